Background: an optimization exercise with open tools, aiming at small area and a short achievable clock period. Do not read the settings as production practice.
Only simulation tests tie the RTL to the original design; equivalence was not proved.
Order is by start time. A run may have started before the one above it ended, and the first run may already hold edits.
Not every run is shown, and edits may drop behaviour that the tests do not exercise.
Power figures rest on the tool's default switching activity, not on a simulated workload.

**flow/design.v**
```verilog
`timescale 1ns / 1ps
module selector16To1(
    input [31:0] iC0,
    input [31:0] iC1,
    input [31:0] iC2,
    input [31:0] iC3,
    input [31:0] iC4,
    input [31:0] iC5,
    input [31:0] iC6,
    input [31:0] iC7,
    input [31:0] iC8,
    input [31:0] iC9,
    input [31:0] iC10,
    input [31:0] iC11,
    input [31:0] iC12,
    input [31:0] iC13,
    input [31:0] iC14,
    input [31:0] iC15,
    input [31:0] iC16,
    input [31:0] iC17,
    input [31:0] iC18,
    input [31:0] iC19,
    input [31:0] iC20,
    input [31:0] iC21,
    input [31:0] iC22,
    input [31:0] iC23,
    input [31:0] iC24,
    input [31:0] iC25,
    input [31:0] iC26,
    input [31:0] iC27,
    input [31:0] iC28,
    input [31:0] iC29,
    input [31:0] iC30,
    input [31:0] iC31,
    input [4:0] raddr,
    input rena,
    output reg [31:0] rdata
    );
    always @ (*) begin
        if (rena == 1) begin
        case(raddr)
            5'b00000: rdata = iC0;
            5'b00001: rdata = iC1;
            5'b00010: rdata = iC2;
            5'b00011: rdata = iC3;
            5'b00100: rdata = iC4;
            5'b00101: rdata = iC5;
            5'b00110: rdata = iC6;
            5'b00111: rdata = iC7;
            5'b01000: rdata = iC8;
            5'b01001: rdata = iC9;
            5'b01010: rdata = iC10;
            5'b01011: rdata = iC11;
            5'b01100: rdata = iC12;
            5'b01101: rdata = iC13;
            5'b01110: rdata = iC14;
            5'b01111: rdata = iC15;
            5'b10000: rdata = iC16;
            5'b10001: rdata = iC17;
            5'b10010: rdata = iC18;
            5'b10011: rdata = iC19;
            5'b10100: rdata = iC20;
            5'b10101: rdata = iC21;
            5'b10110: rdata = iC22;
            5'b10111: rdata = iC23;
            5'b11000: rdata = iC24;
            5'b11001: rdata = iC25;
            5'b11010: rdata = iC26;
            5'b11011: rdata = iC27;
            5'b11100: rdata = iC28;
            5'b11101: rdata = iC29;
            5'b11110: rdata = iC30;
            5'b11111: rdata = iC31;
            default: rdata = 0;
        endcase
        end
        else rdata = 32'b0;
    end
endmodule
module decoder5To32(
    input [4:0] iData,
    input iEna,
    output reg [31:0] oData
    );
    always @ (iEna or iData)
    begin
        oData = 32'h0000_0000;
        if (iEna == 1)
            oData[iData[0] + 2*iData[1] + 4*iData[2] + 8*iData[3] + 16*iData[4]] = 1'b1;
    end
endmodule
   module reg32(
    input clk,
    input rst,
    input wena,
    input [31:0] wdata,
    output reg [31:0] data_out
    );
    reg [31:0] register;
    always @ (posedge clk or posedge rst) begin
        if (rst)
            data_out <= 32'h0000_0000;
        else if (wena == 0)
            data_out <= register;
    end
    always @ (posedge clk) begin
        if (!rst && wena == 1)
            register <= wdata;
    end
endmodule
module Regfiles(
    input clk,
    input rst,
    input we,
    input [4:0] raddr1,
    input [4:0] raddr2,
    input [4:0] waddr,
    input [31:0] wdata,
    output reg [31:0] rdata1,
    output reg [31:0] rdata2
    );
    wire [31:0] wrdata1;
    wire [31:0] wrdata2;
    wire [31:0] out_decoder;
    decoder5To32 decoder(waddr, we, out_decoder);        
    wire [31:0] out_reg0;
    wire [31:0] out_reg1; 
    wire [31:0] out_reg2; 
    wire [31:0] out_reg3; 
    wire [31:0] out_reg4; 
    wire [31:0] out_reg5; 
    wire [31:0] out_reg6;
    wire [31:0] out_reg7;
    wire [31:0] out_reg8;
    wire [31:0] out_reg9; 
    wire [31:0] out_reg10; 
    wire [31:0] out_reg11;
    wire [31:0] out_reg12; 
    wire [31:0] out_reg13; 
    wire [31:0] out_reg14; 
    wire [31:0] out_reg15; 
    wire [31:0] out_reg16; 
    wire [31:0] out_reg17; 
    wire [31:0] out_reg18; 
    wire [31:0] out_reg19; 
    wire [31:0] out_reg20; 
    wire [31:0] out_reg21; 
    wire [31:0] out_reg22;
    wire [31:0] out_reg23; 
    wire [31:0] out_reg24; 
    wire [31:0] out_reg25; 
    wire [31:0] out_reg26; 
    wire [31:0] out_reg27; 
    wire [31:0] out_reg28; 
    wire [31:0] out_reg29; 
    wire [31:0] out_reg30; 
    wire [31:0] out_reg31;
    reg32 r0(clk, rst, out_decoder[0], wdata, out_reg0);
    reg32 r1(clk, rst, out_decoder[1], wdata, out_reg1);   
    reg32 r2(clk, rst, out_decoder[2], wdata, out_reg2);    
    reg32 r6(clk, rst, out_decoder[3], wdata, out_reg3);    
    reg32 r3(clk, rst, out_decoder[4], wdata, out_reg4);    
    reg32 r4(clk, rst, out_decoder[5], wdata, out_reg5);    
    reg32 r5(clk, rst, out_decoder[6], wdata, out_reg6);    
    reg32 r7(clk, rst, out_decoder[7], wdata, out_reg7);    
    reg32 r8(clk, rst, out_decoder[8], wdata, out_reg8);    
    reg32 r9(clk, rst, out_decoder[9], wdata, out_reg9);    
    reg32 r10(clk, rst, out_decoder[10], wdata, out_reg10);  
    reg32 r11(clk, rst, out_decoder[11], wdata, out_reg11);    
    reg32 r12(clk, rst, out_decoder[12], wdata, out_reg12);    
    reg32 r13(clk, rst, out_decoder[13], wdata, out_reg13);    
    reg32 r14(clk, rst, out_decoder[14], wdata, out_reg14);    
    reg32 r15(clk, rst, out_decoder[15], wdata, out_reg15);    
    reg32 r16(clk, rst, out_decoder[16], wdata, out_reg16);    
    reg32 r17(clk, rst, out_decoder[17], wdata, out_reg17);    
    reg32 r18(clk, rst, out_decoder[18], wdata, out_reg18);    
    reg32 r19(clk, rst, out_decoder[19], wdata, out_reg19);    
    reg32 r20(clk, rst, out_decoder[20], wdata, out_reg20);    
    reg32 r21(clk, rst, out_decoder[21], wdata, out_reg21);    
    reg32 r22(clk, rst, out_decoder[22], wdata, out_reg22);    
    reg32 r23(clk, rst, out_decoder[23], wdata, out_reg23);    
    reg32 r24(clk, rst, out_decoder[24], wdata, out_reg24);    
    reg32 r25(clk, rst, out_decoder[25], wdata, out_reg25);    
    reg32 r26(clk, rst, out_decoder[26], wdata, out_reg26);    
    reg32 r27(clk, rst, out_decoder[27], wdata, out_reg27);    
    reg32 r28(clk, rst, out_decoder[28], wdata, out_reg28);    
    reg32 r29(clk, rst, out_decoder[29], wdata, out_reg29);   
    reg32 r30(clk, rst, out_decoder[30], wdata, out_reg30);    
    reg32 r31(clk, rst, out_decoder[31], wdata, out_reg31);  
    selector16To1 s1(out_reg0, out_reg1, out_reg2, out_reg3, out_reg4, out_reg5, out_reg6, out_reg7, out_reg8, out_reg9, out_reg10, out_reg11,
          out_reg12, out_reg13, out_reg14, out_reg15, out_reg16, out_reg17, out_reg18, out_reg19, out_reg20, out_reg21, out_reg22,
          out_reg23, out_reg24, out_reg25, out_reg26, out_reg27, out_reg28, out_reg29, out_reg30, out_reg31,
          raddr1, 1'b1, wrdata1);         
    selector16To1 s2(out_reg0, out_reg1, out_reg2, out_reg3, out_reg4, out_reg5, out_reg6, out_reg7, out_reg8, out_reg9, out_reg10, out_reg11,
          out_reg12, out_reg13, out_reg14, out_reg15, out_reg16, out_reg17, out_reg18, out_reg19, out_reg20, out_reg21, out_reg22,
          out_reg23, out_reg24, out_reg25, out_reg26, out_reg27, out_reg28, out_reg29, out_reg30, out_reg31,
          raddr2, 1'b1, wrdata2);
    always @ (*) begin
        rdata1 <= wrdata1;
        rdata2 <= wrdata2;
    end
endmodule
```
**flow/run.sh**
```bash
#!/bin/bash
# synth_recipe.tcl (not shown) runs the flow's synth.tcl, then flattens the netlist and writes it again
# the make line also repeats each setting of config.mk as NAME=value (left out here)
make -C /OpenROAD-flow-scripts/flow DESIGN_CONFIG=/design/flow/config.mk WORK_HOME=/design/flow/orfs CLKGATE_MAP_FILE= SYNTH_SCRIPT=/design/flow/synth_recipe.tcl finish
```
**flow/config.mk**
```make
export PLATFORM = sky130hd
export DESIGN_NAME = Regfiles
export DESIGN_NICKNAME = Regfiles
export VERILOG_FILES = /design/flow/design.v
export SDC_FILE = /design/flow/constraint.sdc
export NUM_CORES = 4
export LEC_CHECK = 0
export CAP_MARGIN = 20
export CORE_MARGIN = 2
export CORE_UTILIZATION = 40
export SLEW_MARGIN = 20
```
**flow/constraint.sdc**
```tcl
create_clock -name core_clock -period 6.5 [get_ports {clk}]
set_input_delay 1.3000 -clock core_clock [delete_from_list [all_inputs] [get_ports {clk}]]
set_output_delay 1.3000 -clock core_clock [all_outputs]
set_load 0.01 [all_outputs]
```
==> run summary, run 1 <==
- Setup repair after global routing missed its margin: false
- The HPWL after detailed placement is 257000 um.
- The floorplan step set the die width to 457 um.
* Total global routing overflow: 0
* Final Wtd Congestion: 1.02
- Most used flip-flop cell after synthesis: edfxtp_1
- For this design the ratio of total power to cell area is 289 nW/um^2.
- Initial core utilization: 40.2%
* Floorplan die area: 209000 um^2
- Status: no timing/DRC/antenna violations
* Antenna violations before repair: 21
* Routed via count: 60018
* Leak Pwr: 0.0358 uW
* Share of Yosys cell area claimed by the top area cell type: 37.5%
- The detail route stage leaves a number of antenna-violating nets equal to 0.
- Clock network latency to the later pin of the worst-skew pair: 890 ps
- During placement, the flow inserted port buffers numbering 113.
- Net switching is 23.5% of the power.
- The layout has 17610 filler cells.
- Counting I/O delays and the setup requirement, the final critical path takes 6360 ps.
- CP max FO: 8
- Setup violations remaining at the end of the flow were counted as 0.
- The clock passes through at most 3 buffers.
* Worst path cell trace: clkdlybuf4s50_1, nand2b_1, buf_4, nor2_4, buf_4, a22oi_1, nand2_1, a311oi_1, a21oi_1, buf_4, clkdlybuf4s50_1
- The detailed router finished its first iteration with 10880 violations.
- The area growth from synthesis to layout is 18.4%.
- # IOs: 114
* Number of clock buffers inserted by TritonCTS: 208
- When the netlist entered floorplanning its net count stood at 5407.
* Global-route total usage across every layer: 38.6%
- On the final layout, the worst clock skew is 53.6 ps.
* Number of synthesis warnings: 4
* Routed wire per std cell: 47.7 um
* Post-Route Setup TNS: 0 ps
- Pin count of the biggest net entering global routing: 155
* Sequential share of power: 49.5%
* FP Rows: 166
- STA classifies the critical path startpoint as an input pin.
- Of the available clock period, the critical path in the final layout requires 97.8%.
* Proportion of power drawn by combinational gates: 5.6%
* Hold violation total from the final report: 0
* First-pass GRT wire length: 539000 um
- Post-CTS clock slew at the launch and capture registers of the worst setup and hold paths: 60 ps
- Crit path buffers/inverters: 5
- After synthesis, the netlist uses 69 different library cells.
- The clock tree synthesis step divided the H-tree into 4 levels.
* Worst hold-check path type: reg2reg
* Post-layout nets: 5785
- Across the VDD grid, the largest voltage drop is 0.310 mV.
* Critical path's largest stage delay: 720 ps
- Internal power: 21500 uW
- Summing all multi-input logic gate instances after layout gives 24800 um^2.
- The floorplan step set the die height to 457 um.
- Library cell used as clock root buffer: clkbuf_16
- The sequential cells in the finished layout cover a total of 56400 um^2.
- In the routed layout, each cell is associated on average with a via count of 6.96.
- The worst setup path is captured at a primary output.
- Clock share of power: 44.9%
- Yosys mapped a number of flops with a built-in enable equal to 1024.
- STA puts the critical path data arrival time at 5060 ps.
- For the pin with the worst max-slew slack, the measured transition is 1280 ps.
- In this run the standard cell core region covers 204000 um^2.
- Power spent charging and discharging nets: 6620 uW
- Most area-consuming cells after synthesis: edfxtp_1, dfrtp_1, mux2_2
- Vias in the first global route: 57065
* Max-capacitance violation count: 0
- Number of buffers inserted to repair setup after CTS: 0
- Fraction of layout cells with a size suffix above 1: 30.9%
- Total of hold buffers inserted after clock tree synthesis: 0
- The clock net in this run drives a total of 2048 sinks.
- The biggest area contributor in the post-synthesis netlist is edfxtp_1.
* Gate count of the mapped netlist: 5355
- Summing the sequential cell areas from Yosys gives 68.7% of the chip area.
- Total design power: 28100 uW
- Drt total wl: 411000 um
- The synthesized netlist occupies a cell area of 82100 um^2.
* DRC violation count after routing: 0
* Worst-case headroom to the max-slew limit: 14.7%
- Timing would allow up to 157 MHz.
- Among all stages on the critical path, the largest delay is contributed by clkdlybuf4s50_1.
- Top Family by Delay on Critical Path: buffers and inverters
- Cell seen most often among critical-path stages: buf_4
- Detailed-routing iteration count for the pre-antenna-repair pass: 10
- Number of gates given a new drive strength after cts: 0
- Dividing the synthesized area by the synthesized cell count gives 15.3 um^2.
- Register bit count reported by yosys: 2048
- Post-route core utilization: 47.6%
- The final-report max-slew violation count is 0.
- CTS tree: built
- STA puts the critical path data required time at 5200 ps.
* Setup CP Type: in2out
* Synth async-reset ratio: 50.0%
==> path summary, 6_finish.rpt <==
kind	slack (ps)	endpoint	start	cells past startpoint
max	140	rdata2[31]	raddr2[0]	11
min	420	r28.data_out[8]$_DFFE_PP0N_	r28.register[8]$_DFFE_PP_	1
max reg2reg	5460	r4.data_out[28]$_DFFE_PP0N_	r4.data_out[28]$_DFFE_PP0N_	1
min reg2reg	420	r28.data_out[8]$_DFFE_PP0N_	r28.register[8]$_DFFE_PP_	1
max in group asynchronous	3670	r30.data_out[28]$_DFFE_PP0N_	rst	5
min in group asynchronous	1190	r22.data_out[31]$_DFFE_PP0N_	rst	4
==> power by group through the flow <==
stage               Combinational (uW)  Clock [uW]  Sequential [uW]
floorplan                          623           0            14100
global placement                  1530           0            14200
detailed placement                1530           0            14200
CTS                               1540       12700            13900
global route                      1610       13200            13900
finish                            1580       12600            13900
==> final cells by class <==
| class | count | share of cell area [%] |
|---|---|---|
| multi-input cells | 2950 | 25.5 |
| clock inverters | 104 | 1.27 |
| inverters | 15 | 0.0618 |
| clock buffers | 292 | 6.15 |
| well taps | 2688 | 3.46 |
| flip-flops and latches | 2048 | 58.0 |
| repair buffers | 510 | 5.55 |
| diodes | 15 | 0.0386 |
==> routing by layer <==
| layer | up-vias | part of all wire, % | global-route usage (%) | routed length [um] |
|---|---|---|---|---|
| met5 | - | 0.025 | 0 | 102 |
| met4 | 16 | 7.7 | 24.4 | 31800 |
| met3 | 1491 | 12 | 11.6 | 48800 |
| met2 | 5176 | 43 | 56.5 | 176000 |
| met1 | 31676 | 38 | 50.1 | 154000 |
| li1 | 21659 | - | - | - |
==> cells by family (layout without fill, tap and decap cells) <==
logic type / after synthesis / count (layout) / synth area share [%]
AO/OA/AOI/OAI: 1080 / 1080 / 9.77
XOR/XNOR: 3 / 3 / 0.0320
buffers and inverters: 357 / 921 / 2.23
adder cells (fa/ha/maj): 2 / 2 / 0.0305
AND/OR/NAND/NOR: 819 / 819 / 4.82
multiplexers: 1046 / 1046 / 14.5
other: 0 / 15 / 0
flip-flops: 2048 / 2048 / 68.7
==> synthesized netlist by cell type, drive strengths merged, types with 13 or more instances <==
library cell,n
buf,242
a31oi,15
nand2b,14
dfrtp,1024
a22oi,826
nand3,59
nand2,260
a22o,21
nand4,103
nor3,81
o21ai,24
mux2,1030
a21oi,83
nor4,29
mux2i,16
a221oi,26
clkbuf,100
a222oi,28
inv,15
and3,13
edfxtp,1024
nor2,196
==> cell usage in the layout, fill, tap and decap left out, types with 29 or more instances in the layout <==
cell / count
clkbuf_1: 43
mux2_1: 97
buf_4: 287
a21oi_1: 82
a22oi_1: 826
clkinv_2: 38
clkbuf_16: 212
edfxtp_1: 1024
nand3_1: 55
mux2_4: 29
nor2_1: 104
buf_12: 108
clkbuf_8: 37
nor2_4: 91
mux2_2: 904
clkdlybuf4s50_1: 94
nand2_1: 250
nand4_1: 103
nor3_1: 62
dfrtp_1: 1024
==> through the flow <==
step	hold WS [ps]	worst slack, ps	instance area (um^2)	instances
after floorplan	432	-12160	82100	5355
after global placement	434	336	90000	8209
after detailed placement	440	323	89900	8210
after CTS	419	304	97100	8606
after global routing	438	169	97200	8610
final	419	143	97200	8622
==> run 2: changes to the inputs <==
==> flow/design.v (replaced) <==
`timescale 1ns / 1ps
module Regfiles(
    input clk,
    input rst,
    input we,
    input [4:0] raddr1,
    input [4:0] raddr2,
    input [4:0] waddr,
    input [31:0] wdata,
    output reg [31:0] rdata1,
    output reg [31:0] rdata2
    );
    reg [31:0] mem [0:31];
    reg [31:0] wb_data;
    reg [4:0]  wb_addr;
    reg        wb_valid;
    reg        vz;
    reg        rst_flag;
    wire wr    = we & ~rst;
    wire same  = waddr == wb_addr;
    wire flush = wb_valid & ~(wr & same);
    always @(posedge clk) begin
        if (flush)
            mem[wb_addr] <= wb_data;
        wb_data  <= wdata;
        wb_addr  <= waddr;
        wb_valid <= wr;
        vz       <= wr & (rst_flag | (vz & same));
    end
    always @(posedge clk or posedge rst) begin
        if (rst)
            rst_flag <= 1'b1;
        else
            rst_flag <= 1'b0;
    end
    wire z1 = rst_flag | (vz & (raddr1 == wb_addr));
    wire z2 = rst_flag | (vz & (raddr2 == wb_addr));
    reg [31:0] sel1, sel2;
    integer i;
    always @(*) begin
        for (i = 0; i < 32; i = i + 1) begin
            sel1[i] = raddr1 == i;
            sel2[i] = raddr2 == i;
        end
    end
    always @(*) begin
        rdata1 = 32'h0;
        rdata2 = 32'h0;
        for (i = 0; i < 32; i = i + 1) begin
            rdata1 = rdata1 | (mem[i] & {32{sel1[i]}});
            rdata2 = rdata2 | (mem[i] & {32{sel2[i]}});
        end
        rdata1 = rdata1 & {32{~z1}};
        rdata2 = rdata2 & {32{~z2}};
    end
endmodule
==> run 2 against run 1 <==
  * The layout now fails its checks (setup timing)
  * Critical path type unchanged
  * Clock-buffer cell count down 156
  * Combinational power down 35%
  * Largest cell class unchanged
  * Clock skew down 23 ps
  * Worst hold slack better by 67 ps
  * Die area down 42%
  * Wire length down 44%
  * Sequential power down 45%
  * Utilization up 0.32 points
==> run summary, run 2 <==
* Maximum achievable frequency: 154 MHz
- The final layout contains routed wiring with a total length of 230000 um.
- Summing over every cut layer, the via total after detailed routing is 39407.
* Number of gates given a new drive strength after cts: 0
* Most frequent standard cell in the layout excluding fill and tap cells: edfxtp_1
- The run finished, with violations left.
- The register with the most flip-flops in the layout has 1024 of them.
- Buffers inserted during clock tree synthesis total 114.
- Global-route total usage across every layer: 37.2%
- Most area-consuming cells after synthesis: edfxtp_1, nand3_1, a22oi_1
- Most used standard cells in the synthesized netlist: edfxtp_1, nand3_1, a22oi_1
- Total of hold buffers inserted after clock tree synthesis: 0
- In this run the count of I/O pins placed on the die edge is 114.
- The most used flip-flop cell after synthesis is edfxtp_1.
- Setup violations remaining at the end of the flow were counted as 1.
- Endpoint arrival time on the critical path: 5210 ps
- The mapped netlist covers 46900 um^2.
- Cell seen most often among critical-path stages: clkdlybuf4s50_1
- Final Hold Slack: 486 ps
- Core outline area: 116000 um^2
- The checks that failed: setup timing.
* Type of destination of the critical path: primary output
* Total design power: 15700 uW
- H-tree levels: 3
* Via/cell ratio: 7.45
* Avg Inst Size Synth: 13.6 um^2
- Setup repair after global routing left no endpoint under its margin.
- For this configuration, the core starts out at a cell density of 40.3%.
- Number of synthesis warnings: 1
- Required time of the worst setup path: 5200 ps
* Final period demand of the worst path: 6510 ps
* CTS tree: built
- Fraction of layout cells with a size suffix above 1: 16.8%
* Maximum clock skew at final layout: 30.1 ps
- Entering global routing, the biggest net connects 81 pins.
- Share of Yosys cell area claimed by the top area cell type: 65.5%
- The root buffer cell chosen for the clock tree is clkbuf_16.
* Die width: 347 um
- The number of nets in the synthesized netlist is 3492.
* Worst slew pin tran: 1280 ps
- Once routing completed, OpenROAD measured the worst setup slack at -6.08 ps.
* Antenna violations before repair: 12
* Category of the worst setup path launch point: input pin
- Clock buffer depth: 3
- Total global routing overflow: 0
- The path class of the tightest hold or removal check is reg2reg.
- Setup CP Type: in2out
- In this run the tightest slew margin relative to its limit is 14.4%.
* I/O Buffers: 113
* Critical path's largest stage delay: 1040 ps
* Register with the most flip-flops: mem
* Sequential cell area fraction in the yosys report: 67.2%
- Clock network latency to the later pin of the worst-skew pair: 730 ps
- Gate count of the mapped netlist: 3442
* Commonest cells after routing, fill and taps aside: edfxtp_1, nand3_1, a22oi_1
* Vias in the first global route: 37253
- For this run, design rule violations remaining after detail routing come to 0.
- Post-layout nets: 3708
- The synthesized design contains 1024 enable-type register cells.
* Post-synthesis cell type count: 74
* Detailed-routing iteration count for the pre-antenna-repair pass: 9
- Floorplan die height: 347 um
* Critical-path top delay cell: nor2_1
- The largest registers in the layout are mem x1024, wb_data x32, wb_addr x5.
- Power spread over the standard cell area amounts to 281 nW/um^2.
- Register bit count reported by yosys: 1064
- The HPWL after detailed placement is 142000 um.
* Clock Sinks: 1064
- Across the VDD grid, the largest voltage drop is 0.219 mV.
* CP max FO: 30
- Relative to the synthesized area, the layout overhead comes to 18.7%.
* Floorplan die area: 120000 um^2
- The synthesized design spends more area on one cell type than any other, namely edfxtp_1.
- Hold violation total from the final report: 0
- Final period utilization: 100%
- Synth async-reset ratio: 0.0940%
* DRT antenna net count: 0
* Number of buffers inserted to repair setup after CTS: 0
- Worst path cell trace: clkdlybuf4s50_1, buf_12, nand3b_2, nor2_1, buf_4, a22oi_1, and3_1, a41oi_1, clkdlybuf4s50_1
* Final-report max-slew violation count: 0
* First-pass GRT wire length: 308000 um
- Final Wtd Congestion: 0.988
- The tool flagged a number of max-cap violations equal to 0.
- Summed over all cells, the static leakage comes to 0.0177 uW.
* Post-CTS clock slew at the launch and capture registers of the worst setup and hold paths: 60 ps
* Routed wire per std cell: 43.5 um
* FP Rows: 125
- Number of fillers in the final layout: 10239
* DR iter-0 viols: 7897
- Yosys instantiated no cell more often than edfxtp_1.
[run 2: cells by family (layout without fill, tap and decap cells)]
kind of cell | Yosys count | after routing | share of synthesized area (%)
AOI/OAI and AO/OA | 768 | 768 | 13.4
DFF | 1064 | 1064 | 67.2
muxes | 38 | 38 | 0.938
and+or+nand+nor | 1243 | 1243 | 14.9
xor gates and xnor gates | 15 | 15 | 0.280
buffers and inverters | 313 | 624 | 3.23
other | 1 | 10 | 0.00799
[run 2: routing by layer]
metal  global-route usage (%)  up-vias  routed length [um]
li1                         -    14761                   -
met3                     13.3     1049               37200
met5                   0.0800        -                  39
met2                     54.0     4374               96000
met1                     47.0    19217               78200
met4                     23.9        6               18500
[run 2: worst max-delay path, delay by kind of cell]
| family | cells | cell delay (ps) |
|---|---|---|
| buffers and inverters | 4 | 1900 |
| AOI/OAI and AO/OA | 2 | 390 |
| and+or+nand+nor | 3 | 1580 |
[run 2: final cells by class]
| type | count | area [um^2] | share of cell area, % |
|---|---|---|---|
| timing repair buffer | 408 | 3840 | 6.89 |
| clock buffer | 136 | 3030 | 5.43 |
| antenna | 9 | 22.5 | 0.0404 |
| multi-input combinational | 2065 | 14400 | 25.9 |
| clock inverter | 75 | 932 | 1.67 |
| tap | 1524 | 1910 | 3.42 |
| sequential | 1064 | 31600 | 56.7 |
| inverter | 5 | 18.8 | 0.0337 |
[run 2: stage by stage]
step	util, %	instances	setup WS (ps)	setup TNS [ps]	instance area [um^2]
finish	47.9	5286	-6.08	-6.08	55700
global route	47.9	5278	104	0	55700
CTS	47.8	5277	207	0	55700
detailed placement	44.4	5066	198	0	51700
global placement	44.4	5065	279	0	51700
floorplan	-	3442	2370	0	46900
[run 2: path summary, 6_finish.rpt]
| path | start | end | slack, ps | depth (start not counted) |
|---|---|---|---|---|
| max reg2reg | wb_addr[2]$_DFF_P_ | mem[28][31]$_DFFE_PP_ | 2580 | 6 |
| min reg2reg | vz$_DFF_P_ | vz$_DFF_P_ | 490 | 2 |
| min in group asynchronous | rst | rst_flag$_DFF_PP1_ | 890 | 2 |
| min | vz$_DFF_P_ | vz$_DFF_P_ | 490 | 2 |
| max in group asynchronous | rst | rst_flag$_DFF_PP1_ | 5590 | 2 |
| max | raddr2[3] | rdata2[27] | -6 | 9 |
[run 2: where the power goes]
| part | internal, uW | total, uW | switching, uW |
|---|---|---|---|
| Sequential | 7540 | 7640 | 101 |
| Clock | 4100 | 7000 | 2890 |
| Combinational | 333 | 1030 | 698 |
| Total | 12000 | 15700 | 3690 |
==> run 3: changes to the inputs <==
--- a/flow/design.v
+++ b/flow/design.v
@@ -35,22 +35,30 @@
     end
-    wire z1 = rst_flag | (vz & (raddr1 == wb_addr));
-    wire z2 = rst_flag | (vz & (raddr2 == wb_addr));
-    reg [31:0] sel1, sel2;
+    reg [31:0] ren;
     integer i;
     always @(*) begin
-        for (i = 0; i < 32; i = i + 1) begin
-            sel1[i] = raddr1 == i;
-            sel2[i] = raddr2 == i;
+        for (i = 0; i < 32; i = i + 1)
+            ren[i] = ~rst_flag & ~(vz & (wb_addr == i));
+    end
+    wire [1023:0] words;
+    genvar g;
+    generate
+        for (g = 0; g < 32; g = g + 1) begin : gw
+            assign words[32*g +: 32] = mem[g];
         end
-    end
+    endgenerate
+    wire [31:0] q1, q2;
+    Regfiles_rdport p1(.a(raddr1), .en(ren), .d(words), .q(q1));
+    Regfiles_rdport p2(.a(raddr2), .en(ren), .d(words), .q(q2));
     always @(*) begin
-        rdata1 = 32'h0;
-        rdata2 = 32'h0;
-        for (i = 0; i < 32; i = i + 1) begin
-            rdata1 = rdata1 | (mem[i] & {32{sel1[i]}});
-            rdata2 = rdata2 | (mem[i] & {32{sel2[i]}});
-        end
-        rdata1 = rdata1 & {32{~z1}};
-        rdata2 = rdata2 & {32{~z2}};
+        rdata1 = q1;
+        rdata2 = q2;
     end
 endmodule
+module Regfiles_rdport(
+    input [4:0] a,
+    input [31:0] en,
+    input [1023:0] d,
+    output [31:0] q
+    );
+    assign q = en[a] ? d[32*a +: 32] : 32'h0;
+endmodule
==> flow/flow/run.sh (new file) <==
#!/bin/bash
# Layout flow: the standard ORFS flow (standard.sh), except that the read-port
# module Regfiles_rdport is replaced, before synthesis, by a hand-mapped
# sky130_fd_sc_hd netlist that flow/gen_rdport.py writes (same function: entry
# a of d when en[a] is set, else 0). Registers are untouched.
set -euo pipefail
python3 -I flow/gen_rdport.py A > rdport_cells.v 2> gen_rdport.log
python3 -I flow/subst.py design.v rdport_cells.v design_mapped.v > subst.log 2>&1
bash standard.sh VERILOG_FILES="$PWD/design_mapped.v" finish > standard.log 2>&1
==> flow/flow/gen_rdport.py (new file) <==
#!/usr/bin/env python3
"""Writes the gate-level netlist of module Regfiles_rdport (one read port of
the register file) in sky130_fd_sc_hd cells.  usage: gen_rdport.py A|B [sizes]"""
import sys

variant = sys.argv[1] if len(sys.argv) > 1 else "B"
SELDRV = sys.argv[2] if len(sys.argv) > 2 else "2"
P = "sky130_fd_sc_hd__"
out = []
w = out.append
w("module Regfiles_rdport(a, en, d, q);")
w("  input [4:0] a;")
w("  input [31:0] en;")
w("  input [1023:0] d;")
w("  output [31:0] q;")
w("  wire [4:0] an;")
w("  wire [3:0] lo;")
w("  wire [7:0] hi;")
w("  wire [31:0] sel;")
n = [0]

def cell(typ, pins):
    n[0] += 1
    conn = ", ".join(".%s(%s)" % (p, s) for p, s in pins)
    w("  %s%s u%d (%s);" % (P, typ, n[0], conn))

for k in range(5):
    cell("inv_1", [("A", "a[%d]" % k), ("Y", "an[%d]" % k)])

def lit(k, v):
    # signal that is 1 when a[k] == v, for a NOR input: pass the opposite
    return "an[%d]" % k if v else "a[%d]" % k

for j in range(4):
    cell("nor2_1", [("A", lit(0, j & 1)), ("B", lit(1, (j >> 1) & 1)), ("Y", "lo[%d]" % j)])
for m in range(8):
    cell("nor3_1", [("A", lit(2, m & 1)), ("B", lit(3, (m >> 1) & 1)), ("C", lit(4, (m >> 2) & 1)),
                    ("Y", "hi[%d]" % m)])

if variant == "B":
    # sel is active low: sel[i] = 0 when entry i is read
    for i in range(32):
        cell("nand3_%s" % SELDRV, [("A", "lo[%d]" % (i & 3)), ("B", "hi[%d]" % (i >> 2)),
                                   ("C", "en[%d]" % i), ("Y", "sel[%d]" % i)])
    for b in range(32):
        w("  wire [15:0] y%d;" % b)
        w("  wire [3:0] g%d;" % b)
        for k in range(16):
            i0, i1 = 2 * k, 2 * k + 1
            cell("o22ai_1", [("A1", "d[%d]" % (32 * i0 + b)), ("A2", "sel[%d]" % i0),
                             ("B1", "d[%d]" % (32 * i1 + b)), ("B2", "sel[%d]" % i1),
                             ("Y", "y%d[%d]" % (b, k))])
        for m in range(4):
            cell("nor4_1", [("A", "y%d[%d]" % (b, 4 * m)), ("B", "y%d[%d]" % (b, 4 * m + 1)),
                            ("C", "y%d[%d]" % (b, 4 * m + 2)), ("D", "y%d[%d]" % (b, 4 * m + 3)),
                            ("Y", "g%d[%d]" % (b, m))])
        cell("and4_1", [("A", "g%d[0]" % b), ("B", "g%d[1]" % b), ("C", "g%d[2]" % b),
                        ("D", "g%d[3]" % b), ("X", "q[%d]" % b)])
else:
    w("  wire [31:0] seln;")
    for i in range(32):
        cell("nand3_1", [("A", "lo[%d]" % (i & 3)), ("B", "hi[%d]" % (i >> 2)),
                         ("C", "en[%d]" % i), ("Y", "seln[%d]" % i)])
        cell("inv_%s" % SELDRV, [("A", "seln[%d]" % i), ("Y", "sel[%d]" % i)])
    for b in range(32):
        w("  wire [10:0] y%d;" % b)
        w("  wire [2:0] g%d;" % b)
        for k in range(11):
            es = [e for e in (3 * k, 3 * k + 1, 3 * k + 2) if e < 32]
            pins = []
            for p, e in zip("ABC", es):
                pins += [(p + "1", "d[%d]" % (32 * e + b)), (p + "2", "sel[%d]" % e)]
            cell("a222oi_1" if len(es) == 3 else "a22oi_1", pins + [("Y", "y%d[%d]" % (b, k))])
        cell("nand4_1", [("A", "y%d[0]" % b), ("B", "y%d[1]" % b), ("C", "y%d[2]" % b),
                         ("D", "y%d[3]" % b), ("Y", "g%d[0]" % b)])
        cell("nand4_1", [("A", "y%d[4]" % b), ("B", "y%d[5]" % b), ("C", "y%d[6]" % b),
                         ("D", "y%d[7]" % b), ("Y", "g%d[1]" % b)])
        cell("nand3_1", [("A", "y%d[8]" % b), ("B", "y%d[9]" % b), ("C", "y%d[10]" % b),
                         ("Y", "g%d[2]" % b)])
        cell("or3_1", [("A", "g%d[0]" % b), ("B", "g%d[1]" % b), ("C", "g%d[2]" % b),
                       ("X", "q[%d]" % b)])
w("endmodule")
print("\n".join(out))
==> flow/flow/subst.py (new file) <==
#!/usr/bin/env python3
# subst.py design.v cells.v out.v : replace module Regfiles_rdport in design.v by cells.v
import re, sys
src = open(sys.argv[1]).read()
cells = open(sys.argv[2]).read()
m = re.search(r"^\s*module\s+Regfiles_rdport\b.*?^\s*endmodule\b", src, re.S | re.M)
assert m, "Regfiles_rdport not found"
open(sys.argv[3], "w").write(src[:m.start()] + "\n" + cells + "\n" + src[m.end():])
==> flow/standard.sh (new file) <==
#!/bin/bash
# synth_recipe.tcl (not shown) runs the flow's synth.tcl, then flattens the netlist and writes it again
# the make line also repeats each setting of config.mk as NAME=value (left out here)
make -C /OpenROAD-flow-scripts/flow DESIGN_CONFIG=/design/flow/config.mk WORK_HOME=/design/flow/orfs CLKGATE_MAP_FILE= SYNTH_SCRIPT=/design/flow/synth_recipe.tcl "${@:-finish}"
--- a/flow/config.mk
+++ b/flow/config.mk
@@ -10,2 +10,3 @@
 export CORE_UTILIZATION = 40
+export SETUP_SLACK_MARGIN = 1.5
 export SLEW_MARGIN = 20
removed: flow/run.sh
==> run 3 against run 2 <==
  * The run now finishes clean
  * Critical path depth grew 1
  * Die area decreased by 11%
  * Sequential share of layout area grew 5.1 points
  * Synthesized cell count fell by 32%
  * Combinational power shrank 42%
  * Sequential power rose by 0.7%
  * Fmax rose by 30%
  * Register-to-register slack better by 750 ps
  * Clock-buffer cell count shrank 13
  * Clock power fell by 7.7%
  * Largest power group unchanged
  * Highest routed layer unchanged
==> run summary, run 3 <==
- Status: no timing/DRC/antenna violations
- Via/cell ratio: 7.68
- DRC violation count after routing: 0
- Vias in the first global route: 31076
- Clock Sinks: 1064
- Maximum achievable frequency: 199 MHz
- In this run the worst path has a maximum fanout of 12.
* Routed via count: 32167
- Sequential cell area fraction in the yosys report: 75.8%
* Register bit count reported by yosys: 1064
- After routing the design area is 51100 um^2.
- Cell area after placement: 46200 um^2
- The final critical path takes up 77.2% of the cycle.
- At the end of routability-driven placement, the weighted congestion stood at 0.914.
* Detailed-routing iteration count for the pre-antenna-repair pass: 13
* Worst-case register-to-register setup slack: 3330 ps
* Pin count of the biggest net entering global routing: 34
- Setup repair after global routing could not meet its margin everywhere.
- Required time of the worst setup path: 5200 ps
* Worst-case headroom to the max-slew limit: 21.9%
* Number of flip-flops under the largest register name: 1024
- The layout has 8484 filler cells.
* Register with the most flip-flops: mem
* Final Hold Slack: 542 ps
- On the final layout, the worst clock skew is 26.5 ps.
* Max-capacitance violation count: 0
* Worst hold-check path type: reg2reg
- Largest area contributor in the netlist: edfxtp_1
- Post-layout nets: 2772
* DR iter-0 viols: 8501
- Routed wire per std cell: 40.5 um
- Highest ir drop seen on vdd: 0.234 mV
- CTS tree: built
- I/O Buffers: 113
- First-pass GRT wire length: 229000 um
* Endpoint arrival time on the critical path: 3720 ps
* Total global routing overflow: 0
- Final-report max-slew violation count: 0
- Proportion of power drawn by combinational gates: 4.0%
* Antenna violations before repair: 10
* Avg Inst Size Synth: 17.8 um^2
- Number of clock buffers inserted by TritonCTS: 105
* Share of Yosys cell area claimed by the top area cell type: 73.8%
- Post-CTS clock slew at the launch and capture registers of the worst setup and hold paths: 70 ps
* FP Rows: 118
- Detailed placement finished with a half-perimeter wire length of 94300 um.
* Floorplan die area: 107000 um^2
- Post-route core utilization: 49.5%
- Most used standard cells in the synthesized netlist: edfxtp_1, a222oi_1, nand3_1, nand4_1
- Sequential share of power: 52.1%
* Drt total wl: 170000 um
- Number of synthesis warnings: 1
- # IOs: 114
- The largest registers in the layout are mem x1024, wb_data x32, wb_addr x5.
- At the pin with the least slew margin, the transition time is 1170 ps.
- H-tree levels: 3
- In the post-synthesis netlist, the biggest area contributors are edfxtp_1, a222oi_1, nand4_1.
- Count of endpoints failing setup in the final report: 0
- For this run, the total global-route usage over all layers was measured as 30.0%.
* Library cell used as clock root buffer: clkbuf_16
- In the synthesized netlist the async set-or-reset flop fraction comes to 0.0940%.
- The analysis attributes to net switching a power of 3160 uW.
- For this design the static power due to leakage is 0.0163 uW.
* Post-synthesis cell type count: 32
* Number of synthesized flops with an enable pin: 1024
- Switching power as a share of total power: 21.4%
* Category of the worst setup path launch point: register
* Clock network latency to the later pin of the worst-skew pair: 700 ps
- The die is 327 um wide.
* Post-Synthesis Net Count: 2389
* Total design power: 14700 uW
- Hold violation total from the final report: 0
* Commonest cells after routing, fill and taps aside: edfxtp_1, a222oi_1, nand4_1
- Area growth syn-to-layout: 22.7%
- The most used flip-flop cell after synthesis is edfxtp_1.
- Post-synthesis instance area: 41700 um^2
- Power density over the cells: 289 nW/um^2
* Most frequent standard cell in the layout excluding fill and tap cells: edfxtp_1
- Once the floorplan was initialized, standard cells occupied 40.3% of the core.
* Floorplan die height: 327 um
- Clock share of power: 43.8%
- The clock passes through at most 3 buffers.
- Type of destination of the critical path: primary output
* Most common cell in the netlist: edfxtp_1
- For the final routed database, the setup TNS stands at 0 ps.
* Fraction of layout cells with a size suffix above 1: 21.3%
* Final period demand of the worst path: 5020 ps
- DRT antenna net count: 0
* Core outline area: 103000 um^2
- The worst setup path is of the reg2out kind.
- Gate count of the mapped netlist: 2339
- Cell internal power was estimated by the tool at 11600 uW.
run 3: cell types whose count changed after synthesis, sizes merged, moves of 103 or more:
cell / previous run / this run
clkbuf: 115 / 12
a22oi: 331 / 64
nand3: 604 / 128
a22o: 214 / 0
and3: 120 / 0
buf: 193 / 13
a222oi: 31 / 640
run 3: kinds of logic (layout without fill, tap and decap cells):
logic type             count (synthesis)  count (layout)  synth area share [%]
buffers and inverters                100             570                  1.02
other                                  1               2               0.00900
AND/OR/NAND/NOR                      400             400                  5.52
flip-flops                          1064            1064                  75.8
AO/OA/AOI/OAI                        769             769                  17.6
XOR/XNOR                               5               5                 0.105
run 3: power by group through the flow:
stage | clock network [uW] | registers [uW] | logic, uW
floorplan | 0 | 7780 | 227
global placement | 0 | 7820 | 539
detailed placement | 0 | 7840 | 538
CTS | 6480 | 7700 | 547
global route | 6750 | 7700 | 608
finish | 6460 | 7690 | 597
run 3: final timing paths:
kind,from,endpoint,cells past startpoint
max in group asynchronous,rst,rst_flag$_DFF_PP1_,2
min,vz$_DFF_P_,vz$_DFF_P_,1
max,wb_addr[1]$_DFF_P_,rdata1[3],10
min in group asynchronous,rst,rst_flag$_DFF_PP1_,2
min reg2reg,vz$_DFF_P_,vz$_DFF_P_,1
max reg2reg,wb_addr[1]$_DFF_P_,mem[2][21]$_DFFE_PP_,5
run 3: timing repair:
item                       in CTS  in global routing
hold buffers                    0                  0
setup buffers                  12                 26
cloned                          2                  6
setup endpoints to repair      64                 64
gates resized for setup       258                107
pin swaps                     156                129
run 3: area by class of cell:
| class | count | area, um^2 | share of cell area [%] |
|---|---|---|---|
| flip-flops and latches | 1064 | 31600 | 61.8 |
| multi-input cells | 1175 | 10500 | 20.5 |
| repair buffers | 297 | 3130 | 6.11 |
| clock buffers | 123 | 2790 | 5.46 |
| well taps | 1380 | 1730 | 3.38 |
| clock inverters | 71 | 863 | 1.69 |
| inverters | 75 | 524 | 1.03 |
| repair inverters | 4 | 35.0 | 0.0685 |
| diodes | 1 | 2.50 | 0.00490 |
run 3: critical path, stage by stage, from the launching register on:
cell	delay, ps
dfxtp_4	380
buf_6	160
nor4_4	420
a21oi_2	130
nand3_2	130
inv_6	110
buf_4	220
a222oi_1	420
nand4_1	280
or3_4	480
clkdlybuf4s15_1	250
run 3: routing by layer:
layer	part of all wire (%)	global-route usage, %
met5	0.021	0
met4	6.8	16.2
met3	15	9.34
met2	45	46.7
met1	33	37.5
run 3: per-stage QoR:
| step | instances | worst slack (ps) |
|---|---|---|
| after floorplan | 2339 | 2610 |
| after global placement | 3946 | 573 |
| after detailed placement | 3946 | 597 |
| after CTS | 4154 | 1440 |
| after global routing | 4189 | 1460 |
| final | 4190 | 1480 |
==> run 4: changes to the inputs <==
--- a/flow/config.mk
+++ b/flow/config.mk
@@ -10,3 +10,3 @@
 export CORE_UTILIZATION = 40
-export SETUP_SLACK_MARGIN = 1.5
+export SETUP_SLACK_MARGIN = 2.5
 export SLEW_MARGIN = 20
==> run 4 against run 3 <==
  * Still clean on timing, DRC and antenna
  * Worst hold slack improved by 32 ps
  * Via count grew 4.5%
  * Combinational power increased by 15%
  * Utilization grew 2.0 points
  * First-iteration DRC count up 12%
  * Global-route usage is 2.3 points higher
  * Critical path type unchanged
  * Critical endpoint is now rdata1[21]
  * Largest cell class unchanged
==> run summary, run 4 <==
* # IOs: 114
* Proportion of power drawn by combinational gates: 4.6%
- Post-synthesis instance area: 41700 um^2
- Number of synthesis warnings: 1
- VDD sags by at most 0.232 mV.
* Sequential share of power: 51.7%
* Final cell count without fillers: 4305
* Most frequent standard cell in the layout excluding fill and tap cells: edfxtp_1
- At the pin with the least slew margin, the transition time is 1290 ps.
- Detailed-routing iteration count for the pre-antenna-repair pass: 14
- Yosys attributes the largest share of cell area to edfxtp_1, a222oi_1, nand4_1.
* Final Wtd Congestion: 0.914
* Number of flip-flops under the largest register name: 1024
- Fraction of layout cells with a size suffix above 1: 26.7%
- The average instance in the mapped netlist occupies 17.8 um^2.
- Vias in the first global route: 31886
- Floorplan die area: 107000 um^2
- Die width: 327 um
- In this run the deepest clock path goes through 3 buffers.
- Clock Sinks: 1064
- Compared with the post-synthesis result, the final layout area differs by 27.6%.
- The first global-routing pass estimated 243000 um of wire.
- Final-report max-slew violation count: 0
- STA classifies the critical path endpoint as a primary output.
- Synthesis produced a netlist with a net count of 2389.
- Placed cells: 3946
- The count of buffers added on input and output ports is 113.
- Most common cell in the netlist: edfxtp_1
- Maximum clock skew at final layout: 31.5 ps
- Share of Yosys cell area claimed by the top area cell type: 73.8%
- Dividing total power by cell area gives a power density of 280 nW/um^2.
- Entering global routing, the biggest net connects 34 pins.
- Status: no timing/DRC/antenna violations
* Clock share of power: 43.6%
* Register with the most flip-flops: mem
- Total of hold buffers inserted after clock tree synthesis: 0
- Adding up every negative setup slack in the final design gives 0 ps.
* DP HPWL: 94300 um
- Max-capacitance violation count: 0
- Number of clock buffers inserted by TritonCTS: 105
- DRT antenna net count: 0
* Most used standard cells in the synthesized netlist: edfxtp_1, a222oi_1, nand3_1, nand4_1
- Clock-pin slew was measured on the worst setup and hold paths at 70 ps.
- The analysis attributes to cell leakage a power of 0.0171 uW.
- The floorplan has 118 rows.
- The min-delay analysis places its worst path in the category reg2reg.
- At the later pin of the worst-skew pair, clock insertion delay measures 710 ps.
- Floorplan die height: 327 um
- The tree is rooted in a clkbuf_16.
- Number of synthesized flops with an enable pin: 1024
- Largest area contributor in the netlist: edfxtp_1
- Antenna violations before repair: 10
* Switching power as a share of total power: 21.7%
* Core outline area: 103000 um^2
* DR iter-0 viols: 9533
- Synth async-reset ratio: 0.0940%
* Sequential cell area fraction in the yosys report: 75.8%
* Category of the worst setup path launch point: register
- For this run, design rule violations remaining after detail routing come to 0.
- Required time of the worst setup path: 5200 ps
- Synthesis instantiated 32 different standard cells from the library.
- Largest registers ranked by flip-flop count: mem x1024, wb_data x32, wb_addr x5
- Routed wire per std cell: 43.4 um
- In this run, synthesis produced a sequential element count of 1064.
* Setup repair after global routing missed its margin: true
* Drt total wl: 187000 um
- Once the floorplan was initialized, standard cells occupied 40.3% of the core.
- Summing over every cut layer, the via total after detailed routing is 33627.
- The internal power of the cells totals 11600 uW.
* Via/cell ratio: 7.81
* Post-layout nets: 2878
* Most used flip-flop cell after synthesis: edfxtp_1
- Setup violations remaining at the end of the flow were counted as 0.
- Worst-case headroom to the max-slew limit: 13.7%
- For the worst setup path, the data arrival time is 3650 ps.
- Static timing analysis puts the maximum clock frequency at 202 MHz.
- Summed over all nets, the switching power comes to 3230 uW.
* CTS tree: built
- In this run the number of H-tree levels came out at 3.
* Gate count of the mapped netlist: 2339
- Global routing finished with a remaining overflow of 0.
- By startpoint and endpoint, the worst setup path is classified as reg2out.
- In the layout the commonest cells are edfxtp_1, a222oi_1, buf_4.
* CP max FO: 8
- The count of final hold-check violations was 0.
- Global routing used 32.3% of the available tracks across all layers.
* Final period demand of the worst path: 4950 ps
- In the finished design, the share of the clock period the worst path needs comes to 76.2%.
==> run 4: cell counts after synthesis <==
Identical to the previous run, type by type.
==> run 4: final cells by class <==
cell class | instances | area (um^2)
repair inverters | 10 | 92.6
multi-input cells | 1175 | 10700
clock buffers | 123 | 2790
clock inverters | 71 | 863
fillers | 8241 | 50200
repair buffers | 397 | 4760
inverters | 75 | 613
well taps | 1380 | 1730
flip-flops and latches | 1064 | 31600
diodes | 10 | 25.0
==> run 4: logic make-up after synthesis <==
group,synth area share [%]
AO/OA/AOI/OAI,17.6
XOR/XNOR,0.105
buffers and inverters,1.02
flip-flops,75.8
other,0.00900
AND/OR/NAND/NOR,5.52
==> run 4: critical path, stage by stage, from the launching register on <==
cell and delay (ps):
dfxtp_4 410, buf_4 190, nor4b_4 260, buf_4 190, a21oi_4 70, nand3_2 100, inv_4 90, clkbuf_16 200
buf_6 180, a222oi_1 400, nand4_1 270, or3_4 440, buf_6 150
==> run 4: final timing paths <==
kind / from / end / slack, ps / cells past startpoint
worst min-delay path: vz$_DFF_P_ / vz$_DFF_P_ / 570 / 1
max in group asynchronous: rst / rst_flag$_DFF_PP1_ / 5570 / 2
worst max register to register: wb_addr[1]$_DFF_P_ / mem[8][17]$_DFFE_PP_ / 3150 / 6
worst max-delay path: wb_addr[1]$_DFF_P_ / rdata1[21] / 1550 / 12
min in group asynchronous: rst / rst_flag$_DFF_PP1_ / 920 / 2
worst min register to register: vz$_DFF_P_ / vz$_DFF_P_ / 570 / 1
==> run 4: through the flow <==
| step | cell area [um^2] | utilization (%) | hold slack, ps | power (uW) | setup WS, ps |
|---|---|---|---|---|---|
| floorplan | 41700 | - | 467 | 8010 | 2610 |
| global placement | 46200 | 44.7 | 484 | 8360 | 573 |
| detailed placement | 46200 | 44.7 | 484 | 8380 | 597 |
| CTS | 52300 | 50.6 | 527 | 14800 | 1690 |
| global route | 53100 | 51.4 | 570 | 15100 | 1530 |
| finish | 53200 | 51.4 | 575 | 14900 | 1550 |
==> run 4: what timing repair did <==
action | CTS | global route
pin swaps | 316 | 176
buffers inserted | 72 | 38
setup endpoints to repair | 64 | 64
gates cloned | 29 | 14
gates resized for setup | 574 | 93
==> run 4: layer usage <==
metal	wire [um]	vias to the layer above	GRT usage (%)	share of wire [%]
met5	212	-	0.266	0.11
met4	16000	10	21.1	8.6
met3	31300	913	11.9	17
met2	80500	3708	49.0	43
met1	58600	16616	38.9	31
li1	-	12380	-	-
==> run 4: power by group through the flow <==
| stage | combinational [uW] | clock [uW] | sequential (uW) |
|---|---|---|---|
| finish | 685 | 6490 | 7690 |
| global route | 693 | 6750 | 7700 |
| CTS | 619 | 6480 | 7690 |
| detailed placement | 538 | 0 | 7840 |
| global placement | 539 | 0 | 7820 |
| floorplan | 227 | 0 | 7780 |
==> run 5: changes to the inputs <==
--- a/flow/design.v
+++ b/flow/design.v
@@ -18,5 +18,6 @@
     reg        rst_flag;
-    wire wr    = we & ~rst;
-    wire same  = waddr == wb_addr;
-    wire flush = wb_valid & ~(wr & same);
+    wire wr      = we & ~rst;
+    wire same    = waddr == wb_addr;
+    wire flush   = wb_valid & ~(wr & same);
+    wire vz_next = wr & (rst_flag | (vz & same));
     always @(posedge clk) begin
@@ -27,3 +28,3 @@
         wb_valid <= wr;
-        vz       <= wr & (rst_flag | (vz & same));
+        vz       <= vz_next;
     end
@@ -37,5 +38,8 @@
     integer i;
-    always @(*) begin
-        for (i = 0; i < 32; i = i + 1)
-            ren[i] = ~rst_flag & ~(vz & (wb_addr == i));
+    always @(posedge clk or posedge rst) begin
+        if (rst)
+            ren <= 32'h0;
+        else
+            for (i = 0; i < 32; i = i + 1)
+                ren[i] <= ~(vz_next & (waddr == i));
     end
==> flow/flow/run.sh (replaced) <==
#!/bin/bash
# Layout flow: the standard ORFS flow (standard.sh), except that
#  - the read-port module Regfiles_rdport is replaced, before synthesis, by a
#    hand-mapped sky130_fd_sc_hd netlist that flow/gen_rdport.py writes (same
#    function: entry a of d when en[a] is set, else 0); registers are untouched;
#  - port buffers are buf_2 cells, and CTS inserts no dummy loads.
set -euo pipefail
python3 -I flow/gen_rdport.py A > rdport_cells.v 2> gen_rdport.log
python3 -I flow/subst.py design.v rdport_cells.v design_mapped.v > subst.log 2>&1
export BUFFER_PORTS_ARGS="-buffer_cell sky130_fd_sc_hd__buf_2"
export CTS_ARGS="-sink_clustering_enable -repair_clock_nets -dont_use_dummy_load -buf_list {sky130_fd_sc_hd__clkbuf_4 sky130_fd_sc_hd__clkbuf_8}"
bash standard.sh VERILOG_FILES="$PWD/design_mapped.v" finish > standard.log 2>&1
--- a/flow/flow/gen_rdport.py
+++ b/flow/flow/gen_rdport.py
@@ -66,3 +66,2 @@
         w("  wire [10:0] y%d;" % b)
-        w("  wire [2:0] g%d;" % b)
         for k in range(11):
@@ -73,10 +72,12 @@
             cell("a222oi_1" if len(es) == 3 else "a22oi_1", pins + [("Y", "y%d[%d]" % (b, k))])
-        cell("nand4_1", [("A", "y%d[0]" % b), ("B", "y%d[1]" % b), ("C", "y%d[2]" % b),
-                         ("D", "y%d[3]" % b), ("Y", "g%d[0]" % b)])
-        cell("nand4_1", [("A", "y%d[4]" % b), ("B", "y%d[5]" % b), ("C", "y%d[6]" % b),
-                         ("D", "y%d[7]" % b), ("Y", "g%d[1]" % b)])
-        cell("nand3_1", [("A", "y%d[8]" % b), ("B", "y%d[9]" % b), ("C", "y%d[10]" % b),
-                         ("Y", "g%d[2]" % b)])
-        cell("or3_1", [("A", "g%d[0]" % b), ("B", "g%d[1]" % b), ("C", "g%d[2]" % b),
-                       ("X", "q[%d]" % b)])
+        h = ["h%d_%d" % (b, j) for j in range(4)]
+        k = ["k%d_%d" % (b, j) for j in range(2)]
+        w("  wire %s;" % ", ".join(h + k))
+        for j in range(3):
+            cell("nand3_1", [("A", "y%d[%d]" % (b, 3 * j)), ("B", "y%d[%d]" % (b, 3 * j + 1)),
+                             ("C", "y%d[%d]" % (b, 3 * j + 2)), ("Y", h[j])])
+        cell("nand2_1", [("A", "y%d[9]" % b), ("B", "y%d[10]" % b), ("Y", h[3])])
+        cell("nor2_1", [("A", h[0]), ("B", h[1]), ("Y", k[0])])
+        cell("nor2_1", [("A", h[2]), ("B", h[3]), ("Y", k[1])])
+        cell("nand2_1", [("A", k[0]), ("B", k[1]), ("Y", "q[%d]" % b)])
 w("endmodule")
--- a/flow/config.mk
+++ b/flow/config.mk
@@ -10,3 +10,3 @@
 export CORE_UTILIZATION = 40
-export SETUP_SLACK_MARGIN = 2.5
+export SETUP_SLACK_MARGIN = 2.0
 export SLEW_MARGIN = 20
==> run 5 against run 4 <==
  * Register-to-register slack lost 160 ps
  * Utilization shrank 2.7 points
  * Final area shrank 3.4%
  * Sequential power grew 2%
  * Power shrank 9.0%
  * Critical path depth is the same
  * Critical path type is now in2out
  * Die area grew 2.3%
  * Clock skew grew 46 ps
  * Combinational power grew 22%
  * Flip-flop and latch count grew 32
  * Largest cell class unchanged
  * Via count shrank 3.6%
==> run summary, run 5 <==
* Total of hold buffers inserted after clock tree synthesis: 0
* Clock Sinks: 1096
- Hold wc startpoint: vz$_DFF_P_
* Area growth syn-to-layout: 20.6%
- The final-report max-slew violation count came to 0.
- For this block, the via count after detailed routing is 32402.
* Share of Yosys cell area claimed by the top area cell type: 72.2%
- Worst-case register-to-register setup slack: 2990 ps
- Data on the critical path is required at its endpoint by 5200 ps.
- After synthesis the netlist holds a flip-flop and latch count of 1096.
- Post-Route Setup TNS: 0 ps
- For this run, design rule violations remaining after detail routing come to 0.
- DP HPWL: 86700 um
- Counting instances, the worst hold path has a depth of 2.
* Power density over the cells: 263 nW/um^2
- Clock-pin slew was measured on the worst setup and hold paths at 50 ps.
- For this run, the register share of the synthesized area comes to 75.9%.
- For this run, the number of Yosys warnings is 1.
- Cell depth of the worst flop-to-flop path: 5
- The synthesized netlist occupies a cell area of 42600 um^2.
- Largest registers ranked by flip-flop count: mem x1024, ren x32, wb_data x32
* Leak Pwr: 0.0168 uW
- The count of final hold-check violations was 0.
- Setup repair after global routing missed its margin: true
- Largest area contributor in the netlist: edfxtp_1
* Category of the worst setup path launch point: input pin
- Endpoint arrival time on the critical path: 3350 ps
* Source of the worst register-to-register timing path: wb_addr[2]$_DFF_P_
- Synth async-reset ratio: 3.01%
- Critical-path top delay cell: a222oi_1
- Worst path cell trace: buf_12, buf_4, nor3_4, buf_12, nand3_4, buf_4, inv_6, a222oi_1, nand3_1, nor2_1, nand2_1, buf_2
- Once layout is complete, the utilization of the core stands at 48.7%.
* Maximum achievable frequency: 215 MHz
- Most frequent standard cell in the layout excluding fill and tap cells: edfxtp_1
* Avg Inst Size Synth: 16.9 um^2
- Core outline area: 105000 um^2
- Beginning of the critical path: raddr1[3]
- Detailed-routing iteration count for the pre-antenna-repair pass: 22
- Most area-consuming cells after synthesis: edfxtp_1, a222oi_1, nand3_1
- The die is 330 um wide.
- Clock buffer depth: 3
* Max-capacitance violation count: 0
- After detailed routing, the number of vias per cell comes to 7.41.
- The worst setup path is captured at a primary output.
- Once the floorplan was initialized, standard cells occupied 40.4% of the core.
- Worst-case headroom to the max-slew limit: 26.0%
- Clock network latency to the later pin of the worst-skew pair: 880 ps
- The endpoint identified for the worst register-to-register timing path is mem[28][11]$_DFFE_PP_.
* Count of endpoints failing setup in the final report: 0
* Post-Synthesis Net Count: 2576
- DR iter-0 viols: 7735
* Final period utilization: 71.5%
* Routed wire per std cell: 38.5 um
- The number of buffers and inverters on the critical path is 6.
- On the final layout, the worst clock skew is 77.7 ps.
* Most used standard cells in the synthesized netlist: edfxtp_1, a222oi_1, nand3_1
- Worst slew pin tran: 1110 ps
* Floorplan die height: 330 um
* Critical path's largest stage delay: 320 ps
- The register with the most flip-flops in the layout has 1024 of them.
- mem holds more flip-flops than any other register.
* Total global routing overflow: 0
* Most used flip-flop cell after synthesis: edfxtp_1
- TritonCTS built the clock tree.
- Top Family by Delay on Critical Path: buffers and inverters
* Drt total wl: 168000 um
* Highest ir drop seen on vdd: 0.219 mV
* Number of synthesized flops with an enable pin: 1024
* FP Rows: 119
- Most common cell in the netlist: edfxtp_1
* Pin count of the biggest net entering global routing: 34
- The worst hold path belongs to the class reg2reg.
* Vias in the first global route: 31462
* Commonest cells after routing, fill and taps aside: edfxtp_1, a222oi_1, nand3_1
- Antenna violations before repair: 3
* Floorplan die area: 109000 um^2
- After synthesis, the netlist uses 35 different library cells.
- The run finished with no timing, DRC or antenna violations.
* Number of clock buffers inserted by TritonCTS: 177
- First-pass GRT wire length: 221000 um
- For the finished layout, the period the worst path requires is 4650 ps.
* H-tree levels: 4
- Setup CP Type: in2out
- Synthesis produced a netlist whose cell count is 2526.
- Once detail routing completed, the nets flagged for antenna violations numbered 0.
* Fraction of layout cells with a size suffix above 1: 25.3%
- In the final design database the tool counted 3030 nets.
- In this run the clock root is driven by a clkbuf_8.
- I/O Buffers: 113
- For hold timing, the worst endpoint is vz$_DFF_P_.
- Routability-driven placement finished with a final weighted congestion of 0.958.
- # IOs: 114
* Global-route total usage across every layer: 28.5%
- Of all nets on the critical path, the largest fanout is 16.
## run 5: cell types whose count changed in the layout (fill, tap and decap cells not counted), sizes merged, moves of 32 or more
cell / change
or3: -63
clkdlybuf4s50: -39
clkbuf: +44
inv: -32
dfrtp: +32
nand3: +163
buf: -58
a21oi: -64
clkinv: -40
nand2: +100
nand4: -128
nor2: +162
## run 5: logic make-up after synthesis
logic type / synth area share (%)
other: 0.00880
DFF: 75.9
and+or+nand+nor: 6.54
buffers and inverters: 0.902
xor gates and xnor gates: 0.0822
AOI/OAI and AO/OA: 16.5
## run 5: what timing repair did
action | in CTS | in global routing
cloned | 5 | 17
setup endpoints to repair | 64 | 63
buffers inserted | 5 | 57
gates resized for setup | 324 | 237
endpoints found under the hold margin | 0 | 0
pin swaps | 48 | 110
## run 5: worst max-delay path by stage
stage / depth (start not counted) / slack [ps] / endpoint
after floorplan: 4 / 2540 / mem[21][0]$_DFFE_PP_
after global placement: 10 / 1150 / rdata2[14]
after detailed placement: 10 / 1160 / rdata2[14]
after CTS: 10 / 1970 / rdata1[20]
after global routing: 11 / 1890 / rdata1[28]
final: 12 / 1850 / rdata1[31]
## run 5: per-layer routing
layer / routed length [um] / share of wire, % / vias to the layer above / track usage (%)
met3: 24500 / 15 / 590 / 8.28
met1: 56600 / 34 / 16189 / 35.6
met2: 77000 / 46 / 3113 / 44.5
met5: 17 / 0.010 / - / 0
li1: - / - / 12508 / -
met4: 10300 / 6.1 / 2 / 16.4
## run 5: per-stage QoR
step           hold slack (ps)  worst slack [ps]  cell area (um^2)  std cells  power, uW
5_1_grt                    545              1890             51400       4370      13800
6_report                   519              1850             51400       4370      13500
3_3_place_gp               481              1150             45700       4106       8620
3_5_place_dp               513              1160             45800       4108       8640
4_1_cts                    509              1970             49600       4295      13400
2_1_floorplan              467              2540             42600       2526       8240
## run 5: worst min-delay path, cell delays in order (launching register included)
cell and delay [ps]:
dfxtp_1 320, o21ai_0 80, o31ai_1 70
## run 5: where the power goes
group          leakage (uW)  switching (uW)  internal (uW)
clock               0.00127            2450           2380
combinational       0.00574             568            267
sequential          0.00983             106           7740
## run 5: final cells by class
class                      count  area (um^2)
antenna                        1         2.50
fill                        8769        54000
sequential                  1096        32400
timing repair buffer         265         2100
clock buffer                 177         2440
multi-input combinational   1342        11100
tap                         1391         1740
timing repair inverter        21          191
inverter                      77         1390
==> run 6: changes to the inputs <==
--- a/flow/config.mk
+++ b/flow/config.mk
@@ -9,3 +9,4 @@
 export CORE_MARGIN = 2
-export CORE_UTILIZATION = 40
+export CORE_UTILIZATION = 65
+export PLACE_DENSITY = 0.75
 export SETUP_SLACK_MARGIN = 2.0
==> run 6 against run 5 <==
  * Sequential power hardly changed
  * Clock power shrank 4%
  * Area after synthesis stayed put
  * Clock-buffer cell count is 9 lower
  * Sequential share of layout area grew 1.9 points
  * Synthesized cell count unchanged
  * Highest routed layer unchanged
==> run summary, run 6 <==
- Status: no timing/DRC/antenna violations
- Clock network latency to the later pin of the worst-skew pair: 840 ps
- By instance count, the leading cell after synthesis is edfxtp_1.
- Total of hold buffers inserted after clock tree synthesis: 0
- The signal on the critical path passes through buf_12, clkinv_8, nor3_4, buf_12, nand3_4, buf_4, inv_6, a222oi_1, nand3_1, nor2_2, nand2_1, buf_2.
* Most frequent standard cell in the layout excluding fill and tap cells: edfxtp_1
- For this run, the top clock speed supported by timing is 214 MHz.
- After synthesis, the most frequently instantiated cells are edfxtp_1, a222oi_1, nand3_1.
* Hold depth: 2
- Post-CTS clock slew at the launch and capture registers of the worst setup and hold paths: 60 ps
- Commonest cells after routing, fill and taps aside: edfxtp_1, a222oi_1, nand3_1
- Avg Inst Size Synth: 16.9 um^2
- # IOs: 114
- Post-synthesis cell type count: 35
* FP Rows: 93
- Post-route core utilization: 77.2%
- Post-layout nets: 2963
- Required time of the worst setup path: 5200 ps
- The congestion estimate from routability-driven global placement came to 0.941.
- Register bit count reported by yosys: 1096
* Most area-consuming cells after synthesis: edfxtp_1, a222oi_1, nand3_1
- In this run the standard cell core region covers 64600 um^2.
* Most used flip-flop cell after synthesis: edfxtp_1
* DR iter-0 viols: 10740
* Floorplan die height: 260 um
- Leak Pwr: 0.0164 uW
- CP max FO: 13
* Maximum clock skew at final layout: 54.6 ps
- Post-synthesis instance area: 42600 um^2
* Final-report max-slew violation count: 0
- Final period demand of the worst path: 4670 ps
- The number of global-route vias before repair was 32132.
- The startpoint identified for the worst hold timing path is vz$_DFF_P_.
- The first global-routing pass estimated 215000 um of wire.
- Setup repair after global routing missed its margin: true
- Worst-case headroom to the max-slew limit: 18.7%
- In the synthesized netlist the async set-or-reset flop fraction comes to 3.01%.
- Buffers inserted during clock tree synthesis total 168.
- Counting every net in the synthesized netlist gives 2576.
* Register with the most flip-flops: mem
- Fin area: 49900 um^2
- Number of flip-flops under the largest register name: 1024
* Power density over the cells: 267 nW/um^2
- Dividing the final minimum period by the clock period gives 71.8%.
- Number of synthesis warnings: 1
* Count of endpoints failing setup in the final report: 0
* Floorplan die area: 67600 um^2
- Summed over all instances, the cell type with the most area after synthesis is edfxtp_1.
- The worst hold path belongs to the class reg2reg.
- Setup CP Type: in2out
- Summed over all layers, the global routing overflow is 0.
* Source of the worst register-to-register timing path: wb_addr[2]$_DFF_P_
- Area growth syn-to-layout: 17.1%
- After routing, the total negative slack on setup checks comes to 0 ps.
- Endpoint arrival time on the critical path: 3370 ps
- VDD sags by at most 0.228 mV.
* Clock buffer depth: 3
- Synthesis produced 2526 cells.
- STA classifies the critical path endpoint as a primary output.
- TritonCTS built the clock tree.
- Among all stages on the critical path, the largest delay is contributed by a222oi_1.
- Once placement completed, the tool counted placed cells totaling 3529.
- Detailed-routing iteration count for the pre-antenna-repair pass: 15
* Hold violation total from the final report: 0
* Routed wire per std cell: 42.9 um
- DP HPWL: 80500 um
- Measured in cells, the most critical reg-to-reg path has a length of 5.
* Worst Hold Path EP: vz$_DFF_P_
* Antenna violations before repair: 8
- In this run the register-to-register setup slack is 3040 ps.
- Max-cap violations in this run came to 0.
- Die width: 260 um
- By instance count, the cell type seen most on the critical path is buf_12.
- Terminus of the critical flop-to-flop path: mem[30][9]$_DFFE_PP_
- Worst slew pin tran: 1220 ps
- Detailed routing inserted a total of 33136 vias.
- Cell area after placement: 44700 um^2
* Drt total wl: 162000 um
* Global-route total usage across every layer: 45.4%
- Clock tree synthesis found a total of 1096 sinks.
- In this design, the stage delay of the slowest critical-path cell is 450 ps.
* Library cell used as clock root buffer: clkbuf_8
* Via/cell ratio: 8.79
- The post-route netlist has 22.8% of its cells at a drive strength greater than 1.
- Final cell count without fillers: 3768
- H-tree levels: 4
* Initial core utilization: 66.0%
- DRC violation count after routing: 0
* I/O Buffers: 113
- Of the post-synthesis cell area, the dominant cell type holds 72.2%.
- The worst setup path is launched from an input pin.
- DRT antenna net count: 0
* Number of synthesized flops with an enable pin: 1024
- Entering global routing, the biggest net connects 34 pins.
- Sequential cells were found to cover 75.9% of the synthesized design area.
- Largest registers ranked by flip-flop count: mem x1024, ren x32, wb_data x32
==> run 6: logic make-up (layout without fill, tap and decap cells) <==
group,after synthesis,after routing,share of synthesized area (%)
AND/OR/NAND/NOR,624,624,6.54
flip-flops,1096,1096,75.9
other,1,3,0.00880
AO/OA/AOI/OAI,713,713,16.5
buffers and inverters,88,473,0.902
XOR/XNOR,4,4,0.0822
==> run 6: worst max path at each step <==
stage,start,endpoint,slack [ps],cells past startpoint
global placement,raddr2[1],rdata2[10],1320,11
CTS,raddr2[3],rdata2[16],1960,11
finish,raddr2[2],rdata2[0],1830,12
floorplan,we,mem[21][0]$_DFFE_PP_,2540,4
global route,raddr1[2],rdata1[18],1920,10
detailed placement,raddr2[4],rdata2[16],1320,10
==> run 6: report_power, final <==
part / internal (uW) / leakage (uW) / total (uW) / switching (uW)
clock: 2270 / 0.00121 / 4660 / 2390
combinational: 257 / 0.00541 / 822 / 564
sequential: 7740 / 0.00983 / 7850 / 112
total: 10300 / 0.0164 / 13300 / 3070
==> run 6: critical path: cells and delay by family <==
kind | cells | cell delay [ps]
buffers and inverters | 6 | 890
AOI/OAI and AO/OA | 1 | 450
and+or+nand+nor | 5 | 710
==> run 6: area by class of cell <==
type,instances,area [um^2]
sequential,1096,32400
inverter,77,1310
timing repair inverter,20,188
antenna,2,5.00
fill,3609,14700
timing repair buffer,208,1640
tap,855,1070
clock buffer,168,2310
multi-input combinational,1342,11000
==> run 6: routing by layer <==
layer,part of all wire [%],vias up,GRT usage [%]
met2,42,4036,64.6
met4,8.2,8,30.8
met5,0.087,-,0
met3,20,910,18.1
met1,29,15813,57.6
li1,-,12369,-
==> run 6: what timing repair did <==
item | 4_1_cts | 5_1_grt
setup buffers | 7 | 42
pin swaps | 27 | 107
gates cloned | 7 | 13
gates resized for setup | 287 | 248
endpoints found under the setup margin | 64 | 64
==> run 6: per-stage QoR <==
step	setup WS (ps)	total power (uW)	hold WS [ps]
global route	1920	13600	537
global placement	1320	8610	479
finish	1830	13300	528
floorplan	2540	8240	467
detailed placement	1320	8620	510
CTS	1960	13100	521
==> run 7: changes to the inputs <==
--- a/flow/flow/run.sh
+++ b/flow/flow/run.sh
@@ -5,3 +5,3 @@
 #    function: entry a of d when en[a] is set, else 0); registers are untouched;
-#  - port buffers are buf_2 cells, and CTS inserts no dummy loads.
+#  - port buffers are buf_2 cells, and CTS uses clkbuf_8 cells, clusters of at most 14 sinks, no dummy loads.
 set -euo pipefail
@@ -10,3 +10,3 @@
 export BUFFER_PORTS_ARGS="-buffer_cell sky130_fd_sc_hd__buf_2"
-export CTS_ARGS="-sink_clustering_enable -repair_clock_nets -dont_use_dummy_load -buf_list {sky130_fd_sc_hd__clkbuf_4 sky130_fd_sc_hd__clkbuf_8}"
+export CTS_ARGS="-sink_clustering_enable -repair_clock_nets -dont_use_dummy_load -buf_list sky130_fd_sc_hd__clkbuf_8 -sink_clustering_size 14 -sink_clustering_max_diameter 80"
 bash standard.sh VERILOG_FILES="$PWD/design_mapped.v" finish > standard.log 2>&1
==> flow/flow/gen_rdport.py (replaced) <==
#!/usr/bin/env python3
"""Writes the gate-level netlist (sky130_fd_sc_hd cells) of module
Regfiles_rdport, one read port of the register file:
q = en[a] ? d[32*a +: 32] : 0.

The address is decoded one-hot (sel[i] = (a == i) & en[i]), then each output
bit is an AND-OR of the 32 entries' bits and their selects.
usage: gen_rdport.py A|C
  A: a222oi (3 entries) + nand3/nand2 + nor2 + nand2
  C: a22oi (2 entries) + nand4 + nor2 + nand2"""
import sys

variant = sys.argv[1] if len(sys.argv) > 1 else "C"
P = "sky130_fd_sc_hd__"
out = []
w = out.append
n = [0]


def cell(typ, pins):
    n[0] += 1
    conn = ", ".join(".%s(%s)" % (p, s) for p, s in pins)
    w("  %s%s u%d (%s);" % (P, typ, n[0], conn))


def lit(k, v):
    # NOR input that is 0 when a[k] == v
    return "an[%d]" % k if v else "a[%d]" % k


w("module Regfiles_rdport(a, en, d, q);")
w("  input [4:0] a;")
w("  input [31:0] en;")
w("  input [1023:0] d;")
w("  output [31:0] q;")
w("  wire [4:0] an;")
w("  wire [3:0] lo;")
w("  wire [7:0] hi;")
w("  wire [31:0] seln, sel;")
for k in range(5):
    cell("inv_1", [("A", "a[%d]" % k), ("Y", "an[%d]" % k)])
for j in range(4):
    cell("nor2_1", [("A", lit(0, j & 1)), ("B", lit(1, (j >> 1) & 1)), ("Y", "lo[%d]" % j)])
for m in range(8):
    cell("nor3_1", [("A", lit(2, m & 1)), ("B", lit(3, (m >> 1) & 1)), ("C", lit(4, (m >> 2) & 1)),
                    ("Y", "hi[%d]" % m)])
for i in range(32):
    cell("nand3_1", [("A", "lo[%d]" % (i & 3)), ("B", "hi[%d]" % (i >> 2)),
                     ("C", "en[%d]" % i), ("Y", "seln[%d]" % i)])
    cell("inv_2", [("A", "seln[%d]" % i), ("Y", "sel[%d]" % i)])

group = 3 if variant == "A" else 2
for b in range(32):
    # y: active-low OR of up to `group` selected entries
    ys = []
    for k in range(0, 32, group):
        es = list(range(k, min(k + group, 32)))
        y = "y%d_%d" % (b, k // group)
        w("  wire %s;" % y)
        pins = []
        for p, e in zip("ABC", es):
            pins += [(p + "1", "d[%d]" % (32 * e + b)), (p + "2", "sel[%d]" % e)]
        cell("a222oi_1" if len(es) == 3 else "a22oi_1", pins + [("Y", y)])
        ys.append(y)
    # h: active-high OR of the groups; 4 of them
    if variant == "A":
        parts = [ys[0:3], ys[3:6], ys[6:9], ys[9:11]]
    else:
        parts = [ys[0:4], ys[4:8], ys[8:12], ys[12:16]]
    hs = []
    for j, part in enumerate(parts):
        h = "h%d_%d" % (b, j)
        w("  wire %s;" % h)
        typ = {2: "nand2_1", 3: "nand3_1", 4: "nand4_1"}[len(part)]
        cell(typ, [(p, s) for p, s in zip("ABCD", part)] + [("Y", h)])
        hs.append(h)
    k0, k1 = "k%d_0" % b, "k%d_1" % b
    w("  wire %s, %s;" % (k0, k1))
    cell("nor2_1", [("A", hs[0]), ("B", hs[1]), ("Y", k0)])
    cell("nor2_1", [("A", hs[2]), ("B", hs[3]), ("Y", k1)])
    cell("nand2_1", [("A", k0), ("B", k1), ("Y", "q[%d]" % b)])
w("endmodule")
print("\n".join(out))
--- a/flow/config.mk
+++ b/flow/config.mk
@@ -9,4 +9,4 @@
 export CORE_MARGIN = 2
-export CORE_UTILIZATION = 65
-export PLACE_DENSITY = 0.75
+export CORE_UTILIZATION = 50
+export PLACE_DENSITY = 0.65
 export SETUP_SLACK_MARGIN = 2.0
==> run 7 against run 6 <==
  * Worst hold slack barely moved
  * Critical path depth fell by 2
  * Via count fell by 1.2%
  * Register-to-register slack barely moved
  * Area after synthesis did not move
  * Fmax fell by 0.62%
  * Die area rose by 30%
  * Sequential power barely moved
  * Critical path type unchanged
  * Critical endpoint is now rdata2[31]
  * Highest routed layer unchanged
==> run summary, run 7 <==
- Count of endpoints failing setup in the final report: 0
* Final Wtd Congestion: 0.904
* # IOs: 114
* Antenna violations before repair: 6
* DP HPWL: 83600 um
- A synthesized cell averages 16.9 um^2.
- The analysis attributes to cell leakage a power of 0.0164 uW.
* Power density over the cells: 239 nW/um^2
* Floorplan die height: 296 um
- Summed over all layers, the global routing overflow is 0.
- Max-capacitance violation count: 0
* Post-Route Setup TNS: 0 ps
- Type of destination of the critical path: primary output
- Post-synthesis cell type count: 35
- Worst-case headroom to the max-slew limit: 21.0%
* First-pass GRT wire length: 222000 um
* Status: no timing/DRC/antenna violations
- Number of clock buffers inserted by TritonCTS: 88
- Final cell count without fillers: 4044
* Post-layout nets: 2949
- STA classifies the critical path startpoint as an input pin.
* Number of synthesis warnings: 1
- Setup repair after global routing missed its margin: true
- In this run the number of H-tree levels came out at 3.
* Final Hold Slack: 528 ps
- Clock Sinks: 1096
- Post-synthesis instance area: 42600 um^2
- The internal power of the cells totals 9220 uW.
* Clock network latency to the later pin of the worst-skew pair: 760 ps
- Core outline area: 84700 um^2
* Endpoint arrival time on the critical path: 3400 ps
* Die width: 296 um
- DRT antenna net count: 0
- Hold violation total from the final report: 0
* Library cell used as clock root buffer: clkbuf_8
- Post-Synthesis Net Count: 2576
- Summed over all nets, the switching power comes to 2870 uW.
- The largest registers in the layout are mem x1024, ren x32, wb_data x32.
* Most area-consuming cells after synthesis: edfxtp_1, a222oi_1, nand3_1
- Synth async-reset ratio: 3.01%
- Area growth syn-to-layout: 18.7%
- The first routing iteration left 9545 violations.
- Most used standard cells in the synthesized netlist: edfxtp_1, a222oi_1, nand3_1
- Placed cells: 3849
- In the synthesized netlist the dominant register cell turns out to be edfxtp_1.
* Number of flip-flops under the largest register name: 1024
- The number of global-route vias before repair was 31214.
- The library cell used most frequently in the layout, excluding fill and tap cells, is edfxtp_1.
- In this run the biggest area consumer among cell types represents 72.2% of the synthesized area.
* Register with the most flip-flops: mem
* I/O Buffers: 113
- The worst setup path is of the in2out kind.
- Proportion of power drawn by combinational gates: 7.3%
- For the pin with the worst max-slew slack, the measured transition is 1180 ps.
* Final period demand of the worst path: 4700 ps
- In the routed design, unresolved DRC markers number 0.
- Clock skew on the completed layout was measured at 105 ps.
- Highest ir drop seen on vdd: 0.185 mV
* Drt total wl: 171000 um
* Number of synthesized flops with an enable pin: 1024
- The filler cells instantiated in the layout total 6130.
- Overall power consumption after layout is estimated at 12100 uW.
- Final period utilization: 72.3%
- Clock buffer depth: 3
- Cells with a size suffix above 1 make up 23.9% of the layout.
- The cell count after synthesis came out at 2526.
* Largest area contributor in the netlist: edfxtp_1
- Final-report max-slew violation count: 0
* Clock share of power: 27.9%
* Switching power as a share of total power: 23.7%
- Most common cell in the netlist: edfxtp_1
* Worst hold-check path type: reg2reg
- Routed via count: 32746
* Routed wire per std cell: 42.3 um
- The library cells used most frequently in the layout, excluding fill and tap cells, are edfxtp_1, a222oi_1, nand3_1.
- TritonCTS built the clock tree.
- Post-CTS clock slew at the launch and capture registers of the worst setup and hold paths: 100 ps
* Sequential share of power: 64.8%
- Global-route total usage across every layer: 36.1%
- In this run the worst path has a maximum fanout of 16.
* Via/cell ratio: 8.10
- The floorplan step defined a die boundary enclosing 87600 um^2.
* FP Rows: 107
* Initial core utilization: 50.3%
- For this run, the detailed router's first-pass iteration total came to 17.
- Sequential cell area fraction in the yosys report: 75.9%
- Entering global routing, the biggest net connects 34 pins.
* Register bit count reported by yosys: 1096
- Maximum achievable frequency: 213 MHz
- Required time of the worst setup path: 5200 ps
-- run 7: power groups by stage --
stage               clock, uW  combinational [uW]  sequential (uW)
floorplan                   0                 310             7930
global placement            0                 653             7970
detailed placement          0                 656             7980
CTS                      3350                 742             7820
global route             3600                 889             7830
finish                   3380                 883             7830
-- run 7: critical path: stages --
cell	delay [ps]
buf_2	140
nor2_1	70
buf_6	160
nand3_4	120
bufinv_16	240
a222oi_1	550
nand3_1	270
nor2_4	240
nand2_1	130
buf_2	160
-- run 7: final timing paths --
path                       slack (ps)  depth (start not counted)          startpoint                     to
max                              1800                         10           raddr2[0]             rdata2[31]
min                               530                          2          vz$_DFF_P_             vz$_DFF_P_
max reg2reg                      3030                          5  wb_addr[2]$_DFF_P_  mem[18][26]$_DFFE_PP_
min reg2reg                       530                          2          vz$_DFF_P_             vz$_DFF_P_
min in group asynchronous         660                          3                 rst       ren[7]$_DFF_PP0_
max in group asynchronous        5460                          3                 rst     rst_flag$_DFF_PP1_
-- run 7: per-stage QoR --
step           setup slack [ps]  util [%]  cell area [um^2]
2_1_floorplan              2540         -             42600
3_3_place_gp               1120      53.5             45300
3_5_place_dp               1140      53.6             45400
4_1_cts                    1960      57.2             48500
5_1_grt                    1850      59.7             50600
6_report                   1800      59.7             50600
-- run 7: layer usage --
| layer | wire length [um] | GRT usage [%] | part of all wire [%] | vias to the layer above |
|---|---|---|---|---|
| met4 | 12600 | 21.5 | 7.3 | 14 |
| li1 | - | - | - | 12352 |
| met1 | 54200 | 45.7 | 32 | 16104 |
| met2 | 74000 | 54.5 | 43 | 3524 |
| met3 | 30100 | 11.9 | 18 | 752 |
| met5 | 137 | 0 | 0.080 | - |
-- run 7: cell type report --
type	instances	area (um^2)	area share [%]
antenna	3	7.51	0.0148
multi-input combinational	1342	11300	22.3
sequential	1096	32400	64.0
tap	1144	1430	2.83
timing repair buffer	261	2400	4.75
clock buffer	88	1210	2.39
inverter	77	1530	3.03
timing repair inverter	33	332	0.656
-- run 7: logic make-up (layout without fill, tap and decap cells) --
family | after synthesis | count (layout) | share of synthesized area (%)
flip-flops | 1096 | 1096 | 75.9
other | 1 | 4 | 0.00880
XOR/XNOR | 4 | 4 | 0.0822
AO/OA/AOI/OAI | 713 | 713 | 16.5
AND/OR/NAND/NOR | 624 | 624 | 6.54
buffers and inverters | 88 | 459 | 0.902
-- run 7: repair_timing --
action,in CTS,in global routing
hold buffers,0,0
gates resized for setup,364,309
endpoints found under the setup margin,64,64
pin swaps,57,171
cloned,15,21
buffers inserted,20,44
==> run 8: changes to the inputs <==
--- a/flow/flow/run.sh
+++ b/flow/flow/run.sh
@@ -7,3 +7,3 @@
 set -euo pipefail
-python3 -I flow/gen_rdport.py A > rdport_cells.v 2> gen_rdport.log
+python3 -I flow/gen_rdport.py C > rdport_cells.v 2> gen_rdport.log
 python3 -I flow/subst.py design.v rdport_cells.v design_mapped.v > subst.log 2>&1
--- a/flow/config.mk
+++ b/flow/config.mk
@@ -9,4 +9,4 @@
 export CORE_MARGIN = 2
-export CORE_UTILIZATION = 50
-export PLACE_DENSITY = 0.65
+export CORE_UTILIZATION = 65
+export PLACE_DENSITY = 0.75
 export SETUP_SLACK_MARGIN = 2.0
==> run 8 against run 7 <==
  * Still clean on timing, DRC and antenna
  * Worst hold slack lost 16 ps
  * Sequential share of layout area grew 0.58 points
  * Sequential power is essentially flat
  * Critical path depth is the same
  * Fmax shrank 1.6%
  * Setup slack lost 76 ps
  * Final area shrank 0.90%
  * Flip-flop and latch count is the same
  * Area after synthesis grew 2.8%
  * Clock-buffer cell count is the same
  * First-iteration DRC count shrank 21%
  * Critical path type unchanged
  * Critical endpoint is now rdata2[20]
  * Highest routed layer unchanged
==> run summary, run 8 <==
- Detailed-routing iteration count for the pre-antenna-repair pass: 9
- Number of clock buffers inserted by TritonCTS: 88
- H-tree levels: 3
- Dividing total power by cell area gives a power density of 239 nW/um^2.
- # IOs: 114
- Post-Synthesis Net Count: 2896
* DRC violation count after routing: 0
* Worst slew pin tran: 1210 ps
- Fraction of layout cells with a size suffix above 1: 18.4%
* Fin area: 50100 um^2
* Area growth syn-to-layout: 14.4%
- Hold depth: 2
- Detailed placement ended at an HPWL of 81300 um.
- CTS tree: built
* Floorplan die height: 264 um
- Summed over its instances, the top area cell type makes up 70.2% of the synthesized netlist area.
- Final Hold Slack: 512 ps
- Die width: 264 um
- Clock network latency to the later pin of the worst-skew pair: 730 ps
- Most frequent standard cell in the layout excluding fill and tap cells: edfxtp_1
* Number of fillers in the final layout: 3941
* Setup CP Type: in2out
- Avg Inst Size Synth: 15.4 um^2
- After floorplanning, the core was divided into 95 placement rows.
- Summed over all layers, the routed wires come to 160000 um.
- DR iter-0 viols: 7576
* Final period utilization: 73.4%
* Final Wtd Congestion: 0.929
* Synth async-reset ratio: 3.01%
- At the worst endpoint, the arrival time is 3470 ps.
- Data on the critical path is required at its endpoint by 5200 ps.
* Register with the most flip-flops: mem
- The clock passes through at most 3 buffers.
- Summed over all cells, the static leakage comes to 0.0154 uW.
- Post-Route Setup TNS: 0 ps
- After detailed placement, the design holds a cell count of 3867.
- Of all cell types, the one taking the most synthesized area is edfxtp_1.
* Final-report max-slew violation count: 0
* Maximum achievable frequency: 209 MHz
* Type of destination of the critical path: primary output
* Library cell used as clock root buffer: clkbuf_8
- The top cell types in the final layout, fill and taps aside, are edfxtp_1, a22oi_1, nand4_1.
* Setup repair after global routing missed its margin: true
- Number of synthesized flops with an enable pin: 1024
* Status: no timing/DRC/antenna violations
- Post-layout nets: 3218
- Cell depth of the worst flop-to-flop path: 5
- Core outline area: 66900 um^2
* Worst hold-check path type: reg2reg
- The detail route stage leaves a number of antenna-violating nets equal to 0.
* Routed wire per std cell: 39.6 um
- Along the worst path, the maximum fanout reaches 32.
- The die covers 69500 um^2.
- Vias in the first global route: 32607
- In this run, distinct cell masters in the synthesized netlist total 35.
* Category of the worst setup path launch point: input pin
* Number of flip-flops under the largest register name: 1024
- The tool flagged a number of max-cap violations equal to 0.
- Once layout is complete, the utilization of the core stands at 74.9%.
- Final period demand of the worst path: 4770 ps
- I/O Buffers: 113
- Number of synthesis warnings: 1
- Setup violations remaining at the end of the flow were counted as 0.
- Largest registers ranked by flip-flop count: mem x1024, ren x32, wb_data x32
- After clock tree synthesis, the clock-pin slew on the worst setup and hold paths is 80 ps.
- Synthesis produced 2846 cells.
* Initial core utilization: 65.5%
- Antenna violations before repair: 6
* Post-synthesis instance area: 43800 um^2
* Via/cell ratio: 8.37
- Clock Sinks: 1096
- Total global routing overflow: 0
* Register bit count reported by yosys: 1096
* Most used standard cells in the synthesized netlist: a22oi_1, edfxtp_1, nand4_1
* Routed via count: 33816
- Sorting the synthesized cells by area gives the leading types as edfxtp_1, a22oi_1, nand4_1.
- First-pass GRT wire length: 210000 um
- The count of final hold-check violations came to 0.
- Across the VDD grid, the largest voltage drop is 0.264 mV.
- Of the synthesized area, sequential elements account for 73.9%.
- Maximum clock skew at final layout: 43.2 ps
- Among all flip-flop cells after synthesis, the most frequent one is edfxtp_1.
- For this run, the total global-route usage over all layers was measured as 42.2%.
- Worst-case headroom to the max-slew limit: 18.9%
* Cell area after placement: 46000 um^2
- Final cell count without fillers: 4042
* Pin count of the biggest net entering global routing: 33
run 8: kinds of logic (layout without fill, tap and decap cells):
| group | Yosys count | count (layout) | synth area share, % |
|---|---|---|---|
| flops | 1096 | 1096 | 73.9 |
| compound gates | 1033 | 1033 | 17.9 |
| simple gates | 624 | 624 | 7.27 |
| buf+inv | 88 | 408 | 0.877 |
| xor+xnor | 4 | 4 | 0.0800 |
| other cells | 1 | 4 | 0.00856 |
run 8: timing repair:
action,4_1_cts,5_1_grt
resized for setup,218,262
hold buffers,0,0
cloned,0,25
pin swaps,0,31
endpoints found under the setup margin,64,64
buffers inserted,0,59
run 8: power breakdown:
group | total, uW | internal [uW] | switching (uW)
Combinational | 785 | 239 | 546
Clock | 3340 | 1210 | 2130
Sequential | 7830 | 7720 | 110
Total | 12000 | 9170 | 2780
run 8: path summary, 6_finish.rpt:
path	start	end	slack, ps
min	vz$_DFF_P_	vz$_DFF_P_	510
max	raddr2[3]	rdata2[20]	1730
min reg2reg	vz$_DFF_P_	vz$_DFF_P_	510
max reg2reg	wb_addr[2]$_DFF_P_	mem[24][28]$_DFFE_PP_	2960
min in group asynchronous	rst	rst_flag$_DFF_PP1_	610
max in group asynchronous	rst	ren[10]$_DFF_PP0_	5460
run 8: layout make-up:
class,instances,area (um^2),share of cell area [%]
Sequential cell,1096,32400,64.6
Multi-Input combinational cell,1662,12000,24.0
Timing Repair Buffer,218,1670,3.32
Inverter,77,1450,2.89
Clock buffer,88,1210,2.42
Tap cell,873,1090,2.18
Timing Repair inverter,25,294,0.587
Antenna cell,3,7.51,0.0150
run 8: metrics by stage:
stage / total power, uW / worst slack [ps]
floorplan: 8240 / 2540
global placement: 8590 / 1400
detailed placement: 8600 / 1410
CTS: 11800 / 1970
global route: 12200 / 1780
finish: 12000 / 1730
run 8: per-layer routing:
| layer | track usage [%] | share of wire [%] |
|---|---|---|
| met1 | 54.4 | 30 |
| met2 | 63.4 | 44 |
| met3 | 14.2 | 18 |
| met4 | 23.7 | 7.2 |
| met5 | 0.970 | 0.093 |
run 8: worst max-delay path: stages:
cell and delay (ps):
buf_2 180, inv_1 160, nor3_2 460, nand3_1 160, bufinv_8 430, a22oi_1 140, nand4_1 150, nor2_1 90
nand2_1 200, buf_2 180
==> run 9: changes to the inputs <==
==> flow/design.v (replaced) <==
`timescale 1ns / 1ps
module Regfiles(
    input clk,
    input rst,
    input we,
    input [4:0] raddr1,
    input [4:0] raddr2,
    input [4:0] waddr,
    input [31:0] wdata,
    output reg [31:0] rdata1,
    output reg [31:0] rdata2
    );
    reg [31:0] mem [0:31];
    reg [31:0] wb_ndata;
    reg [4:0]  wb_addr;
    reg        wb_valid;
    reg        vz;
    reg        rst_flag;
    wire wr    = we & ~rst;
    wire same  = waddr == wb_addr;
    wire flush = wb_valid & ~(wr & same);
    always @(posedge clk) begin
        if (flush)
            mem[wb_addr] <= wb_ndata;
        wb_ndata <= ~wdata;
        wb_addr  <= waddr;
        wb_valid <= wr;
        vz       <= wr & (rst_flag | (vz & same));
    end
    always @(posedge clk or posedge rst) begin
        if (rst)
            rst_flag <= 1'b1;
        else
            rst_flag <= 1'b0;
    end
    wire [1023:0] words;
    genvar g;
    generate
        for (g = 0; g < 32; g = g + 1) begin : gw
            assign words[32*g +: 32] = mem[g];
        end
    endgenerate
    wire [31:0] q1, q2;
    Regfiles_rdport p1(.a(raddr1), .rf(rst_flag), .zv(vz), .zw(wb_addr), .dn(words), .q(q1));
    Regfiles_rdport p2(.a(raddr2), .rf(rst_flag), .zv(vz), .zw(wb_addr), .dn(words), .q(q2));
    always @(*) begin
        rdata1 = q1;
        rdata2 = q2;
    end
endmodule
module Regfiles_rdport(
    input [4:0] a,
    input rf,
    input zv,
    input [4:0] zw,
    input [1023:0] dn,
    output [31:0] q
    );
    assign q = (rf | (zv & (a == zw))) ? 32'h0 : ~dn[32*a +: 32];
endmodule
==> flow/flow/run.sh (replaced) <==
#!/bin/bash
# Layout flow: the standard ORFS flow (standard.sh), except that
#  - the read-port module Regfiles_rdport is replaced, before synthesis, by a
#    hand-mapped sky130_fd_sc_hd netlist that flow/gen_rdport.py writes (same
#    function as the RTL module); registers are untouched;
#  - port buffers are buf_2 cells, and CTS uses clkbuf_8 cells, clusters of at most 12 sinks, no dummy loads.
set -euo pipefail
python3 -I flow/gen_rdport.py > rdport_cells.v 2> gen_rdport.log
python3 -I flow/subst.py design.v rdport_cells.v design_mapped.v > subst.log 2>&1
export BUFFER_PORTS_ARGS="-buffer_cell sky130_fd_sc_hd__buf_2"
export CTS_ARGS="-sink_clustering_enable -repair_clock_nets -dont_use_dummy_load -buf_list sky130_fd_sc_hd__clkbuf_8 -sink_clustering_size 12 -sink_clustering_max_diameter 60"
bash standard.sh VERILOG_FILES="$PWD/design_mapped.v" finish > standard.log 2>&1
==> flow/flow/gen_rdport.py (replaced) <==
#!/usr/bin/env python3
"""Writes the gate-level netlist (sky130_fd_sc_hd cells) of module
Regfiles_rdport, one read port of the register file:
q = (rf | (zv & (a == zw))) ? 0 : ~dn[32*a +: 32].

The address is decoded one-hot (sel). For each output bit, a222oi cells give
y = NOT(OR of dn & sel) over groups of 3 entries, which is the selected
entry's bit (dn inverted back) in its group and 1 elsewhere; the last group
(an a221oi) also takes z = rf | (zv & (a == zw)), forcing 0. The output is the
AND of the 11 groups: nand4 / nand4 / nand3, then nor3."""
P = "sky130_fd_sc_hd__"
out = []
w = out.append
n = [0]


def cell(typ, pins):
    n[0] += 1
    conn = ", ".join(".%s(%s)" % (p, s) for p, s in pins)
    w("  %s%s u%d (%s);" % (P, typ, n[0], conn))


def lit(k, v):
    # NOR input that is 0 when a[k] == v
    return "an[%d]" % k if v else "a[%d]" % k


w("module Regfiles_rdport(a, rf, zv, zw, dn, q);")
w("  input [4:0] a;")
w("  input rf;")
w("  input zv;")
w("  input [4:0] zw;")
w("  input [1023:0] dn;")
w("  output [31:0] q;")
w("  wire [4:0] an, x;")
w("  wire [3:0] lo;")
w("  wire [7:0] hi;")
w("  wire [31:0] seln, sel;")
w("  wire t, u, z;")
for k in range(5):
    cell("inv_1", [("A", "a[%d]" % k), ("Y", "an[%d]" % k)])
for j in range(4):
    cell("nor2_1", [("A", lit(0, j & 1)), ("B", lit(1, (j >> 1) & 1)), ("Y", "lo[%d]" % j)])
for m in range(8):
    cell("nor3_1", [("A", lit(2, m & 1)), ("B", lit(3, (m >> 1) & 1)), ("C", lit(4, (m >> 2) & 1)),
                    ("Y", "hi[%d]" % m)])
for i in range(32):
    cell("nand2_1", [("A", "lo[%d]" % (i & 3)), ("B", "hi[%d]" % (i >> 2)), ("Y", "seln[%d]" % i)])
    cell("inv_2", [("A", "seln[%d]" % i), ("Y", "sel[%d]" % i)])
# z = rf | (zv & (a == zw))
for k in range(5):
    cell("xor2_1", [("A", "a[%d]" % k), ("B", "zw[%d]" % k), ("X", "x[%d]" % k)])
cell("nor3_1", [("A", "x[0]"), ("B", "x[1]"), ("C", "x[2]"), ("Y", "t")])
cell("nor2_1", [("A", "x[3]"), ("B", "x[4]"), ("Y", "u")])
cell("a31o_1", [("A1", "zv"), ("A2", "t"), ("A3", "u"), ("B1", "rf"), ("X", "z")])
for b in range(32):
    ys = []
    for k in range(11):
        y = "y%d_%d" % (b, k)
        w("  wire %s;" % y)
        es = list(range(3 * k, min(3 * k + 3, 32)))
        pins = []
        for p, e in zip("ABC", es):
            pins += [(p + "1", "dn[%d]" % (32 * e + b)), (p + "2", "sel[%d]" % e)]
        if len(es) == 3:
            cell("a222oi_1", pins + [("Y", y)])
        else:
            cell("a221oi_1", pins + [("C1", "z"), ("Y", y)])
        ys.append(y)
    hs = []
    for j, part in enumerate([ys[0:4], ys[4:8], ys[8:11]]):
        h = "h%d_%d" % (b, j)
        w("  wire %s;" % h)
        typ = {3: "nand3_1", 4: "nand4_1"}[len(part)]
        cell(typ, [(p, s) for p, s in zip("ABCD", part)] + [("Y", h)])
        hs.append(h)
    cell("nor3_1", [("A", hs[0]), ("B", hs[1]), ("C", hs[2]), ("Y", "q[%d]" % b)])
w("endmodule")
print("\n".join(out))
--- a/flow/config.mk
+++ b/flow/config.mk
@@ -9,4 +9,4 @@
 export CORE_MARGIN = 2
-export CORE_UTILIZATION = 65
-export PLACE_DENSITY = 0.75
+export CORE_UTILIZATION = 50
+export PLACE_DENSITY = 0.65
 export SETUP_SLACK_MARGIN = 2.0
==> run 9 against run 8 <==
  * Largest power group unchanged
  * Sequential share of layout area up 3.1 points
  * Still clean on timing, DRC and antenna
  * Critical path type unchanged
  * Fmax up 2.9%
  * Combinational power down 17%
  * Clock-buffer cell count up 15
  * Final area down 7.0%
  * Setup slack better by 130 ps
  * Clock power up 5%
==> run summary, run 9 <==
* Final-report max-slew violation count: 0
* Final cell count without fillers: 3659
* Hold wc startpoint: vz$_DFF_P_
- Core outline area: 82000 um^2
* Via/cell ratio: 8.30
* H-tree levels: 3
- Max-cap violations in this run came to 0.
- Post-synthesis cell type count: 33
- For this design the ratio of total power to cell area is 254 nW/um^2.
* First-pass GRT wire length: 205000 um
* Total of hold buffers inserted after clock tree synthesis: 0
- Post-layout nets: 2639
* Register bit count reported by yosys: 1064
* Floorplan die height: 292 um
* Clock network latency to the later pin of the worst-skew pair: 770 ps
- After floorplanning, the core was divided into 105 placement rows.
- Fraction of layout cells with a size suffix above 1: 18.5%
- For hold timing, the worst endpoint is vz$_DFF_P_.
- Avg Inst Size Synth: 17.8 um^2
- Register with the most flip-flops: mem
* Clock share of power: 29.7%
* Critical path's largest stage delay: 470 ps
- Worst hold-check path type: reg2reg
- Most used flip-flop cell after synthesis: edfxtp_1
- The root buffer cell chosen for the clock tree is clkbuf_8.
* Number of clock buffers inserted by TritonCTS: 103
- Summing all placed instances gives a cell area of 43900 um^2.
- In this run the critical register-to-register path is launched from wb_addr[4]$_DFF_P_.
* Vias in the first global route: 29352
- In this run the critical register-to-register path is captured at mem[27][9]$_DFFE_PP_.
* Floorplan die area: 85100 um^2
* I/O Buffers: 113
- Cell depth of the worst flop-to-flop path: 5
- Entering global routing, the biggest net connects 34 pins.
- For the pin with the worst max-slew slack, the measured transition is 1150 ps.
- Detailed-routing iteration count for the pre-antenna-repair pass: 12
- The clock drives 1064 sinks.
* Number of flip-flops under the largest register name: 1024
* Final Wtd Congestion: 0.867
- The worst setup path is of the in2out kind.
* Worst-case register-to-register setup slack: 3500 ps
- Of the total power, combinational logic draws 5.5%.
* CTS tree: built
* Most frequent standard cell in the layout excluding fill and tap cells: edfxtp_1
- For this design the static power due to leakage is 0.0143 uW.
- Hold violation total from the final report: 0
- DR iter-0 viols: 8160
* Number of synthesized flops with an enable pin: 1024
- For this run, the share of the core covered by cells in the final layout is 56.9%.
* Drt total wl: 149000 um
* Synth async-reset ratio: 0.0940%
- After synthesis the cells add up to 41400 um^2.
- The top cell types in the final layout, fill and taps aside, are edfxtp_1, a222oi_1, nand4_1.
- Fin area: 46600 um^2
* Endpoint arrival time on the critical path: 3340 ps
* Routed wire per std cell: 40.6 um
- # IOs: 114
- Yosys instantiated no cell more often than edfxtp_1.
- Global-route total usage across every layer: 33.5%
- Post-Route Setup TNS: 0 ps
- Final period utilization: 71.4%
- Hold depth: 1
- Of the total power, the share spent switching nets is 22.6%.
- STA classifies the critical path endpoint as a primary output.
- DRT antenna net count: 0
- Headroom to the max-slew limit came out at 23.2%.
- For this run, the register share of the synthesized area comes to 76.2%.
* Number of synthesis warnings: 1
- The largest total area in the synthesized netlist belongs to edfxtp_1.
* DRC violation count after routing: 0
- Maximum achievable frequency: 216 MHz
- Most used standard cells in the synthesized netlist: edfxtp_1, a222oi_1, nand4_1
- Post-CTS clock slew at the launch and capture registers of the worst setup and hold paths: 60 ps
- Initial core utilization: 50.5%
- CP max FO: 32
- Sequential share of power: 64.8%
- The cell count after synthesis came out at 2326.
* Required time of the worst setup path: 5200 ps
- Highest ir drop seen on vdd: 0.167 mV
- Internal power: 9170 uW
- Category of the worst setup path launch point: input pin
- For this block, the via count after detailed routing is 30384.
- Final period demand of the worst path: 4640 ps
- Area growth syn-to-layout: 12.5%
- The analysis attributes to net switching a power of 2680 uW.
- Critical-path top delay cell: nor3_1
* Setup repair after global routing missed its margin: true
- Setup violations remaining at the end of the flow were counted as 0.
- Once detailed placement completed, the half-perimeter wirelength came to 75500 um.
* Most area-consuming cells after synthesis: edfxtp_1, a222oi_1, nand4_1
- The initial antenna violation count came to 2.
- The run finished with no timing, DRC or antenna violations.
* Share of Yosys cell area claimed by the top area cell type: 74.2%
* Placed cells: 3533
- The number of nets in the synthesized netlist is 2376.
* Total global routing overflow: 0
- Worst path cell trace: buf_4, inv_4, nor3_1, nand2_1, inv_6, a222oi_1, nand3_1, nor3_4, buf_2
- In the final layout, the registers with the most flip-flops are mem x1024, wb_ndata x32, wb_addr x5.
- From left edge to right edge, the die measures 292 um.
- The clock passes through at most 3 buffers.
- Clock skew on the completed layout was measured at 87.4 ps.
-- run 9: changes by cell type after synthesis, moves of 13 or more --
cell      delta
a222oi_1   +640
inv_1       +32
a221oi_1    +64
nand3_1     -32
nor2_1     -160
a21oi_1     +18
nor3_1      +67
a22oi_1   -1024
nand4_1    -126
a211oi_1    +13
dfrtp_1     -32
-- run 9: final cells by class --
cell class,instances,area [um^2]
Clock buffer,103,1420
Timing Repair Buffer,164,1010
Antenna cell,2,5.00
Tap cell,1070,1340
Multi-Input combinational cell,1142,10200
Fill cell,6224,35400
Inverter,108,971
Timing Repair inverter,6,52.6
Sequential cell,1064,31600
-- run 9: per-layer routing --
metal	part of all wire (%)	wire length (um)	global-route usage, %
met5	0.046	69	0.624
met1	34	50400	44.5
met2	43	64500	49.3
met4	6.5	9650	18.6
met3	16	24100	10.4
-- run 9: critical path: cells and delay by family --
kind,cells,cell delay (ps)
and+or+nand+nor,4,960
buffers and inverters,4,810
AOI/OAI and AO/OA,1,250
-- run 9: per-stage QoR --
step                      hold slack, ps  setup WS, ps  power (uW)
final                                610          1860       11800
after global routing                 588          1890       12100
after CTS                            581          1950       11800
after detailed placement             554          1470        8390
after global placement               546          1550        8370
after floorplan                      492          1840        8080
-- run 9: repair_timing --
action | in CTS | in global routing
cloned | 3 | 3
buffers inserted | 3 | 11
pin swaps | 37 | 81
setup endpoints to repair | 64 | 64
resized for setup | 205 | 136
-- run 9: how the worst max path moves through the flow --
stage,start,to,depth (start not counted)
floorplan,waddr[2],mem[10][0]$_DFFE_PP_,4
global placement,raddr1[2],rdata1[6],9
detailed placement,raddr1[0],rdata1[19],9
CTS,raddr2[0],rdata2[1],9
global route,raddr2[1],rdata2[15],9
finish,raddr2[3],rdata2[5],9
-- run 9: power by group through the flow --
stage          clock, uW  combinational, uW  sequential, uW
2_1_floorplan          0                292            7780
3_3_place_gp           0                553            7820
3_5_place_dp           0                559            7830
4_1_cts             3540                593            7680
5_1_grt             3770                669            7690
6_report            3520                650            7680
-- run 9: cells by family after synthesis --
kind of cell           synth area share, %
AND/OR/NAND/NOR                       4.90
buffers and inverters                 1.16
other                              0.00906
AO/OA/AOI/OAI                         17.4
flip-flops                            76.2
XOR/XNOR                             0.296
==> run 10: changes to the inputs <==
--- a/flow/flow/gen_rdport.py
+++ b/flow/flow/gen_rdport.py
@@ -5,3 +5,4 @@
 
-The address is decoded one-hot (sel). For each output bit, a222oi cells give
+The address is decoded one-hot (sel); the selects and z have one driver
+for output bits 0-15 and one for 16-31. For each output bit, a222oi cells give
 y = NOT(OR of dn & sel) over groups of 3 entries, which is the selected
@@ -37,14 +38,16 @@
 w("  wire [7:0] hi;")
-w("  wire [31:0] seln, sel;")
-w("  wire t, u, z;")
+w("  wire [31:0] seln, sel, selh;")
+w("  wire t, u, z, zh;")
 for k in range(5):
-    cell("inv_1", [("A", "a[%d]" % k), ("Y", "an[%d]" % k)])
+    cell("inv_2", [("A", "a[%d]" % k), ("Y", "an[%d]" % k)])
 for j in range(4):
-    cell("nor2_1", [("A", lit(0, j & 1)), ("B", lit(1, (j >> 1) & 1)), ("Y", "lo[%d]" % j)])
+    cell("nor2_2", [("A", lit(0, j & 1)), ("B", lit(1, (j >> 1) & 1)), ("Y", "lo[%d]" % j)])
 for m in range(8):
-    cell("nor3_1", [("A", lit(2, m & 1)), ("B", lit(3, (m >> 1) & 1)), ("C", lit(4, (m >> 2) & 1)),
+    cell("nor3_2", [("A", lit(2, m & 1)), ("B", lit(3, (m >> 1) & 1)), ("C", lit(4, (m >> 2) & 1)),
                     ("Y", "hi[%d]" % m)])
+# each select has two drivers, one for output bits 0-15 and one for 16-31
 for i in range(32):
-    cell("nand2_1", [("A", "lo[%d]" % (i & 3)), ("B", "hi[%d]" % (i >> 2)), ("Y", "seln[%d]" % i)])
-    cell("inv_2", [("A", "seln[%d]" % i), ("Y", "sel[%d]" % i)])
+    cell("nand2_2", [("A", "lo[%d]" % (i & 3)), ("B", "hi[%d]" % (i >> 2)), ("Y", "seln[%d]" % i)])
+    cell("inv_4", [("A", "seln[%d]" % i), ("Y", "sel[%d]" % i)])
+    cell("inv_4", [("A", "seln[%d]" % i), ("Y", "selh[%d]" % i)])
 # z = rf | (zv & (a == zw))
@@ -54,3 +57,4 @@
 cell("nor2_1", [("A", "x[3]"), ("B", "x[4]"), ("Y", "u")])
-cell("a31o_1", [("A1", "zv"), ("A2", "t"), ("A3", "u"), ("B1", "rf"), ("X", "z")])
+cell("a31o_2", [("A1", "zv"), ("A2", "t"), ("A3", "u"), ("B1", "rf"), ("X", "z")])
+cell("a31o_2", [("A1", "zv"), ("A2", "t"), ("A3", "u"), ("B1", "rf"), ("X", "zh")])
 for b in range(32):
@@ -63,3 +67,3 @@
         for p, e in zip("ABC", es):
-            pins += [(p + "1", "dn[%d]" % (32 * e + b)), (p + "2", "sel[%d]" % e)]
+            pins += [(p + "1", "dn[%d]" % (32 * e + b)), (p + "2", ("sel[%d]" if b < 16 else "selh[%d]") % e)]
         if len(es) == 3:
@@ -67,3 +71,3 @@
         else:
-            cell("a221oi_1", pins + [("C1", "z"), ("Y", y)])
+            cell("a221oi_1", pins + [("C1", "z" if b < 16 else "zh"), ("Y", y)])
         ys.append(y)
==> run 10 against run 9 <==
  * Largest power group unchanged
  * Critical endpoint is now rdata2[18]
  * Combinational power up about 20%
  * Die area up 2.0%
  * Critical path type unchanged
  * Synthesized cell count up 2.8%
==> run summary, run 10 <==
- DR iter-0 viols: 8991
- The signal on the critical path passes through buf_12, buf_12, nor2_4, nand2_4, buf_12, inv_4, buf_4, a222oi_1, nand4_1, nor3_2, buf_2.
* Library cell used as clock root buffer: clkbuf_8
- On the critical path, the stage with the largest delay is an instance of a222oi_1.
- Yosys mapped the design onto 37 distinct sky130hd cell types.
- TritonCTS built the clock tree.
* Most common cell in the netlist: edfxtp_1
* Max-capacitance violation count: 0
* Required time of the worst setup path: 5200 ps
- Clock network latency to the later pin of the worst-skew pair: 780 ps
* Count of endpoints failing setup in the final report: 0
- Headroom to the max-slew limit came out at 26.9%.
- Clock Sinks: 1064
* Post-Synthesis Net Count: 2442
- Area growth syn-to-layout: 14.6%
* Hold violation total from the final report: 0
* Maximum achievable frequency: 216 MHz
- The number of global-route vias before repair came to 29232.
- For this run, the number of Yosys warnings is 1.
- Met2 track demand over resource: 49.7%
* Critical path's largest stage delay: 490 ps
- Share of Yosys cell area claimed by the top area cell type: 72.8%
- DRC violation count after routing: 0
- Clock buffer depth: 3
- In this run the standard cell core region covers 83700 um^2.
- The initial antenna violation count was 2.
- mem holds more flip-flops than any other register.
- In this run the power density over the cells is 248 nW/um^2.
* Most utilized layer in the global route result: met2
- Area taken by flip-flops and latches: 31600 um^2
- Highest ir drop seen on vdd: 0.149 mV
- Most used flip-flop cell after synthesis: edfxtp_1
- Min setup slack post-route: 1870 ps
- Category of the worst setup path launch point: input pin
- Dividing the detail-routed wire length by the instance count gives 37.7 um.
* Setup repair after global routing missed its margin: true
* Final period demand of the worst path: 4630 ps
- Endpoint arrival time on the critical path: 3330 ps
- By startpoint and endpoint, the worst setup path is classified as in2out.
- H-tree levels: 3
- Using the TritonRoute via totals, the vias-per-cell ratio works out to 7.94.
- After floorplanning, the core was divided into 106 placement rows.
- Avg Inst Size Synth: 17.7 um^2
* Worst slew pin tran: 1090 ps
* # IOs: 114
- Cell seen most often among critical-path stages: buf_12
- Final-report max-slew violation count: 0
* Worst hold-check path type: in2async
* Most frequent standard cell in the layout excluding fill and tap cells: edfxtp_1
- Drt total wl: 146000 um
- Final Wtd Congestion: 0.905
- Summed over all layers, the global routing overflow is 0.
- Summed over all failing endpoints, the final setup total negative slack is 0 ps.
- Initial core utilization: 50.5%
- Post-synthesis instance area: 42300 um^2
- Before antenna repair, the detailed router went through 13 iterations.
- Of all nets on the critical path, the largest fanout is 8.
- Ranked by instance count, the synthesized netlist is headed by edfxtp_1, a222oi_1, nand4_1.
- Sequential cells were found to cover 74.7% of the synthesized design area.
- Gate count of the mapped netlist: 2392
* Area of combinational cells with multiple inputs: 10800 um^2
- Global routing usage on met1: 44.7%
- In the finished design, the share of the clock period the worst path needs comes to 71.3%.
- Pin count of the biggest net entering global routing: 34
- Number of synthesized flops with an enable pin: 1024
- Worst Setup Slack post-DPL: 1610 ps
- Number of flip-flops under the largest register name: 1024
- Post-layout nets: 2793
* Floorplan die height: 295 um
- Most area-consuming cells after synthesis: edfxtp_1, a222oi_1, nand4_1
- Commonest cells after routing, fill and taps aside: edfxtp_1, a222oi_1, nand4_1
- Met3 usage in global routing: 9.63%
* Status: no timing/DRC/antenna violations
- Number of fillers in the final layout: 6283
- For this design the static power due to leakage is 0.0156 uW.
* Maximum clock skew at final layout: 65.8 ps
- After clock tree synthesis, the clock-pin slew on the worst setup and hold paths is 70 ps.
- In this run, synthesis produced a sequential element count of 1064.
* DRT antenna net count: 0
- Number of clock buffers inserted by TritonCTS: 103
- Routed via count: 30816
- I/O Buffers: 113
- The worst setup path is captured at a primary output.
- Largest area contributor in the netlist: edfxtp_1
- Largest registers ranked by flip-flop count: mem x1024, wb_ndata x32, wb_addr x5
- The die covers 86800 um^2.
* Die width: 295 um
- Cells with a size suffix above 1 make up 26.2% of the layout.
* First-pass GRT wire length: 203000 um
* DP HPWL: 86800 um
- In this run, post-CTS hold repair placed 0 buffers.
* Synth async-reset ratio: 0.0940%
* Global-route total usage across every layer: 32.4%
run 10: cell types whose count changed after synthesis, sizes merged:
cell,previous run,this run
inv,108,172
a31o,2,4
run 10: final cells by class:
type | instances | share of cell area [%]
sequential | 1064 | 65.3
multi-input combinational | 1145 | 22.3
timing repair buffer | 252 | 3.89
tap | 1134 | 2.93
clock buffer | 103 | 2.93
inverter | 172 | 2.63
timing repair inverter | 5 | 0.0698
antenna | 4 | 0.0207
run 10: final timing paths:
check | slack, ps | cells after the start | startpoint | endpoint
max | 1870 | 11 | raddr2[1] | rdata2[18]
min in group core_clock | 650 | 2 | wdata[30] | wb_ndata[30]$_DFF_P_
max reg2reg | 3190 | 3 | wb_addr[1]$_DFF_P_ | mem[26][19]$_DFFE_PP_
max in group asynchronous | 5940 | 2 | rst | rst_flag$_DFF_PP1_
min | 540 | 2 | rst | rst_flag$_DFF_PP1_
min reg2reg | 730 | 1 | wb_ndata[11]$_DFF_P_ | mem[27][11]$_DFFE_PP_
run 10: logic make-up (layout without fill, tap and decap cells):
family	count (synthesis)	after routing	synth area share, %
compound gates	743	744	17.1
xor+xnor	14	14	0.290
buf+inv	184	532	2.47
flops	1064	1064	74.7
other cells	1	5	0.00888
simple gates	386	386	5.42
run 10: where the power goes:
part	total (uW)	internal, uW	switching, uW
sequential	7690	7560	122
combinational	781	244	537
clock	3540	1400	2130
total	12000	9210	2790
run 10: critical path: cells and delay by family:
family | cells | cell delay (ps)
AND/OR/NAND/NOR | 4 | 830
buffers and inverters | 6 | 690
AO/OA/AOI/OAI | 1 | 490
run 10: repair_timing:
action / in CTS / in global routing
gates resized for setup: 141 / 144
pin swaps: 71 / 158
buffers inserted: 27 / 69
cloned: 3 / 3
setup endpoints to repair: 61 / 64
run 10: metal layers:
metal | wire length, um | up-vias
met2 | 65000 | 3054
met4 | 6580 | 0
met1 | 50600 | 15212
met5 | 0 | -
met3 | 24000 | 550
li1 | - | 12000
run 10: per-stage QoR:
| step | std cells | cell area [um^2] | hold slack (ps) | util [%] | total power (uW) |
|---|---|---|---|---|---|
| after floorplan | 2392 | 42300 | 538 | - | 8100 |
| after global placement | 3668 | 44900 | 647 | 53.6 | 8450 |
| after global routing | 3876 | 48400 | 536 | 57.8 | 12300 |
| final | 3879 | 48400 | 545 | 57.8 | 12000 |
| after detailed placement | 3668 | 44900 | 656 | 53.6 | 8470 |
| after CTS | 3801 | 47100 | 531 | 56.3 | 11900 |
==> run 11: changes to the inputs <==
==> flow/flow/gen_rdport.py: back to that of run 9 <==
--- a/flow/config.mk
+++ b/flow/config.mk
@@ -9,4 +9,4 @@
 export CORE_MARGIN = 2
-export CORE_UTILIZATION = 50
-export PLACE_DENSITY = 0.65
+export CORE_UTILIZATION = 56
+export PLACE_DENSITY = 0.68
 export SETUP_SLACK_MARGIN = 2.0
==> run 11 against run 10 <==
  * Critical path depth decreased by 2
  * Final cell count is 8.4% lower
  * Power is 1.5% lower
  * Largest power group unchanged
  * Still clean
  * Utilization rose by 5.9 points
  * Highest routed layer is now met5
==> run summary, run 11 <==
- Initial core utilization: 56.7%
- Number of synthesized flops with an enable pin: 1024
- Fraction of synthesized area in multiplexers: 0%
- Source of the worst register-to-register timing path: wb_addr[2]$_DFF_P_
- Fraction of the mapped netlist area in simple logic gates: 4.90%
* Final Wtd Congestion: 0.874
- Synth async-reset ratio: 0.0940%
- Worst hold-check path type: in2async
- Number of synthesis warnings: 1
* Most utilized layer in the global route result: met2
- Most area-consuming cells after synthesis: edfxtp_1, a222oi_1, nand4_1
- For this design, the CTS-stage hold fixing added 0 buffers.
- Global routing usage on met1: 48.2%
- The slowest stage of the critical path belongs to the cell a222oi_1.
- Drt total wl: 152000 um
* Share of Yosys cell area claimed by the top area cell type: 74.2%
* Core outline area: 73100 um^2
* Sequential cell area fraction in the yosys report: 76.2%
- Clock tree synthesis found a total of 1064 sinks.
- Final period utilization: 71.0%
- DR iter-0 viols: 8298
- Post-Route Setup TNS: 0 ps
* Total global routing overflow: 0
- Proportion of power drawn by combinational gates: 5.6%
- No sink is reached through more buffers than the 3 on the longest clock path.
* Sequential share of power: 65.0%
- Number of clock buffers inserted by TritonCTS: 99
- The critical path starts at raddr2[3].
- Antenna violations before repair: 2
* # IOs: 114
* Endpoint arrival time on the critical path: 3320 ps
- Derived from the worst setup path, the maximum achievable clock frequency is 217 MHz.
- In this run the core area contains 99 standard-cell rows.
* DRC violation count after routing: 0
- Worst slew pin tran: 1210 ps
- Library cell used as clock root buffer: clkbuf_8
- Vias in the first global route: 30009
- Worst-case headroom to the max-slew limit: 19.0%
* H-tree levels: 3
* Floorplan die height: 276 um
- Area growth syn-to-layout: 12.5%
- Entering global routing, the biggest net connects 34 pins.
- Met2 track demand over resource: 58.3%
- STA classifies the critical path startpoint as an input pin.
* Type of destination of the critical path: primary output
* Max-capacitance violation count: 0
- Highest ir drop seen on vdd: 0.188 mV
- The internal power of the cells totals 9120 uW.
- After legalization and detailed placement, the total HPWL measured 78600 um.
- At the later pin of the worst-skew pair, clock insertion delay measures 740 ps.
* Commonest cells after routing, fill and taps aside: edfxtp_1, a222oi_1, nand4_1
- Using the TritonRoute via totals, the vias-per-cell ratio works out to 8.69.
- Avg Inst Size Synth: 17.8 um^2
- Setup crit end: rdata2[4]
- Largest family of logic cells by synthesized area: compound AO/OA/AOI/OAI gates
- After detailed placement, the design holds a cell count of 3427.
- In the final design database the tool counted 2641 nets.
- The synthesized netlist contains 33 unique library cells.
* Clock share of power: 29.3%
* Worst path cell trace: buf_2, inv_2, nor3_2, nand2_1, inv_6, a222oi_1, nand4_1, nor3_2, buf_2
- Most used flip-flop cell after synthesis: edfxtp_1
- Parity-gate share of the synthesized area counting xor and xnor cells: 0.296%
- The register with the most flip-flops in the layout has 1024 of them.
* Register with the most flip-flops: mem
- Detailed-routing iteration count for the pre-antenna-repair pass: 22
- Post-Synth Adder-Cell Area: 0%
- Worst Setup Slack post-DPL: 1520 ps
- The synthesized netlist devotes 17.4% of its cell area to compound gates.
* Met3 usage in global routing: 14.1%
- CTS tree: built
- Terminus of the critical flop-to-flop path: mem[13][31]$_DFFE_PP_
* Post-synthesis instance area: 41400 um^2
* Cell area after placement: 43800 um^2
- Global-route total usage across every layer: 38.5%
- Summing over every cut layer, the via total after detailed routing is 30889.
- Switching power as a share of total power: 22.8%
- Largest registers ranked by flip-flop count: mem x1024, wb_ndata x32, wb_addr x5
* Most frequent standard cell in the layout excluding fill and tap cells: edfxtp_1
* Maximum clock skew at final layout: 45.3 ps
- The count of final hold-check violations is 0.
- DRT antenna net count: 0
- Power density over the cells: 254 nW/um^2
- Excluding fillers, the count of instances in the completed layout stands at 3555.
- The finished cells cover 46600 um^2.
- On the worst path, the slowest cell contributes a delay of 400 ps.
* I/O Buffers: 113
- Status: no timing/DRC/antenna violations
- Final period demand of the worst path: 4620 ps
- Of all nets on the critical path, the largest fanout is 32.
- In the final layout, the share of cells above drive strength 1 is 19.3%.
- Setup violations remaining at the end of the flow were counted as 0.
* Cell depth of the worst flop-to-flop path: 5
- The floorplan step defined a die boundary enclosing 76100 um^2.
* Setup CP Type: in2out
- The first global-routing pass estimated 207000 um of wire.
- Setup repair after global routing missed its margin: true
- Largest area contributor in the netlist: edfxtp_1
- Min setup slack post-route: 1880 ps
* Post-Synthesis Net Count: 2376
- After detailed routing, the average wire length per cell comes to 42.8 um.
* Post-CTS clock slew at the launch and capture registers of the worst setup and hold paths: 70 ps
* Register bit count reported by yosys: 1064
* Most common cell in the netlist: edfxtp_1
- Power spent charging and discharging nets: 2700 uW
* Required time of the worst setup path: 5200 ps
* Die width: 276 um
- Leak Pwr: 0.0144 uW
- Gate count of the mapped netlist: 2326
- By count the netlist is led by edfxtp_1, a222oi_1, nand4_1.
- For flop-to-flop paths, the worst setup slack is 3210 ps.
- Post-route core utilization: 63.7%
* Final-report max-slew violation count: 0
==> run 11: layout make-up <==
cell class / instances / area [um^2]
Antenna cell: 7 / 17.5
Clock buffer: 99 / 1360
Fill cell: 5110 / 26500
Timing Repair Buffer: 167 / 1070
Sequential cell: 1064 / 31600
Timing Repair inverter: 9 / 78.8
Inverter: 108 / 991
Tap cell: 959 / 1200
Multi-Input combinational cell: 1142 / 10300
==> run 11: power by group through the flow <==
stage	logic (uW)	registers, uW	clock network (uW)
after global placement	555	7820	0
after detailed placement	560	7840	0
final	662	7690	3470
after global routing	673	7700	3710
after CTS	587	7680	3470
after floorplan	292	7780	0
==> run 11: cells by family (layout without fill, tap and decap cells) <==
family	after synthesis	in the layout
buffers and inverters	120	383
AO/OA/AOI/OAI	741	741
flip-flops	1064	1064
AND/OR/NAND/NOR	386	386
XOR/XNOR	14	14
other	1	8
==> run 11: through the flow <==
step / power [uW] / hold slack [ps]
after floorplan: 8080 / 492
after global placement: 8380 / 543
after detailed placement: 8400 / 558
after CTS: 11700 / 570
after global routing: 12100 / 607
final: 11800 / 599
==> run 11: metal layers <==
layer	share of wire, %	wire, um
met5	0.044	67
met4	6.8	10400
met3	17	26500
met2	44	67100
met1	32	48100
==> run 11: worst min path at each step <==
stage	endpoint	start	depth (start not counted)
2_1_floorplan	vz$_DFF_P_	vz$_DFF_P_	1
3_3_place_gp	vz$_DFF_P_	vz$_DFF_P_	1
3_5_place_dp	vz$_DFF_P_	vz$_DFF_P_	1
4_1_cts	rst_flag$_DFF_PP1_	rst	2
5_1_grt	rst_flag$_DFF_PP1_	rst	2
6_report	rst_flag$_DFF_PP1_	rst	2
==> run 11: what timing repair did <==
item | 4_1_cts | 5_1_grt
setup buffers | 0 | 13
pin swaps | 21 | 109
setup endpoints to repair | 64 | 64
gates cloned | 0 | 9
gates resized for setup | 167 | 217
==> run 11: worst max-delay path, delay by kind of cell <==
family                 cells  cell delay (ps)
and+or+nand+nor            4              940
AOI/OAI and AO/OA          1              400
buffers and inverters      4              660
==> run 12: changes to the inputs <==
--- a/flow/config.mk
+++ b/flow/config.mk
@@ -9,4 +9,4 @@
 export CORE_MARGIN = 2
-export CORE_UTILIZATION = 56
-export PLACE_DENSITY = 0.68
+export CORE_UTILIZATION = 60
+export PLACE_DENSITY = 0.7
 export SETUP_SLACK_MARGIN = 2.0
==> run 12 against run 11 <==
  * Critical path depth stayed put
  * Combinational power is 2% higher
  * Worst hold slack better by 45 ps
  * Area after synthesis stayed put
  * Clock-buffer cell count stayed put
  * Setup slack worse by 42 ps
  * Clock skew is 56 ps higher
  * Final area is 0.23% lower
  * Wire length is 0.47% higher
  * Power hardly changed
  * Critical endpoint is now rdata2[13]
  * Largest cell class unchanged
  * Highest routed layer unchanged
==> run summary, run 12 <==
- In the final layout, the registers with the most flip-flops are mem x1024, wb_ndata x32, wb_addr x5.
- Along the worst path, the maximum fanout reaches 32.
- Data arrives at the worst endpoint at 3360 ps.
* Sequential cell area fraction in the yosys report: 76.2%
* Post-CTS clock slew at the launch and capture registers of the worst setup and hold paths: 60 ps
* Max-capacitance violation count: 0
* H-tree levels: 3
* Floorplan die height: 267 um
- Via/cell ratio: 9.00
- Number of synthesized flops with an enable pin: 1024
- Die width: 267 um
- Worst slew pin tran: 1140 ps
- Among all cell types in the netlist, the one instantiated most often is edfxtp_1.
- Core outline area: 68500 um^2
- The HPWL after detailed placement is 77700 um.
- Critical path's largest stage delay: 400 ps
* Clock Sinks: 1064
* Fin area: 46500 um^2
* Hold wc startpoint: rst_flag$_DFF_PP1_
* Fraction of layout cells with a size suffix above 1: 19.4%
- Gate count of the mapped netlist: 2326
* Global-route total usage across every layer: 41.5%
- The flow ran to the end and the layout has no timing, DRC or antenna violations.
* Crit path buffers/inverters: 4
* Maximum clock skew at final layout: 102 ps
- Maximum achievable frequency: 215 MHz
* Leak Pwr: 0.0143 uW
- Final period demand of the worst path: 4660 ps
- In this run the tool buffered the top-level ports with 113 buffer cells.
* FP Rows: 96
* Most frequent standard cell in the layout excluding fill and tap cells: edfxtp_1
* Synth async-reset ratio: 0.0940%
- Critical-path top delay cell: nor3_2
- Sorting the synthesized cells by area gives the leading types as edfxtp_1, a222oi_1, nand4_1.
- The count of final hold-check violations was 0.
- Highest ir drop seen on vdd: 0.177 mV
- Final period utilization: 71.7%
* Setup repair after global routing missed its margin: true
* Category of the worst setup path launch point: input pin
- Initial core utilization: 60.5%
- The synthesized design spends more area on one cell type than any other, namely edfxtp_1.
- In this run the worst setup path begins at raddr2[3].
- Count of endpoints failing setup in the final report: 0
* Post-synthesis instance area: 41400 um^2
- Required time of the worst setup path: 5200 ps
* DR iter-0 viols: 8983
- The first global-routing pass estimated 208000 um of wire.
* Register with the most flip-flops: mem
- The signal on the critical path passes through buf_2, inv_2, nor3_2, nand2_1, bufinv_8, a222oi_1, nand4_1, nor3_2, buf_2.
* Number of clock buffers inserted by TritonCTS: 99
- Summed over its instances, the top area cell type makes up 74.2% of the synthesized netlist area.
- Final Hold Slack: 644 ps
- Pin count of the biggest net entering global routing: 33
- In this design, the largest share of critical-path delay is due to simple AND/OR/NAND/NOR gates.
- The tree is rooted in a clkbuf_8.
* Clock buffer depth: 3
- The tightest min-delay check is of the reg2reg type.
* Power density over the cells: 254 nW/um^2
- Post-route core utilization: 67.9%
- Summing all placed instances gives a cell area of 43700 um^2.
- Setup CP Type: in2out
* Number of synthesis warnings: 1
* Post-layout nets: 2631
- Antenna violations before repair: 2
- Final-report max-slew violation count: 0
- Area growth syn-to-layout: 12.2%
- In the routed design, unresolved DRC markers number 0.
- Drt total wl: 153000 um
* Final Wtd Congestion: 0.880
* Clock network latency to the later pin of the worst-skew pair: 740 ps
- The filler cells instantiated in the layout total 4466.
* Vias in the first global route: 30534
* Total global routing overflow: 0
* Most used standard cells in the synthesized netlist: edfxtp_1, a222oi_1, nand4_1
- Number of flip-flops under the largest register name: 1024
* Worst Setup Slack post-DPL: 1470 ps
- The multi-input combinational cells in the finished layout cover a total of 10300 um^2.
- Synthesis inferred 1064 register bits.
* DRT antenna net count: 0
- Measured against its own limit, the worst slew margin works out to 23.8%.
* CTS tree: built
- Synthesis produced a netlist with a net count of 2376.
- Post-Route Setup TNS: 0 ps
* Source of the worst register-to-register timing path: wb_addr[2]$_DFF_P_
- The worst setup path is captured at a primary output.
- Routed via count: 31142
* Most used flip-flop cell after synthesis: edfxtp_1
- After detailed routing, the average wire length per cell comes to 44.2 um.
- Post-synthesis cell type count: 33
- Setup slack closes at 1840 ps.
- The floorplan step defined a die boundary enclosing 71100 um^2.
- Summing all flip-flop and latch instances after layout gives 31600 um^2.
* Detailed-routing iteration count for the pre-antenna-repair pass: 13
- Averaged over all synthesized cells, the footprint is 17.8 um^2.
- Commonest cells after routing, fill and taps aside: edfxtp_1, a222oi_1, nand4_1
- # IOs: 114
-- run 12: cell counts after synthesis --
Identical to the previous run, type by type.
-- run 12: cell type report --
cell class	instances	share of cell area [%]
clock buffer	99	2.93
multi-input combinational	1142	22.3
sequential	1064	67.9
antenna	1	0.00539
tap	882	2.37
inverter	108	2.23
timing repair buffer	160	2.16
timing repair inverter	6	0.113
-- run 12: power by group --
group	internal (uW)	leakage [uW]	switching [uW]
sequential	7560	0.00955	121
combinational	209	0.00405	469
clock	1350	0.000712	2110
total	9120	0.0143	2700
-- run 12: repair_timing --
item | 4_1_cts | 5_1_grt
pin swaps | 19 | 110
setup buffers | 0 | 6
setup endpoints to repair | 64 | 64
gates cloned | 0 | 6
hold buffers | 0 | 0
resized for setup | 168 | 295
-- run 12: logic make-up (layout without fill, tap and decap cells) --
logic type	count (synthesis)	after routing	synth area share, %
and+or+nand+nor	386	386	4.90
AOI/OAI and AO/OA	741	741	17.4
buffers and inverters	120	373	1.16
other	1	2	0.00906
DFF	1064	1064	76.2
xor gates and xnor gates	14	14	0.296
-- run 12: worst paths after layout --
path                            depth (start not counted)              endpoint  slack (ps)
worst max-delay path                                    9            rdata2[13]        1840
worst min-delay path                                    1            vz$_DFF_P_         640
worst max register to register                          5  mem[20][3]$_DFFE_PP_        3240
worst min register to register                          1            vz$_DFF_P_         640
max in group asynchronous                               2    rst_flag$_DFF_PP1_        5830
min in group asynchronous                               2    rst_flag$_DFF_PP1_         650
-- run 12: stage by stage --
stage	cells	power [uW]
2_1_floorplan	2326	8080
3_3_place_gp	3349	8380
3_5_place_dp	3349	8400
4_1_cts	3448	11700
5_1_grt	3462	12100
6_report	3462	11800
-- run 12: per-layer routing --
layer  global-route usage, %  up-vias  routed length (um)
met5                   0.347        -                  86
met4                    25.4        6               11000
met3                    18.1      738               29000
met2                    59.2     3620               64900
met1                    52.5    15137               48000
li1                        -    11641                   -

[port drivers added, routing unchanged]
In the flow no input, the clock included, has a driving cell. The finished layouts below were timed again as built, in two steps.
Step 1 sets driving cells, clkbuf_16 on the clock port and buf_2 on the other inputs (assumed; they add their load-dependent delay and slew).
Step 2 times the ports against the registers' clock, not the clock port: input delays grow and output delays shrink by t, the midpoint of the rising clock arrivals with the driver on.
Three values: no drivers, after step 1, after step 2; two values: the first two.
| run | t (ns) | setup WS [ns] | worst setup path after step 2 | cell pins on the clock port's net |
|---|---|---|---|---|
| run 1 | 0.963 | 0.143 / 0.122 / 0.122 | input to output | 1 |
| run 2 | 0.782 | -0.006 / -0.042 / -0.042 | input to output | 1 |
| run 3 | 0.754 | 1.485 / 1.418 / 1.473 | input to output | 1 |
| run 4 | 0.756 | 1.546 / 1.482 / 1.529 | input to output | 1 |
| run 5 | 0.904 | 1.851 / 1.788 / 1.788 | input to output | 1 |
| run 6 | 0.877 | 1.832 / 1.779 / 1.779 | input to output | 1 |
| run 7 | 0.774 | 1.803 / 1.774 / 1.774 | input to output | 1 |
| run 8 | 0.783 | 1.727 / 1.702 / 1.702 | input to output | 1 |
| run 9 | 0.787 | 1.860 / 1.827 / 1.827 | input to output | 1 |
| run 10 | 0.812 | 1.866 / 1.750 / 1.750 | input to output | 1 |
| run 11 | 0.782 | 1.883 / 1.862 / 1.862 | input to output | 1 |
| run 12 | 0.749 | 1.841 / 1.814 / 1.814 | input to output | 1 |
For run 10, which loses most, drivers alone change the setup slack by -0.116 ns; drivers and shift together by -0.116 ns.
